Source: an optimization exercise on an open RTL-to-GDS flow (aim: small area, a short achievable clock period and few clock cycles). Production flows keep margins and buffers that such runs may drop. The RTL was checked by simulation tests, not by an equivalence proof against the original design. Runs are listed by start time; runs that overlapped did not see each other's results, and the first one shown may already differ from the original design. The series may have gaps, and a smaller design here may also do less where the tests do not look. Power figures rest on the tool's default switching activity, not on a simulated workload.

==> design/flow/design.v <==
`timescale 1ns / 1ps
module queue_mac_controller #(parameter data_size= 8, out_data_size= 24, img_address_size = 14, weight_address_size = 8,out_address_size = 17,img_size = 128) (
    input clk,
    input rst,
    input start,
    input [data_size-1:0] img_data,
    input [data_size-1:0] weight_data,
    output [img_address_size -1:0] img_address,
    output [weight_address_size-1:0] weight_address,
    output img_data_ena,
    output weight_data_ena,
    output reg done,
    output reg data_validity,
    output reg [out_address_size-1:0] out_address,
    output [out_data_size-1:0] out_data
    );
    reg        busy;       
    reg        wld;        
    reg [1:0]  q;          
    reg        iss;        
    reg [2:0]  ph;         
    reg [6:0]  c;          
    reg [6:0]  r;          
    reg [6:0]  ra;         
    reg [4:0]  waddr;
    reg        wena;
    wire last_ph = (ph == 3'd5);
    wire last_c  = (c == 7'd127);
    wire last_r  = (r == 7'd122);
    wire iss_end = last_ph & last_c & last_r;
    reg        busy_n, wld_n, iss_n;
    reg [1:0]  q_n;
    reg [2:0]  ph_n;
    reg [6:0]  c_n, r_n, ra_n;
    wire begin_img = start & (~busy | done);
    always @(*) begin
        busy_n = busy; wld_n = wld; iss_n = iss; q_n = q;
        ph_n = last_ph ? 3'd0 : ph + 3'd1;
        c_n = c; r_n = r; ra_n = ra;
        if (begin_img) begin
            busy_n = 1'b1; wld_n = 1'b1; iss_n = 1'b0; q_n = 2'd0; ph_n = 3'd0;
            c_n = 7'd0; r_n = 7'd0; ra_n = 7'd0;
        end else if (done) begin
            busy_n = 1'b0; wld_n = 1'b0; iss_n = 1'b0;
        end else if (busy) begin
            if (last_ph) q_n = q + 2'd1;
            if (wld && last_ph && q == 2'd3) begin
                wld_n = 1'b0;
                iss_n = 1'b1;
            end
            if (iss) begin
                if (iss_end) iss_n = 1'b0;
                if (last_ph) begin
                    c_n = c + 7'd1;
                    if (last_c) begin
                        r_n  = r + 7'd2;
                        ra_n = r + 7'd2;
                    end else
                        ra_n = r;
                end else
                    ra_n = ra + 7'd1;
            end
        end
    end
    reg [4:0] wbase;
    always @(*) begin
        case (ph_n)
            3'd2:    wbase = 5'd5;
            3'd3:    wbase = 5'd10;
            3'd4:    wbase = 5'd15;
            3'd5:    wbase = 5'd20;
            default: wbase = 5'd0;
        endcase
        waddr = wbase + (iss_n ? 5'd4 : {3'b000, ~q_n});
    end
    reg [4:0] waddr_q;
    always @(posedge clk) begin
        if (rst) begin
            busy <= 1'b0;
            wld  <= 1'b0;
            iss  <= 1'b0;
            wena <= 1'b0;
        end else begin
            busy <= busy_n;
            wld  <= wld_n;
            iss  <= iss_n;
            wena <= (wld_n | iss_n) & (ph_n != 3'd0);
        end
        q  <= q_n;
        ph <= ph_n;
        c  <= c_n;
        r  <= r_n;
        ra <= ra_n;
        waddr_q <= waddr;
    end
    assign img_address     = {ra, c};
    assign img_data_ena    = iss;
    assign weight_address  = {3'b000, waddr_q};
    assign weight_data_ena = wena;
    reg [2:0] f_zero, f_wld;             
    reg [3:0] f_first;                   
    reg [4:0] f_col;                     
    reg [5:0] f_last, f_cend;            
    reg       out_b;
    always @(posedge clk) begin
        if (rst) begin
            f_zero  <= 3'd0;
            f_wld   <= 3'd0;
            f_first <= 4'd0;
            f_col   <= 5'd0;
            f_last  <= 6'd0;
            f_cend  <= 6'd0;
            out_b   <= 1'b0;
            data_validity <= 1'b0;
            done    <= 1'b0;
        end else begin
            f_zero  <= {f_zero[1:0],  busy & (ph == 3'd0)};
            f_wld   <= {f_wld[1:0],   wld};
            f_first <= {f_first[2:0], iss & (ph == 3'd1)};
            f_col   <= {f_col[3:0],   iss & last_ph & (c >= 7'd4)};
            f_last  <= {f_last[4:0],  iss & iss_end};
            f_cend  <= {f_cend[4:0],  iss & last_ph & last_c};
            out_b   <= f_col[4];
            data_validity <= f_col[3] | f_col[4];
            done    <= f_last[4];
        end
    end
    reg [7:0] pix, pixd, wt;
    always @(posedge clk) begin
        pix  <= img_data;
        pixd <= pix;
        wt   <= f_zero[1] ? 8'd0 : weight_data;
    end
    reg [31:0] wr0, wr1, wr2, wr3, wr4, wr5;
    always @(posedge clk) begin
        wr0 <= wr1;
        wr1 <= wr2;
        wr2 <= wr3;
        wr3 <= wr4;
        wr4 <= wr5;
        wr5 <= f_wld[2] ? {wr0[23:0], wt} : wr0;
    end
    wire signed [7:0] w0 = wr0[7:0];
    wire signed [7:0] w1 = wr0[15:8];
    wire signed [7:0] w2 = wr0[23:16];
    wire signed [7:0] w3 = wr0[31:24];
    wire signed [7:0] w4 = wt;
    wire signed [8:0] pa = {1'b0, pixd};
    wire signed [8:0] pb = {1'b0, pix};
    reg signed [15:0] pa0, pa1, pa2, pa3, pa4, pb0, pb1, pb2, pb3, pb4;
    always @(posedge clk) begin
        pa0 <= pa * w0;  pb0 <= pb * w0;
        pa1 <= pa * w1;  pb1 <= pb * w1;
        pa2 <= pa * w2;  pb2 <= pb * w2;
        pa3 <= pa * w3;  pb3 <= pb * w3;
        pa4 <= pa * w4;  pb4 <= pb * w4;
    end
    reg signed [18:0] a0, b0;
    reg signed [19:0] a1, a2, b1, b2;
    reg signed [20:0] a3, a4, b3, b4;
    wire first = f_first[3];
    wire shift = f_col[4];       
    always @(posedge clk) begin
        a0 <= (first ? 19'sd0 : a0) + pa0;
        a1 <= (first ? a0 : a1) + pa1;
        a2 <= (first ? a1 : a2) + pa2;
        a3 <= (first ? a2 : a3) + pa3;
        a4 <= (shift ? b4 : first ? a3 : a4) + pa4;
        b0 <= (first ? 19'sd0 : b0) + pb0;
        b1 <= (first ? b0 : b1) + pb1;
        b2 <= (first ? b1 : b2) + pb2;
        b3 <= (first ? b2 : b3) + pb3;
        b4 <= (first ? b3 : b4) + pb4;
    end
    assign out_data = {{3{a4[20]}}, a4};
    always @(posedge clk) begin
        if (rst || !busy || begin_img) out_address <= 0;
        else if (data_validity) begin
            if (!out_b)                    out_address <= out_address + 17'd124;
            else if (f_cend[5])            out_address <= out_address + 17'd1;
            else                           out_address <= out_address - 17'd123;
        end
    end
endmodule
==> design/flow/run.sh <==
#!/bin/bash
# synth_recipe.tcl (not shown) runs the flow's synth.tcl, then flattens the netlist and writes it again
# the make line also repeats each setting of config.mk as NAME=value (left out here)
make -C /OpenROAD-flow-scripts/flow DESIGN_CONFIG=/design/flow/config.mk WORK_HOME=/design/flow/orfs CLKGATE_MAP_FILE= SYNTH_SCRIPT=/design/flow/synth_recipe.tcl finish
==> design/flow/config.mk <==
export PLATFORM = sky130hd
export DESIGN_NAME = queue_mac_controller
export DESIGN_NICKNAME = queue_mac_controller
export VERILOG_FILES = /design/flow/design.v
export SDC_FILE = /design/flow/constraint.sdc
export NUM_CORES = 4
export LEC_CHECK = 0
export CAP_MARGIN = 20
export CORE_MARGIN = 2
export CORE_UTILIZATION = 30
export SLEW_MARGIN = 20
==> design/flow/constraint.sdc <==
create_clock -name core_clock -period 9.0 [get_ports {clk}]
set_input_delay 1.8000 -clock core_clock [delete_from_list [all_inputs] [get_ports {clk}]]
set_output_delay 1.8000 -clock core_clock [all_outputs]
set_load 0.01 [all_outputs]
==> results of run 1 <==
cells in the mapped netlist, types with 9 or more instances:
cell type / n / area share, %
and3_1: 36 / 0.46
mux2i_1: 39 / 0.80
nand2_1: 315 / 2.4
a21oi_1: 212 / 2.2
xor2_1: 88 / 1.6
a2111oi_0: 13 / 0.23
clkbuf_1: 160 / 1.2
a31oi_1: 26 / 0.33
nor4_1: 15 / 0.19
a31o_2: 9 / 0.16
and2_1: 423 / 5.4
a21boi_1: 10 / 0.15
or4_1: 13 / 0.20
dfxtp_1: 657 / 27
mux2_2: 160 / 3.7
nand3_1: 50 / 0.51
ha_1: 613 / 16
nand4_1: 29 / 0.37
nor3_1: 61 / 0.62
nor2_1: 274 / 2.1
o21ai_0: 165 / 1.7
nand3b_1: 11 / 0.17
o211ai_1: 32 / 0.49
fa_1: 381 / 16
xnor2_1: 215 / 3.8
o31ai_1: 12 / 0.18
nor2b_1: 112 / 1.4
o21a_1: 51 / 0.78
a21o_1: 78 / 1.2
o21ai_1: 15 / 0.15
a211oi_1: 24 / 0.37
inv_1: 657 / 5.0
o31a_1: 9 / 0.16
or3_1: 18 / 0.23
nand2b_1: 82 / 1.0
o21bai_1: 16 / 0.25
worst max-delay path, cell delays in order, from the launching register on:
cell,delay (ps)
dfxtp_1,650
inv_1,440
fa_1,550
fa_1,550
inv_1,60
fa_1,540
inv_1,50
fa_1,470
inv_1,40
ha_1,320
o21a_1,200
nor2_1,120
nor3_1,80
a2111oi_0,630
a21oi_1,170
xnor2_1,170
layout by cell type, fill, tap and decap left out, types with 165 or more instances in the layout:
cell type	count
and2_1	423
nand2_1	315
fa_1	381
ha_1	613
nor2_1	274
xnor2_1	215
inv_1	657
o21ai_0	165
dfxtp_1	656
a21oi_1	212
final cells by class:
type	count	area, um^2
multi-input cells	3733	32700
inverters	658	2470
diodes	1	2.50
clock inverters	34	400
well taps	2175	2720
fillers	16734	108000
clock buffers	97	2080
repair buffers	109	1020
flip-flops and latches	657	13200
worst paths after layout:
kind,to
worst max-delay path,pb1[15]$_DFF_P_
worst min-delay path,wr0[8]$_DFF_P_
worst max register to register,pb1[15]$_DFF_P_
worst min register to register,wr0[8]$_DFF_P_
per-stage QoR:
step	worst slack, ps	utilization (%)	std cells	total power, mW
after CTS	3800	33.6	7463	13.7
after global routing	3480	33.6	7464	14.7
final	3860	33.6	7464	13.6
after global placement	3890	32.0	7332	10.4
after detailed placement	3810	32.0	7332	10.5
after floorplan	4330	-	5226	8.74
logic make-up after synthesis:
family | synth area share [%]
adders and majority gates | 31.2
xor gates and xnor gates | 5.41
AOI/OAI and AO/OA | 9.98
DFF | 26.8
buffers and inverters | 6.46
and+or+nand+nor | 15.6
other | 0.00765
muxes | 4.49
registers in the layout (all words and copies together), names as in the netlist, 21 cells and up:
register  flops
wr0          32
wr4          32
a3           21
wr5          32
wr2          32
a4           21
wr3          32
b4           21
b3           21
wr1          32
power groups by stage:
stage	Combinational (mW)	Clock [mW]	Sequential (mW)
detailed placement	6.20	0	4.30
finish	6.27	3.13	4.22
global route	7.07	3.32	4.28
CTS	6.25	3.22	4.24
floorplan	4.85	0	3.90
global placement	6.09	0	4.30
metal layers:
metal	vias to the layer above	global-route usage [%]	share of wire, %
li1	17235	-	-
met1	17081	19.9	48
met2	508	24.2	46
met3	149	1.41	3.6
met4	2	4.43	2.5
met5	-	0	0.0099
==> results.sh, run 1 <==
export IMPL_path_class="reg2reg"
export IMPL_finalCritPeriodShare_pct=57.1
export IMPL_finalSetupTns_ps=0
export IMPL_hold_path_class="reg2reg"
export IMPL_cts_tree="built"
export IMPL_cap_violations=0
export IMPL_hpwl_mm=92.8
export IMPL_io_pins=86
export IMPL_dpl_instance_area_mm2=0.0521
export IMPL_reg2reg_depth=15
export IMPL_clock_power_share_pct=23.0
export IMPL_syn_cell_area_mm2=0.0490
export IMPL_rsz0062_at_grt="false"
export IMPL_avgSynthCellArea_um2=9.38
export IMPL_drt_pass1_iter_count=5
export IMPL_power_switching_mw=5.30
export IMPL_p_leak_nw=25.2
export IMPL_grt_pass1_wl_mm=194
export IMPL_clock_sinks=657
export IMPL_final_hold_viol_count=0
export IMPL_critPathMaxFanout=13
export IMPL_numPortBuffers=82
export IMPL_slew_headroom_pct=24.4
export IMPL_netSwitchingFraction_pct=39.0
export IMPL_slew_violations=0
export IMPL_setup_viol=0
export IMPL_htree_num_levels=3
export IMPL_synth_ff_type="dfxtp_1"
export IMPL_crit_start="wr0[15]$_DFF_P_"
export IMPL_whs_path_depth=0
export IMPL_intPower_mw=8.31
export IMPL_grt_antenna_before_repair=14
export IMPL_endpoint_kind="flop"
export IMPL_start_kind="flop"
export IMPL_async_reset_ff_share_pct=0
export IMPL_ctsResizeCount=0
export IMPL_p_comb_share_pct=46.0
export IMPL_vias=34975
export IMPL_dieArea_mm2=0.167
export IMPL_holdWs_ps=314
export IMPL_synth_seq_cells=657
export IMPL_wl_mm=121
export IMPL_r2r_slack_ps=3860
export IMPL_timing_rr_start="wr0[15]$_DFF_P_"
export IMPL_rows=148
export IMPL_p_seq_share_pct=31.0
export IMPL_synth_cell_types=77
export IMPL_drtIter0Drc=1877
export IMPL_critical_path_arrival_ps=5680
export IMPL_period_needed_ps=5140
export IMPL_hp_start="wr1[8]$_DFF_P_"
export IMPL_cts_setup_buffers=0
export IMPL_clk_path_buf_depth=3
export IMPL_grt_pass1_vias=35290
export IMPL_fin_area_mm2=0.0546
export IMPL_tightest_slew_ps=1130
export IMPL_overflow=0
export IMPL_antenna_left=0
export IMPL_grt_total_usage_pct=14.6
export IMPL_synth_cells=5224
export IMPL_path_clk_slew_ps=60
export IMPL_peakVddDrop_mv=0.151
export IMPL_root_buffer="clkbuf_16"
export IMPL_area_growth_pct=11.3
export IMPL_final_nets=6246
export IMPL_cp_required_ps=9530
export IMPL_gp_congestion=0.877
export IMPL_wl_per_cell_um=16.2
export IMPL_die_width_um=408
export IMPL_max_freq_mhz=195
export IMPL_hold_buffers=0
export IMPL_power_density_mw_per_mm2=249
export IMPL_drive_gt1_share_pct=6.30
export IMPL_die_y_um=408
export IMPL_clkLatencyLatePin_ps=660
export IMPL_drcViolationCount=0
export IMPL_via_per_inst=4.69
export IMPL_synth_edff_count=0
export IMPL_numCtsBuffers=74
export IMPL_fin_skew_ps=29.7
export IMPL_grt_max_degree=56
export IMPL_start_util_pct=30.1
export IMPL_ys_warn_count=1
export IMPL_coreArea_mm2=0.163
export IMPL_status="complete, no violations"
export IMPL_synth_seq_area_share_pct=26.8
Testbench counts, summed over its fixed seeds: cycles 762,336.
==> inputs of run 2 (changes only) <==
--- a/design/flow/design.v
+++ b/design/flow/design.v
@@ -1,2 +1,42 @@
+`timescale 1ns / 1ps
+module booth_digit (
+    input  [2:0] t,             
+    output [3:0] sel            
+    );
+    assign sel[0] = ~t[2] & (t[1] ^ t[0]);
+    assign sel[1] = ~t[2] &  t[1] &  t[0];
+    assign sel[2] =  t[2] & (t[1] ^ t[0]);
+    assign sel[3] =  t[2] & ~t[1] & ~t[0];
+endmodule
+module mac_cs (
+    input  [7:0]  p,
+    input  [9:0]  np,
+    input  [15:0] sel,           
+    input  [20:0] x_s,
+    input  [20:0] x_c,
+    output [20:0] s,
+    output [20:0] c
+    );
+    wire [9:0] p1  = {2'b00, p};
+    wire [9:0] p2  = {1'b0, p, 1'b0};
+    wire [9:0] n2  = {np[8:0], 1'b0};
+    wire [20:0] row [0:3];
+    genvar j;
+    generate for (j = 0; j < 4; j = j + 1) begin : g_pp
+        wire [3:0] d = sel[4*j+3:4*j];
+        wire [9:0] v = ({10{d[0]}} & p1) | ({10{d[1]}} & p2) |
+                       ({10{d[2]}} & np) | ({10{d[3]}} & n2);
+        wire [9:0] e = {~v[9], v[8:0]};
+        assign row[j] = {11'd0, e} << (2*j);
+    end endgenerate
+    wire [20:0] s1 = x_s ^ x_c ^ row[0];
+    wire [20:0] c1 = {(x_s[19:0] & x_c[19:0]) | (x_s[19:0] & row[0][19:0]) | (x_c[19:0] & row[0][19:0]), 1'b0};
+    wire [20:0] s2 = row[1] ^ row[2] ^ row[3];
+    wire [20:0] c2 = {(row[1][19:0] & row[2][19:0]) | (row[1][19:0] & row[3][19:0]) | (row[2][19:0] & row[3][19:0]), 1'b0};
+    wire [20:0] s3 = s1 ^ c1 ^ s2;
+    wire [20:0] c3 = {(s1[19:0] & c1[19:0]) | (s1[19:0] & s2[19:0]) | (c1[19:0] & s2[19:0]), 1'b0};
+    assign s = s3 ^ c3 ^ c2;
+    assign c = {(s3[19:0] & c3[19:0]) | (s3[19:0] & c2[19:0]) | (c3[19:0] & c2[19:0]), 1'b0};
+endmodule
 `timescale 1ns / 1ps
 module queue_mac_controller #(parameter data_size= 8, out_data_size= 24, img_address_size = 14, weight_address_size = 8,out_address_size = 17,img_size = 128) (
@@ -33,5 +73,6 @@
     reg [2:0]  ph_n;
     reg [6:0]  c_n, r_n, ra_n;
-    wire begin_img = start & (~busy | done);
+    reg  go;
+    wire begin_img = go;
     always @(*) begin
         busy_n = busy; wld_n = wld; iss_n = iss; q_n = q;
@@ -77,4 +118,5 @@
     always @(posedge clk) begin
         if (rst) begin
+            go   <= 1'b0;
             busy <= 1'b0;
             wld  <= 1'b0;
@@ -82,4 +124,5 @@
             wena <= 1'b0;
         end else begin
+            go   <= start & ~go & (~busy | done);
             busy <= busy_n;
             wld  <= wld_n;
@@ -100,6 +143,6 @@
     reg [2:0] f_zero, f_wld;             
     reg [3:0] f_first;                   
-    reg [4:0] f_col;                     
-    reg [5:0] f_last, f_cend;            
+    reg [5:0] f_col, f_last;             
+    reg [6:0] f_cend;                    
     reg       out_b;
     always @(posedge clk) begin
@@ -108,7 +151,7 @@
             f_wld   <= 3'd0;
             f_first <= 4'd0;
-            f_col   <= 5'd0;
+            f_col   <= 6'd0;
             f_last  <= 6'd0;
-            f_cend  <= 6'd0;
+            f_cend  <= 7'd0;
             out_b   <= 1'b0;
             data_validity <= 1'b0;
@@ -118,17 +161,22 @@
             f_wld   <= {f_wld[1:0],   wld};
             f_first <= {f_first[2:0], iss & (ph == 3'd1)};
-            f_col   <= {f_col[3:0],   iss & last_ph & (c >= 7'd4)};
+            f_col   <= {f_col[4:0],   iss & last_ph & (c >= 7'd4)};
             f_last  <= {f_last[4:0],  iss & iss_end};
-            f_cend  <= {f_cend[4:0],  iss & last_ph & last_c};
-            out_b   <= f_col[4];
-            data_validity <= f_col[3] | f_col[4];
-            done    <= f_last[4];
-        end
-    end
-    reg [7:0] pix, pixd, wt;
-    always @(posedge clk) begin
-        pix  <= img_data;
-        pixd <= pix;
-        wt   <= f_zero[1] ? 8'd0 : weight_data;
+            f_cend  <= {f_cend[5:0],  iss & last_ph & last_c};
+            out_b   <= f_col[5];
+            data_validity <= f_col[4] | f_col[5];
+            done    <= f_last[5];
+        end
+    end
+    reg [7:0] pix, pixd, pixdd, wt, wtd;
+    reg [9:0] npd, npdd;
+    always @(posedge clk) begin
+        pix   <= img_data;
+        pixd  <= pix;
+        pixdd <= pixd;
+        npd   <= ~{2'b00, pix} + 10'd1;
+        npdd  <= npd;
+        wt    <= f_zero[1] ? 8'd0 : weight_data;
+        wtd   <= wt;
     end
     reg [31:0] wr0, wr1, wr2, wr3, wr4, wr5;
@@ -141,42 +189,59 @@
         wr5 <= f_wld[2] ? {wr0[23:0], wt} : wr0;
     end
-    wire signed [7:0] w0 = wr0[7:0];
-    wire signed [7:0] w1 = wr0[15:8];
-    wire signed [7:0] w2 = wr0[23:16];
-    wire signed [7:0] w3 = wr0[31:24];
-    wire signed [7:0] w4 = wt;
-    wire signed [8:0] pa = {1'b0, pixd};
-    wire signed [8:0] pb = {1'b0, pix};
-    reg signed [15:0] pa0, pa1, pa2, pa3, pa4, pb0, pb1, pb2, pb3, pb4;
-    always @(posedge clk) begin
-        pa0 <= pa * w0;  pb0 <= pb * w0;
-        pa1 <= pa * w1;  pb1 <= pb * w1;
-        pa2 <= pa * w2;  pb2 <= pb * w2;
-        pa3 <= pa * w3;  pb3 <= pb * w3;
-        pa4 <= pa * w4;  pb4 <= pb * w4;
-    end
-    reg signed [18:0] a0, b0;
-    reg signed [19:0] a1, a2, b1, b2;
-    reg signed [20:0] a3, a4, b3, b4;
+    wire [39:0] wrow = {wtd, wr5};
+    wire [79:0] sel;                
+    genvar gb, gj;
+    generate for (gb = 0; gb < 5; gb = gb + 1) begin : g_w
+        wire [8:0] wx = {wrow[8*gb+7:8*gb], 1'b0};
+        for (gj = 0; gj < 4; gj = gj + 1) begin : g_d
+            booth_digit bd (.t(wx[2*gj+2:2*gj]), .sel(sel[16*gb+4*gj+3:16*gb+4*gj]));
+        end
+    end endgenerate
+    localparam [20:0] START_A = 21'd835072;    
+    localparam [20:0] START_B = 21'd791552;    
     wire first = f_first[3];
     wire shift = f_col[4];       
-    always @(posedge clk) begin
-        a0 <= (first ? 19'sd0 : a0) + pa0;
-        a1 <= (first ? a0 : a1) + pa1;
-        a2 <= (first ? a1 : a2) + pa2;
-        a3 <= (first ? a2 : a3) + pa3;
-        a4 <= (shift ? b4 : first ? a3 : a4) + pa4;
-        b0 <= (first ? 19'sd0 : b0) + pb0;
-        b1 <= (first ? b0 : b1) + pb1;
-        b2 <= (first ? b1 : b2) + pb2;
-        b3 <= (first ? b2 : b3) + pb3;
-        b4 <= (first ? b3 : b4) + pb4;
-    end
-    assign out_data = {{3{a4[20]}}, a4};
+    reg  [20:0] as [0:4], ac [0:4], bs [0:4], bc [0:4];
+    wire [20:0] as_n [0:4], ac_n [0:4], bs_n [0:4], bc_n [0:4];
+    reg  [20:0] axs [0:4], axc [0:4], bxs [0:4], bxc [0:4];
+    integer k;
+    always @(*) begin
+        axs[0] = first ? START_A : as[0];
+        axc[0] = first ? 21'd0   : ac[0];
+        bxs[0] = first ? START_B : bs[0];
+        bxc[0] = first ? 21'd0   : bc[0];
+        for (k = 1; k < 5; k = k + 1) begin
+            axs[k] = first ? as[k-1] : as[k];
+            axc[k] = first ? ac[k-1] : ac[k];
+            bxs[k] = first ? bs[k-1] : bs[k];
+            bxc[k] = first ? bc[k-1] : bc[k];
+        end
+        if (shift) begin
+            axs[4] = bs[4];
+            axc[4] = bc[4];
+        end
+    end
+    generate for (gb = 0; gb < 5; gb = gb + 1) begin : g_mac
+        mac_cs ma (.p(pixdd), .np(npdd), .sel(sel[16*gb+15:16*gb]),
+                   .x_s(axs[gb]), .x_c(axc[gb]), .s(as_n[gb]), .c(ac_n[gb]));
+        mac_cs mb (.p(pixd),  .np(npd),  .sel(sel[16*gb+15:16*gb]),
+                   .x_s(bxs[gb]), .x_c(bxc[gb]), .s(bs_n[gb]), .c(bc_n[gb]));
+    end endgenerate
+    always @(posedge clk) begin
+        for (k = 0; k < 5; k = k + 1) begin
+            as[k] <= as_n[k];
+            ac[k] <= ac_n[k];
+            bs[k] <= bs_n[k];
+            bc[k] <= bc_n[k];
+        end
+    end
+    reg [20:0] res;
+    always @(posedge clk) res <= as[4] + ac[4];
+    assign out_data = {{3{res[20]}}, res};
     always @(posedge clk) begin
         if (rst || !busy || begin_img) out_address <= 0;
         else if (data_validity) begin
             if (!out_b)                    out_address <= out_address + 17'd124;
-            else if (f_cend[5])            out_address <= out_address + 17'd1;
+            else if (f_cend[6])            out_address <= out_address + 17'd1;
             else                           out_address <= out_address - 17'd123;
         end
==> results.sh, run 2 <==
export IMPL_io_pins=86
export IMPL_cap_violations=0
export IMPL_grt_antenna_before_repair=5
export IMPL_die_width_um=401
export IMPL_finalSetupTns_ps=0
export IMPL_rsz0062_at_grt="false"
export IMPL_start_util_pct=30.2
export IMPL_overflow=0
export IMPL_p_leak_nw=22.7
export IMPL_numCtsBuffers=85
export IMPL_avgSynthCellArea_um2=10.0
export IMPL_cp_required_ps=9580
export IMPL_die_y_um=401
export IMPL_status="complete, no violations"
export IMPL_wl_per_cell_um=21.4
export IMPL_grt_pass1_wl_mm=220
export IMPL_power_mw=12.6
export IMPL_clock_sinks=744
export IMPL_root_buffer="clkbuf_16"
export IMPL_cts_setup_buffers=0
export IMPL_fill_cells=15528
export IMPL_synth_cell_types=73
export IMPL_syn_cell_area_mm2=0.0472
export IMPL_hold_buffers=0
export IMPL_synth_top_area_share_pct=31.6
export IMPL_hpwl_mm=94.3
export IMPL_drtIter0Drc=3186
export IMPL_peakVddDrop_mv=0.163
export IMPL_pre_cts_ws_ps=4840
export IMPL_reg2reg_depth=9
export IMPL_synth_seq_area_share_pct=31.6
export IMPL_antenna_left=0
export IMPL_synth_top_area_cell="dfxtp_1"
export IMPL_ys_warn_count=18
export IMPL_critPathMaxFanout=55
export IMPL_synth_edff_count=0
export IMPL_critical_path_arrival_ps=4830
export IMPL_clk_path_buf_depth=3
export IMPL_coreArea_mm2=0.156
export IMPL_vias=34953
export IMPL_grt_pass1_vias=35425
export IMPL_path_clk_slew_ps=60
export IMPL_synth_cells=4719
export IMPL_start_kind="flop"
export IMPL_slew_violations=0
export IMPL_setup_ws_ps=4760
export IMPL_yosysMostFrequentCell="dfxtp_1"
export IMPL_final_cells=6697
export IMPL_synth_ff_type="dfxtp_1"
export IMPL_place_inst=6539
export IMPL_yosys_top_cells_area="dfxtp_1, fa_1, ha_1"
export IMPL_slew_headroom_pct=25.4
export IMPL_layout_commonest_cell="dfxtp_1"
export IMPL_synth_seq_cells=744
export IMPL_wl_mm=143
export IMPL_whs_path_depth=0
export IMPL_final_cell_mix="dfxtp_1, inv_1, fa_1, mux2_2, ha_1"
export IMPL_path_class="reg2reg"
export IMPL_drt_pass1_iter_count=6
export IMPL_async_reset_ff_share_pct=0
export IMPL_dieArea_mm2=0.160
export IMPL_endpoint_kind="flop"
export IMPL_htree_num_levels=3
export IMPL_tightest_slew_ps=1120
export IMPL_rows=145
export IMPL_synth_common_cells="dfxtp_1, inv_1, fa_1, mux2_2, clkbuf_1"
export IMPL_setup_viol=0
export IMPL_grt_total_usage_pct=17.7
export IMPL_cts_tree="built"
export IMPL_drive_gt1_share_pct=14.7
export IMPL_max_freq_mhz=236
export IMPL_final_hold_viol_count=0
export IMPL_ctsResizeCount=0
export IMPL_via_per_inst=5.22
export IMPL_hold_path_class="reg2reg"
export IMPL_largestRegisters="as x105, bs x105"
export IMPL_numPortBuffers=82
export IMPL_final_nets=5299
export IMPL_area_growth_pct=12.3
export IMPL_grt_max_degree=161
export IMPL_period_needed_ps=4240
export IMPL_clkLatencyLatePin_ps=740
export IMPL_finalCritPeriodShare_pct=47.1
export IMPL_power_density_mw_per_mm2=238
export IMPL_drcViolationCount=0
export IMPL_gp_congestion=0.860
export IMPL_fin_skew_ps=55.6
run 2: cell count changes after synthesis, sizes merged, moves of 70 or more:
cell,before,now
ha,613,339
mux2i,39,178
clkbuf,160,353
inv,657,507
a221oi,7,99
dfxtp,657,744
and2,423,39
nand2,315,245
xnor2,215,46
a22oi,8,145
mux2,161,368
nor2,274,139
a22o,1,134
run 2: critical path, stage by stage, from the launching register on:
cell,delay (ps)
dfxtp_4,760
buf_4,540
buf_4,780
mux2i_1,260
o21ai_0,130
fa_1,540
inv_1,50
fa_1,480
inv_1,50
fa_1,420
run 2: stage by stage:
stage / utilization (%) / hold WS (ps) / area, um^2
4_1_cts: 33.9 / 294 / 53000
3_3_place_gp: 31.9 / 310 / 49900
2_1_floorplan: - / 310 / 47200
3_5_place_dp: 31.9 / 312 / 49900
5_1_grt: 33.9 / 322 / 53000
6_report: 33.9 / 313 / 53000
run 2: per-layer routing:
| layer | track usage (%) | routed length, um |
|---|---|---|
| met5 | 0 | 34 |
| met4 | 7.99 | 6200 |
| met3 | 3.20 | 11500 |
| met2 | 28.9 | 66500 |
| met1 | 22.6 | 58900 |
run 2: report_power, final:
part / internal (mW) / switching [mW] / leakage, nW
Sequential: 4.06 / 0.492 / 6.12
Clock: 2.22 / 1.55 / 1.49
Combinational: 1.93 / 2.34 / 15.1
run 2: area by class of cell:
cell class,count,area [um^2],share of cell area (%)
Clock inverter,45,741,1.40
Tap cell,2058,2570,4.86
Timing Repair Buffer,184,1620,3.06
Inverter,510,1910,3.61
Antenna cell,3,7.51,0.0142
Clock buffer,109,2340,4.41
Multi-Input combinational cell,3044,28900,54.5
Sequential cell,744,14900,28.2
run 2: logic make-up after synthesis:
| logic type | after synthesis | share of synthesized area [%] |
|---|---|---|
| flops | 744 | 31.6 |
| mux | 552 | 12.8 |
| compound gates | 977 | 14.2 |
| fa+ha+maj | 711 | 24.8 |
| buf+inv | 933 | 7.51 |
| simple gates | 703 | 7.23 |
| other cells | 1 | 0.00795 |
| xor+xnor | 98 | 1.82 |
run 2: path summary, 6_finish.rpt:
path / to / startpoint / slack [ps]
worst max-delay path: as[4][6]$_DFF_P_ / f_first[3]$_SDFF_PP0_ / 4760
worst min-delay path: wr2[16]$_DFF_P_ / wr3[16]$_DFF_P_ / 310
worst max register to register: as[4][6]$_DFF_P_ / f_first[3]$_SDFF_PP0_ / 4760
worst min register to register: wr2[16]$_DFF_P_ / wr3[16]$_DFF_P_ / 310
Testbench counts for the RTL of run 2, summed over its fixed seeds: cycles 762,368.
==> inputs of run 3 (changes only) <==
--- a/design/flow/design.v
+++ b/design/flow/design.v
@@ -21,21 +21,164 @@
     wire [9:0] p2  = {1'b0, p, 1'b0};
     wire [9:0] n2  = {np[8:0], 1'b0};
-    wire [20:0] row [0:3];
-    genvar j;
-    generate for (j = 0; j < 4; j = j + 1) begin : g_pp
-        wire [3:0] d = sel[4*j+3:4*j];
-        wire [9:0] v = ({10{d[0]}} & p1) | ({10{d[1]}} & p2) |
-                       ({10{d[2]}} & np) | ({10{d[3]}} & n2);
-        wire [9:0] e = {~v[9], v[8:0]};
-        assign row[j] = {11'd0, e} << (2*j);
-    end endgenerate
-    wire [20:0] s1 = x_s ^ x_c ^ row[0];
-    wire [20:0] c1 = {(x_s[19:0] & x_c[19:0]) | (x_s[19:0] & row[0][19:0]) | (x_c[19:0] & row[0][19:0]), 1'b0};
-    wire [20:0] s2 = row[1] ^ row[2] ^ row[3];
-    wire [20:0] c2 = {(row[1][19:0] & row[2][19:0]) | (row[1][19:0] & row[3][19:0]) | (row[2][19:0] & row[3][19:0]), 1'b0};
-    wire [20:0] s3 = s1 ^ c1 ^ s2;
-    wire [20:0] c3 = {(s1[19:0] & c1[19:0]) | (s1[19:0] & s2[19:0]) | (c1[19:0] & s2[19:0]), 1'b0};
-    assign s = s3 ^ c3 ^ c2;
-    assign c = {(s3[19:0] & c3[19:0]) | (s3[19:0] & c2[19:0]) | (c3[19:0] & c2[19:0]), 1'b0};
+    wire [3:0] d0 = sel[3:0];
+    wire [9:0] v0 = ({10{d0[0]}} & p1) | ({10{d0[1]}} & p2) |
+                    ({10{d0[2]}} & np) | ({10{d0[3]}} & n2);
+    wire [9:0] e0 = {~v0[9], v0[8:0]};
+    wire [3:0] d1 = sel[7:4];
+    wire [9:0] v1 = ({10{d1[0]}} & p1) | ({10{d1[1]}} & p2) |
+                    ({10{d1[2]}} & np) | ({10{d1[3]}} & n2);
+    wire [9:0] e1 = {~v1[9], v1[8:0]};
+    wire [3:0] d2 = sel[11:8];
+    wire [9:0] v2 = ({10{d2[0]}} & p1) | ({10{d2[1]}} & p2) |
+                    ({10{d2[2]}} & np) | ({10{d2[3]}} & n2);
+    wire [9:0] e2 = {~v2[9], v2[8:0]};
+    wire [3:0] d3 = sel[15:12];
+    wire [9:0] v3 = ({10{d3[0]}} & p1) | ({10{d3[1]}} & p2) |
+                    ({10{d3[2]}} & np) | ({10{d3[3]}} & n2);
+    wire [9:0] e3 = {~v3[9], v3[8:0]};
+    wire s1 = x_s[4] ^ x_c[4];
+    wire c2 = x_s[4] & x_c[4];
+    wire s3 = x_s[5] ^ x_c[5] ^ e0[5];
+    wire c4 = (x_s[5] & x_c[5]) | (x_s[5] & e0[5]) | (x_c[5] & e0[5]);
+    wire s5 = x_s[6] ^ x_c[6] ^ e0[6];
+    wire c6 = (x_s[6] & x_c[6]) | (x_s[6] & e0[6]) | (x_c[6] & e0[6]);
+    wire s7 = e1[4] ^ e2[2];
+    wire c8 = e1[4] & e2[2];
+    wire s9 = x_s[7] ^ x_c[7] ^ e0[7];
+    wire c10 = (x_s[7] & x_c[7]) | (x_s[7] & e0[7]) | (x_c[7] & e0[7]);
+    wire s11 = e1[5] ^ e2[3] ^ e3[1];
+    wire c12 = (e1[5] & e2[3]) | (e1[5] & e3[1]) | (e2[3] & e3[1]);
+    wire s13 = x_s[8] ^ x_c[8] ^ e0[8];
+    wire c14 = (x_s[8] & x_c[8]) | (x_s[8] & e0[8]) | (x_c[8] & e0[8]);
+    wire s15 = e1[6] ^ e2[4] ^ e3[2];
+    wire c16 = (e1[6] & e2[4]) | (e1[6] & e3[2]) | (e2[4] & e3[2]);
+    wire s17 = x_s[9] ^ x_c[9] ^ e0[9];
+    wire c18 = (x_s[9] & x_c[9]) | (x_s[9] & e0[9]) | (x_c[9] & e0[9]);
+    wire s19 = e1[7] ^ e2[5] ^ e3[3];
+    wire c20 = (e1[7] & e2[5]) | (e1[7] & e3[3]) | (e2[5] & e3[3]);
+    wire s21 = x_s[10] ^ x_c[10] ^ e1[8];
+    wire c22 = (x_s[10] & x_c[10]) | (x_s[10] & e1[8]) | (x_c[10] & e1[8]);
+    wire s23 = e2[6] ^ e3[4];
+    wire c24 = e2[6] & e3[4];
+    wire s25 = x_s[11] ^ x_c[11] ^ e1[9];
+    wire c26 = (x_s[11] & x_c[11]) | (x_s[11] & e1[9]) | (x_c[11] & e1[9]);
+    wire s27 = e2[7] ^ e3[5];
+    wire c28 = e2[7] & e3[5];
+    wire s29 = x_s[12] ^ x_c[12] ^ e2[8];
+    wire c30 = (x_s[12] & x_c[12]) | (x_s[12] & e2[8]) | (x_c[12] & e2[8]);
+    wire s31 = x_s[13] ^ x_c[13];
+    wire c32 = x_s[13] & x_c[13];
+    wire s33 = x_s[2] ^ x_c[2];
+    wire c34 = x_s[2] & x_c[2];
+    wire s35 = x_s[3] ^ x_c[3] ^ e0[3];
+    wire c36 = (x_s[3] & x_c[3]) | (x_s[3] & e0[3]) | (x_c[3] & e0[3]);
+    wire s37 = e0[4] ^ e1[2] ^ e2[0];
+    wire c38 = (e0[4] & e1[2]) | (e0[4] & e2[0]) | (e1[2] & e2[0]);
+    wire s39 = e1[3] ^ e2[1] ^ c2;
+    wire c40 = (e1[3] & e2[1]) | (e1[3] & c2) | (e2[1] & c2);
+    wire s41 = e3[0] ^ c4 ^ s5;
+    wire c42 = (e3[0] & c4) | (e3[0] & s5) | (c4 & s5);
+    wire s43 = c6 ^ c8 ^ s9;
+    wire c44 = (c6 & c8) | (c6 & s9) | (c8 & s9);
+    wire s45 = c10 ^ c12 ^ s13;
+    wire c46 = (c10 & c12) | (c10 & s13) | (c12 & s13);
+    wire s47 = c14 ^ c16 ^ s17;
+    wire c48 = (c14 & c16) | (c14 & s17) | (c16 & s17);
+    wire s49 = c18 ^ c20 ^ s21;
+    wire c50 = (c18 & c20) | (c18 & s21) | (c20 & s21);
+    wire s51 = c22 ^ c24 ^ s25;
+    wire c52 = (c22 & c24) | (c22 & s25) | (c24 & s25);
+    wire s53 = e3[6] ^ c26 ^ c28;
+    wire c54 = (e3[6] & c26) | (e3[6] & c28) | (c26 & c28);
+    wire s55 = e2[9] ^ e3[7] ^ c30;
+    wire c56 = (e2[9] & e3[7]) | (e2[9] & c30) | (e3[7] & c30);
+    wire s57 = x_s[14] ^ x_c[14] ^ e3[8];
+    wire c58 = (x_s[14] & x_c[14]) | (x_s[14] & e3[8]) | (x_c[14] & e3[8]);
+    wire s59 = x_s[15] ^ x_c[15];
+    wire c60 = x_s[15] & x_c[15];
+    wire s61 = x_s[0] ^ x_c[0];
+    wire c62 = x_s[0] & x_c[0];
+    wire s63 = x_s[1] ^ x_c[1] ^ e0[1];
+    wire c64 = (x_s[1] & x_c[1]) | (x_s[1] & e0[1]) | (x_c[1] & e0[1]);
+    wire s65 = e0[2] ^ e1[0] ^ s33;
+    wire c66 = (e0[2] & e1[0]) | (e0[2] & s33) | (e1[0] & s33);
+    wire s67 = e1[1] ^ c34 ^ s35;
+    wire c68 = (e1[1] & c34) | (e1[1] & s35) | (c34 & s35);
+    wire s69 = s1 ^ c36 ^ s37;
+    wire c70 = (s1 & c36) | (s1 & s37) | (c36 & s37);
+    wire s71 = s3 ^ c38 ^ s39;
+    wire c72 = (s3 & c38) | (s3 & s39) | (c38 & s39);
+    wire s73 = s7 ^ c40 ^ s41;
+    wire c74 = (s7 & c40) | (s7 & s41) | (c40 & s41);
+    wire s75 = s11 ^ c42 ^ s43;
+    wire c76 = (s11 & c42) | (s11 & s43) | (c42 & s43);
+    wire s77 = s15 ^ c44 ^ s45;
+    wire c78 = (s15 & c44) | (s15 & s45) | (c44 & s45);
+    wire s79 = s19 ^ c46 ^ s47;
+    wire c80 = (s19 & c46) | (s19 & s47) | (c46 & s47);
+    wire s81 = s23 ^ c48 ^ s49;
+    wire c82 = (s23 & c48) | (s23 & s49) | (c48 & s49);
+    wire s83 = s27 ^ c50 ^ s51;
+    wire c84 = (s27 & c50) | (s27 & s51) | (c50 & s51);
+    wire s85 = s29 ^ c52 ^ s53;
+    wire c86 = (s29 & c52) | (s29 & s53) | (c52 & s53);
+    wire s87 = s31 ^ c54 ^ s55;
+    wire c88 = (s31 & c54) | (s31 & s55) | (c54 & s55);
+    wire s89 = c32 ^ c56 ^ s57;
+    wire c90 = (c32 & c56) | (c32 & s57) | (c56 & s57);
+    wire s91 = e3[9] ^ c58 ^ s59;
+    wire c92 = (e3[9] & c58) | (e3[9] & s59) | (c58 & s59);
+    wire s93 = x_s[16] ^ x_c[16] ^ c60;
+    wire c94 = (x_s[16] & x_c[16]) | (x_s[16] & c60) | (x_c[16] & c60);
+    wire s95 = x_s[17] ^ x_c[17];
+    wire c96 = x_s[17] & x_c[17];
+    wire s97 = x_s[18] ^ x_c[18];
+    wire c98 = x_s[18] & x_c[18];
+    wire s99 = x_s[19] ^ x_c[19];
+    wire c100 = x_s[19] & x_c[19];
+    wire s101 = x_s[20] ^ x_c[20];
+    wire c102 = x_s[20] & x_c[20];
+    assign s[0] = e0[0];
+    assign c[0] = s61;
+    assign s[1] = c62;
+    assign c[1] = s63;
+    assign s[2] = c64;
+    assign c[2] = s65;
+    assign s[3] = c66;
+    assign c[3] = s67;
+    assign s[4] = c68;
+    assign c[4] = s69;
+    assign s[5] = c70;
+    assign c[5] = s71;
+    assign s[6] = c72;
+    assign c[6] = s73;
+    assign s[7] = c74;
+    assign c[7] = s75;
+    assign s[8] = c76;
+    assign c[8] = s77;
+    assign s[9] = c78;
+    assign c[9] = s79;
+    assign s[10] = c80;
+    assign c[10] = s81;
+    assign s[11] = c82;
+    assign c[11] = s83;
+    assign s[12] = c84;
+    assign c[12] = s85;
+    assign s[13] = c86;
+    assign c[13] = s87;
+    assign s[14] = c88;
+    assign c[14] = s89;
+    assign s[15] = c90;
+    assign c[15] = s91;
+    assign s[16] = c92;
+    assign c[16] = s93;
+    assign s[17] = c94;
+    assign c[17] = s95;
+    assign s[18] = c96;
+    assign c[18] = s97;
+    assign s[19] = c98;
+    assign c[19] = s99;
+    assign s[20] = c100;
+    assign c[20] = s101;
 endmodule
 `timescale 1ns / 1ps
@@ -200,20 +343,31 @@
     localparam [20:0] START_A = 21'd835072;    
     localparam [20:0] START_B = 21'd791552;    
-    wire first = f_first[3];
     wire shift = f_col[4];       
     reg  [20:0] as [0:4], ac [0:4], bs [0:4], bc [0:4];
     wire [20:0] as_n [0:4], ac_n [0:4], bs_n [0:4], bc_n [0:4];
-    reg  [20:0] axs [0:4], axc [0:4], bxs [0:4], bxc [0:4];
     integer k;
+    reg  [2:0] jca [0:4], jcb [0:4];
+    wire [4:0] fa, fb;
+    always @(posedge clk) begin
+        for (k = 0; k < 5; k = k + 1) begin
+            jca[k] <= begin_img ? 3'b000 : {jca[k][1:0], ~jca[k][2]};
+            jcb[k] <= begin_img ? 3'b000 : {jcb[k][1:0], ~jcb[k][2]};
+        end
+    end
+    generate for (gb = 0; gb < 5; gb = gb + 1) begin : g_first
+        assign fa[gb] = jca[gb][2] & ~jca[gb][1];
+        assign fb[gb] = jcb[gb][2] & ~jcb[gb][1];
+    end endgenerate
+    reg  [20:0] axs [0:4], axc [0:4], bxs [0:4], bxc [0:4];
     always @(*) begin
-        axs[0] = first ? START_A : as[0];
-        axc[0] = first ? 21'd0   : ac[0];
-        bxs[0] = first ? START_B : bs[0];
-        bxc[0] = first ? 21'd0   : bc[0];
+        axs[0] = fa[0] ? START_A : as[0];
+        axc[0] = fa[0] ? 21'd0   : ac[0];
+        bxs[0] = fb[0] ? START_B : bs[0];
+        bxc[0] = fb[0] ? 21'd0   : bc[0];
         for (k = 1; k < 5; k = k + 1) begin
-            axs[k] = first ? as[k-1] : as[k];
-            axc[k] = first ? ac[k-1] : ac[k];
-            bxs[k] = first ? bs[k-1] : bs[k];
-            bxc[k] = first ? bc[k-1] : bc[k];
+            axs[k] = fa[k] ? as[k-1] : as[k];
+            axc[k] = fa[k] ? ac[k-1] : ac[k];
+            bxs[k] = fb[k] ? bs[k-1] : bs[k];
+            bxc[k] = fb[k] ? bc[k-1] : bc[k];
         end
         if (shift) begin
==> results.sh, run 3 <==
export IMPL_syn_cell_area_mm2=0.0446
export IMPL_path_class="reg2out"
export IMPL_drt_pass1_iter_count=7
export IMPL_io_pins=86
export IMPL_p_comb_share_pct=34.7
export IMPL_status="complete, no violations"
export IMPL_overflow=0
export IMPL_cp_required_ps=7200
export IMPL_via_per_inst=5.26
export IMPL_grt_pass1_wl_mm=204
export IMPL_fin_area_mm2=0.0505
export IMPL_start_kind="flop"
export IMPL_synth_top_area_share_pct=35.9
export IMPL_start_util_pct=30.2
export IMPL_coreArea_mm2=0.148
export IMPL_htree_num_levels=3
export IMPL_final_nets=4677
export IMPL_max_freq_mhz=250
export IMPL_clk_path_buf_depth=3
export IMPL_worstPathCellList="clkdlybuf4s50_1"
export IMPL_cts_setup_buffers=0
export IMPL_yosys_top_cells_area="dfxtp_1, fa_1, mux2_2"
export IMPL_cts_tree="built"
export IMPL_gp_congestion=0.899
export IMPL_p_seq_share_pct=37.1
export IMPL_grt_antenna_before_repair=6
export IMPL_grt_total_usage_pct=17.5
export IMPL_endpoint_kind="output pin"
export IMPL_synth_top_area_cell="dfxtp_1"
export IMPL_clock_power_share_pct=28.2
export IMPL_power_density_mw_per_mm2=276
export IMPL_finalCritPeriodShare_pct=44.5
export IMPL_numPortBuffers=82
export IMPL_grt_pass1_vias=32528
export IMPL_die_width_um=389
export IMPL_dieArea_mm2=0.152
export IMPL_antenna_left=0
export IMPL_seqCellArea_mm2=0.0160
export IMPL_area_growth_pct=13.2
export IMPL_peakVddDrop_mv=0.152
export IMPL_period_needed_ps=4010
export IMPL_vias=32172
export IMPL_netSwitchingFraction_pct=35.2
export IMPL_path_clk_slew_ps=60
export IMPL_synth_ff_type="dfxtp_1"
export IMPL_final_cell_mix="dfxtp_1, inv_1, fa_1, mux2_2, a22oi_1"
export IMPL_wl_per_cell_um=22.0
export IMPL_numCtsBuffers=89
export IMPL_rows=141
export IMPL_slew_headroom_pct=21.3
export IMPL_synth_seq_area_share_pct=35.9
export IMPL_critical_path_arrival_ps=2210
export IMPL_drive_gt1_share_pct=14.6
export IMPL_tightest_slew_ps=1180
export IMPL_ctsResizeCount=0
export IMPL_die_y_um=389
export IMPL_slew_violations=0
export IMPL_power_switching_mw=4.89
export IMPL_hpwl_mm=89.7
export IMPL_max_stage_delay_ps=870
export IMPL_root_buffer="clkbuf_16"
export IMPL_final_hold_viol_count=0
export IMPL_drtIter0Drc=3155
export IMPL_clkLatencyLatePin_ps=680
export IMPL_final_cells=6116
export IMPL_async_reset_ff_share_pct=0
export IMPL_cap_violations=0
export IMPL_finalSetupTns_ps=0
export IMPL_fill_cells=14664
export IMPL_setup_viol=0
export IMPL_drcViolationCount=0
export IMPL_layout_commonest_cell="dfxtp_1"
export IMPL_hold_path_class="reg2reg"
export IMPL_intPower_mw=9.01
export IMPL_synth_edff_count=0
export IMPL_place_inst=5953
export IMPL_rsz0062_at_grt="false"
export IMPL_avgSynthCellArea_um2=10.6
export IMPL_p_leak_nw=22.2
export IMPL_dpl_instance_area_mm2=0.0473
export IMPL_fin_skew_ps=36.4
export IMPL_multi_input_area_mm2=0.0257
export IMPL_crit_buf_inv=1
export IMPL_cp_slowest_cell="dfxtp_1"
export IMPL_hold_buffers=0
export IMPL_clock_sinks=800
export IMPL_synth_seq_cells=800
export IMPL_yosysMostFrequentCell="dfxtp_1"
export IMPL_synth_common_cells="dfxtp_1, inv_1, fa_1, clkbuf_1, mux2_2"
export IMPL_crit_family="flip-flops"
export IMPL_synth_cells=4215
export IMPL_synth_cell_types=70
export IMPL_wl_mm=134
export IMPL_critPathMaxFanout=26
export IMPL_ys_warn_count=21
export IMPL_grt_max_degree=83
## run 3: cell types whose count changed in the layout (fill, tap and decap cells not counted), sizes merged, moves of 82 or more
| cell | previous run | this run |
|---|---|---|
| a221oi | 99 | 181 |
| ha | 339 | 152 |
| a22oi | 145 | 265 |
| nand2 | 245 | 154 |
| o21ai | 183 | 54 |
| inv | 510 | 413 |
## run 3: cells by family after synthesis
family	Yosys count	share of synthesized area (%)
multiplexers	495	12.0
buffers and inverters	793	6.75
flip-flops	800	35.9
AO/OA/AOI/OAI	933	15.6
AND/OR/NAND/NOR	574	6.40
other	1	0.00841
adder cells (fa/ha/maj)	544	21.9
XOR/XNOR	75	1.47
## run 3: per-stage QoR
| step | total power, mW | hold slack, ps | util [%] | setup WS, ps |
|---|---|---|---|---|
| CTS | 14.1 | 322 | 34.2 | 4970 |
| detailed placement | 10.1 | 312 | 32.0 | 4520 |
| global route | 15.0 | 322 | 34.2 | 4880 |
| global placement | 9.86 | 310 | 32.0 | 4540 |
| finish | 13.9 | 317 | 34.2 | 4990 |
| floorplan | 8.49 | 310 | - | 5810 |
## run 3: final timing paths
kind | start | endpoint | slack (ps) | cells past startpoint
max | data_validity$_SDFF_PP0_ | data_validity | 4990 | 1
min | wr2[7]$_DFF_P_ | wr1[7]$_DFF_P_ | 320 | 0
max reg2reg | wtd[1]$_DFF_P_ | bc[4][10]$_DFF_P_ | 5030 | 7
min reg2reg | wr2[7]$_DFF_P_ | wr1[7]$_DFF_P_ | 320 | 0
## run 3: cell type report
class | instances | share of cell area [%]
clock inverters | 43 | 1.15
inverters | 410 | 3.05
flip-flops and latches | 800 | 31.7
repair buffers | 189 | 3.22
diodes | 1 | 0.00496
well taps | 1930 | 4.78
multi-input cells | 2624 | 50.9
clock buffers | 119 | 5.12
## run 3: power groups by stage
stage | registers (mW) | logic (mW) | clock network, mW
floorplan | 4.88 | 3.61 | 0
global placement | 5.24 | 4.62 | 0
detailed placement | 5.25 | 4.87 | 0
CTS | 5.18 | 4.87 | 4.00
global route | 5.25 | 5.62 | 4.15
finish | 5.16 | 4.82 | 3.92
## run 3: per-layer routing
metal / vias to the layer above / GRT usage (%) / wire, um / part of all wire (%)
met5: - / 0 / 48 / 0.036
met4: 8 / 7.65 / 5890 / 4.4
met3: 335 / 4.05 / 12600 / 9.3
met2: 1552 / 28.4 / 62200 / 46
met1: 15925 / 22.2 / 53700 / 40
li1: 14352 / - / - / -
Testbench counts for the RTL of run 3, summed over its fixed seeds: cycles 762,368.
==> inputs of run 4 (changes only) <==
--- a/design/flow/config.mk
+++ b/design/flow/config.mk
@@ -8,4 +8,4 @@
 export CAP_MARGIN = 20
 export CORE_MARGIN = 2
-export CORE_UTILIZATION = 30
+export CORE_UTILIZATION = 55
 export SLEW_MARGIN = 20
==> results.sh, run 4 <==
export IMPL_cp_required_ps=7200
export IMPL_final_cell_mix="dfxtp_1, inv_1, fa_1, mux2_2, a22oi_1"
export IMPL_critical_path_arrival_ps=2310
export IMPL_final_hold_viol_count=0
export IMPL_drt_pass1_iter_count=6
export IMPL_ctsResizeCount=0
export IMPL_dieArea_mm2=0.0833
export IMPL_overflow=0
export IMPL_setup_ws_ps=4890
export IMPL_grt_total_usage_pct=33.0
export IMPL_worstSetupEndpoint="data_validity"
export IMPL_io_pins=86
export IMPL_cp_slowest_cell="dfxtp_1"
export IMPL_peakVddDrop_mv=0.184
export IMPL_drive_gt1_share_pct=14.6
export IMPL_endpoint_kind="output pin"
export IMPL_reg2reg_depth=9
export IMPL_rows=104
export IMPL_final_nets=4670
export IMPL_timing_rr_start="wr5[29]$_DFF_P_"
export IMPL_die_width_um=289
export IMPL_ys_warn_count=21
export IMPL_vias=32758
export IMPL_async_reset_ff_share_pct=0
export IMPL_avgSynthCellArea_um2=10.6
export IMPL_power_mw=14.1
export IMPL_grt_antenna_before_repair=4
export IMPL_cap_violations=0
export IMPL_hold_buffers=0
export IMPL_synth_seq_area_share_pct=35.9
export IMPL_slew_violations=0
export IMPL_rr_endpoint="ac[3][8]$_DFF_P_"
export IMPL_synth_seq_cells=800
export IMPL_gp_congestion=0.942
export IMPL_via_per_inst=6.26
export IMPL_diodes=0
export IMPL_antenna_left=0
export IMPL_grt_pass1_vias=33176
export IMPL_start_util_pct=55.4
export IMPL_pre_cts_ws_ps=4360
export IMPL_power_density_mw_per_mm2=285
export IMPL_htree_num_levels=3
export IMPL_finalCritPeriodShare_pct=45.7
export IMPL_hpwl_mm=93.3
export IMPL_whs_path_depth=0
export IMPL_synth_cells=4215
export IMPL_synth_ff_type="dfxtp_1"
export IMPL_fin_skew_ps=23.7
export IMPL_slew_headroom_pct=23.1
export IMPL_period_needed_ps=4110
export IMPL_crit_start="data_validity$_SDFF_PP0_"
export IMPL_coreArea_mm2=0.0804
export IMPL_setup_viol=0
export IMPL_p_leak_nw=22.2
export IMPL_numCtsBuffers=87
export IMPL_root_buffer="clkbuf_16"
export IMPL_synth_common_cells="dfxtp_1, inv_1, fa_1, clkbuf_1, mux2_2"
export IMPL_syn_cell_area_mm2=0.0446
export IMPL_path_class="reg2out"
export IMPL_tightest_slew_ps=1150
export IMPL_cts_tree="built"
export IMPL_fin_area_mm2=0.0493
export IMPL_die_y_um=289
export IMPL_status="complete, no violations"
export IMPL_yosysMostFrequentCell="dfxtp_1"
export IMPL_worstPathCellList="clkdlybuf4s50_1"
export IMPL_synth_edff_count=0
export IMPL_grt_max_degree=83
export IMPL_synth_cell_types=70
export IMPL_max_stage_delay_ps=950
export IMPL_area_growth_pct=10.5
export IMPL_fill_cells=6677
export IMPL_clock_sinks=800
export IMPL_drcViolationCount=0
export IMPL_dpl_instance_area_mm2=0.0462
export IMPL_holdWs_ps=319
export IMPL_max_freq_mhz=243
export IMPL_critPathMaxFanout=26
export IMPL_r2r_slack_ps=5250
export IMPL_grt_pass1_wl_mm=206
export IMPL_synth_top_area_share_pct=35.9
export IMPL_hold_path_class="reg2reg"
export IMPL_wl_mm=136
export IMPL_wl_per_cell_um=26.1
export IMPL_clkLatencyLatePin_ps=660
export IMPL_path_clk_slew_ps=70
export IMPL_crit_buf_inv=1
export IMPL_crit_family="flip-flops"
export IMPL_layout_commonest_cell="dfxtp_1"
export IMPL_start_kind="flop"
export IMPL_path_depth=1
export IMPL_numPortBuffers=82
export IMPL_cts_setup_buffers=0
export IMPL_synth_top_area_cell="dfxtp_1"
export IMPL_finalSetupTns_ps=0
export IMPL_rsz0062_at_grt="false"
export IMPL_clk_path_buf_depth=3
export IMPL_yosys_top_cells_area="dfxtp_1, fa_1, mux2_2"
export IMPL_drtIter0Drc=3245
[run 4: cell counts after synthesis]
No cell type changed its count.
[run 4: worst min-delay path by stage]
stage | endpoint | from
floorplan | wr0[0]$_DFF_P_ | wr1[0]$_DFF_P_
finish | wr3[27]$_DFF_P_ | wr4[27]$_DFF_P_
detailed placement | wr1[10]$_DFF_P_ | wr2[10]$_DFF_P_
CTS | wr3[15]$_DFF_P_ | wr4[15]$_DFF_P_
global placement | wr2[8]$_DFF_P_ | wr3[8]$_DFF_P_
global route | wr2[0]$_DFF_P_ | wr3[0]$_DFF_P_
[run 4: final cells by class]
type	instances	area [um^2]	share of cell area, %
clock buffers	105	2380	4.83
clock inverters	53	689	1.40
inverters	410	1540	3.12
multi-input cells	2624	25700	52.2
flip-flops and latches	800	16000	32.5
well taps	1060	1330	2.69
repair buffers	184	1590	3.22
[run 4: logic make-up (layout without fill, tap and decap cells)]
kind of cell,count (synthesis),in the layout,share of synthesized area (%)
AO/OA/AOI/OAI,933,933,15.6
flip-flops,800,800,35.9
buffers and inverters,793,752,6.75
AND/OR/NAND/NOR,574,574,6.40
adder cells (fa/ha/maj),544,544,21.9
multiplexers,495,495,12.0
XOR/XNOR,75,75,1.47
other,1,3,0.00841
[run 4: worst register-to-register path, delay by kind of cell (launching register included)]
kind / cells / cell delay, ps
AOI/OAI and AO/OA: 2 / 370
and+or+nand+nor: 2 / 980
adders and majority gates: 3 / 1500
DFF: 1 / 310
buffers and inverters: 2 / 460
[run 4: through the flow]
| step | instances | util [%] |
|---|---|---|
| 6_report | 5236 | 61.3 |
| 5_1_grt | 5236 | 61.3 |
| 4_1_cts | 5236 | 61.3 |
| 3_5_place_dp | 5078 | 57.4 |
| 3_3_place_gp | 5078 | 57.4 |
| 2_1_floorplan | 4217 | - |
[run 4: layer usage]
| layer | vias up | routed length, um | track usage [%] |
|---|---|---|---|
| met2 | 1698 | 59400 | 49.7 |
| met4 | 2 | 6130 | 13.8 |
| met5 | - | 13 | 0 |
| met1 | 16336 | 59200 | 46.5 |
| met3 | 382 | 11700 | 6.42 |
| li1 | 14340 | - | - |
[run 4: report_power, final]
group	internal, mW	total, mW	leakage (nW)	switching [mW]
logic	2.17	4.95	14.1	2.78
clock network	2.25	3.83	1.50	1.58
registers	4.51	5.27	6.60	0.765
==> inputs of run 5 (changes only) <==
--- a/design/flow/config.mk
+++ b/design/flow/config.mk
@@ -9,3 +9,4 @@
 export CORE_MARGIN = 2
 export CORE_UTILIZATION = 55
+export SETUP_SLACK_MARGIN = 5
 export SLEW_MARGIN = 20
==> results.sh, run 5 <==
export IMPL_status="complete, no violations"
export IMPL_area_growth_pct=10.5
export IMPL_synth_cell_types=70
export IMPL_clk_path_buf_depth=3
export IMPL_antenna_left=0
export IMPL_final_hold_viol_count=0
export IMPL_max_stage_delay_ps=650
export IMPL_htree_num_levels=3
export IMPL_synth_ff_type="dfxtp_1"
export IMPL_slew_headroom_pct=23.2
export IMPL_hold_path_class="reg2reg"
export IMPL_wl_mm=136
export IMPL_grt_pass1_wl_mm=206
export IMPL_dieArea_mm2=0.0833
export IMPL_cts_setup_buffers=0
export IMPL_synth_common_cells="dfxtp_1, inv_1, fa_1, clkbuf_1, mux2_2"
export IMPL_ys_warn_count=21
export IMPL_grt_total_usage_pct=33.0
export IMPL_max_freq_mhz=266
export IMPL_grt_max_degree=83
export IMPL_path_class="reg2out"
export IMPL_reg2reg_depth=9
export IMPL_vias=32692
export IMPL_cp_required_ps=7200
export IMPL_clock_power_share_pct=27.2
export IMPL_crit_buf_inv=1
export IMPL_synth_edff_count=0
export IMPL_synth_seq_cells=800
export IMPL_rows=104
export IMPL_p_comb_share_pct=35.2
export IMPL_synth_cells=4215
export IMPL_crit_family="flip-flops"
export IMPL_holdWs_ps=320
export IMPL_clkLatencyLatePin_ps=660
export IMPL_intPower_mw=8.93
export IMPL_rr_endpoint="ac[3][8]$_DFF_P_"
export IMPL_p_leak_nw=22.2
export IMPL_grt_pass1_vias=33176
export IMPL_synth_seq_area_share_pct=35.9
export IMPL_clock_sinks=800
export IMPL_drive_gt1_share_pct=14.7
export IMPL_setup_viol=0
export IMPL_overflow=0
export IMPL_final_nets=4670
export IMPL_power_density_mw_per_mm2=285
export IMPL_numCtsBuffers=87
export IMPL_start_util_pct=55.4
export IMPL_cts_tree="built"
export IMPL_slew_violations=0
export IMPL_die_y_um=289
export IMPL_hold_buffers=0
export IMPL_finalSetupTns_ps=0
export IMPL_async_reset_ff_share_pct=0
export IMPL_critPathMaxFanout=26
export IMPL_yosys_top_cells_area="dfxtp_1, fa_1, mux2_2"
export IMPL_endpoint_kind="output pin"
export IMPL_final_cell_mix="dfxtp_1, inv_1, fa_1, mux2_2, a22oi_1"
export IMPL_path_clk_slew_ps=60
export IMPL_min_to="wr3[15]$_DFF_P_"
export IMPL_timing_rr_start="wr5[29]$_DFF_P_"
export IMPL_hp_start="wr4[15]$_DFF_P_"
export IMPL_p_seq_share_pct=37.5
export IMPL_coreArea_mm2=0.0804
export IMPL_rsz0062_at_grt="false"
export IMPL_drt_pass1_iter_count=9
export IMPL_power_switching_mw=5.12
export IMPL_layout_commonest_cell="dfxtp_1"
export IMPL_finalCritPeriodShare_pct=41.7
export IMPL_whs_path_depth=0
export IMPL_period_needed_ps=3750
export IMPL_tightest_slew_ps=1150
export IMPL_root_buffer="clkbuf_16"
export IMPL_cp_slowest_cell="dfxtp_2"
export IMPL_diodes=0
export IMPL_numPortBuffers=82
export IMPL_start_kind="flop"
export IMPL_critical_path_arrival_ps=1950
export IMPL_wl_per_cell_um=26.0
export IMPL_gp_congestion=0.942
export IMPL_r2r_slack_ps=5250
export IMPL_synth_top_area_cell="dfxtp_1"
export IMPL_synth_top_area_share_pct=35.9
export IMPL_peakVddDrop_mv=0.184
export IMPL_die_width_um=289
export IMPL_worstPathCellList="clkdlybuf4s50_1"
export IMPL_avgSynthCellArea_um2=10.6
export IMPL_fill_cells=6678
export IMPL_fin_skew_ps=23.5
export IMPL_via_per_inst=6.24
export IMPL_io_pins=86
export IMPL_netSwitchingFraction_pct=36.4
export IMPL_drcViolationCount=0
export IMPL_yosysMostFrequentCell="dfxtp_1"
export IMPL_grt_antenna_before_repair=4
export IMPL_hpwl_mm=93.3
export IMPL_cap_violations=0
export IMPL_drtIter0Drc=3354
export IMPL_syn_cell_area_mm2=0.0446
-- run 5: cell counts after synthesis --
Identical to the previous run, type by type.
-- run 5: kinds of logic (layout without fill, tap and decap cells) --
group / after synthesis / count (layout) / synth area share [%]
and+or+nand+nor: 574 / 574 / 6.40
DFF: 800 / 800 / 35.9
adders and majority gates: 544 / 544 / 21.9
xor gates and xnor gates: 75 / 75 / 1.47
other: 1 / 3 / 0.00841
buffers and inverters: 793 / 752 / 6.75
AOI/OAI and AO/OA: 933 / 933 / 15.6
muxes: 495 / 495 / 12.0
-- run 5: area by class of cell --
type	instances	area [um^2]	area share (%)
Multi-Input combinational cell	2624	25700	52.2
Sequential cell	800	16000	32.5
Clock buffer	105	2380	4.82
Timing Repair Buffer	184	1590	3.22
Inverter	410	1540	3.12
Tap cell	1060	1330	2.69
Clock inverter	53	689	1.40
-- run 5: power groups by stage --
stage                     clock [mW]  combinational, mW  sequential [mW]
after floorplan                    0               3.61             4.88
after global placement             0               4.61             5.29
after detailed placement           0               4.95             5.32
after CTS                       3.88               4.98             5.25
after global routing            4.02               5.72             5.33
final                           3.83               4.95             5.27
-- run 5: repair_timing --
action	4_1_cts	5_1_grt
gates resized for setup	1	1
endpoints found under the setup margin	1	1
endpoints found under the hold margin	0	0
-- run 5: metal layers --
metal	up-vias	GRT usage [%]	part of all wire, %
met5	-	0	0.0095
met4	2	13.8	4.4
met3	368	6.42	8.5
met2	1684	49.7	44
met1	16303	46.5	44
li1	14335	-	-
-- run 5: worst max path at each step --
stage,slack [ps],start,endpoint,depth (start not counted)
finish,5250,data_validity$_SDFF_PP0_,data_validity,1
global route,5130,rst,out_address[12]$_SDFFE_PP0P_,5
CTS,5040,rst,out_address[12]$_SDFFE_PP0P_,5
detailed placement,4360,rst,out_address[12]$_SDFFE_PP0P_,5
global placement,4440,rst,out_address[12]$_SDFFE_PP0P_,5
floorplan,5810,wr5[17]$_DFF_P_,ac[2][7]$_DFF_P_,8
-- run 5: per-stage QoR --
| step | power, mW | instance area, um^2 | setup WS, ps | utilization, % | std cells |
|---|---|---|---|---|---|
| 3_3_place_gp | 9.91 | 46200 | 4440 | 57.4 | 5078 |
| 2_1_floorplan | 8.49 | 44600 | 5810 | - | 4217 |
| 5_1_grt | 15.1 | 49300 | 5130 | 61.3 | 5236 |
| 4_1_cts | 14.1 | 49300 | 5040 | 61.3 | 5236 |
| 3_5_place_dp | 10.3 | 46200 | 4360 | 57.4 | 5078 |
| 6_report | 14.0 | 49300 | 5250 | 61.3 | 5236 |
==> inputs of run 6 (changes only) <==
--- a/design/flow/design.v
+++ b/design/flow/design.v
@@ -225,5 +225,5 @@
             busy_n = 1'b1; wld_n = 1'b1; iss_n = 1'b0; q_n = 2'd0; ph_n = 3'd0;
             c_n = 7'd0; r_n = 7'd0; ra_n = 7'd0;
-        end else if (done) begin
+        end else if (f_last[5]) begin
             busy_n = 1'b0; wld_n = 1'b0; iss_n = 1'b0;
         end else if (busy) begin
@@ -267,5 +267,5 @@
             wena <= 1'b0;
         end else begin
-            go   <= start & ~go & (~busy | done);
+            go   <= start & ~go & ~busy;
             busy <= busy_n;
             wld  <= wld_n;
@@ -285,16 +285,15 @@
     assign weight_data_ena = wena;
     reg [2:0] f_zero, f_wld;             
-    reg [3:0] f_first;                   
     reg [5:0] f_col, f_last;             
     reg [6:0] f_cend;                    
-    reg       out_b;
+    reg       out_a, out_b;                
     always @(posedge clk) begin
         if (rst) begin
             f_zero  <= 3'd0;
             f_wld   <= 3'd0;
-            f_first <= 4'd0;
             f_col   <= 6'd0;
             f_last  <= 6'd0;
             f_cend  <= 7'd0;
+            out_a   <= 1'b0;
             out_b   <= 1'b0;
             data_validity <= 1'b0;
@@ -303,8 +302,8 @@
             f_zero  <= {f_zero[1:0],  busy & (ph == 3'd0)};
             f_wld   <= {f_wld[1:0],   wld};
-            f_first <= {f_first[2:0], iss & (ph == 3'd1)};
             f_col   <= {f_col[4:0],   iss & last_ph & (c >= 7'd4)};
             f_last  <= {f_last[4:0],  iss & iss_end};
             f_cend  <= {f_cend[5:0],  iss & last_ph & last_c};
+            out_a   <= f_col[4];
             out_b   <= f_col[5];
             data_validity <= f_col[4] | f_col[5];
@@ -312,5 +311,5 @@
         end
     end
-    reg [7:0] pix, pixd, pixdd, wt, wtd;
+    reg [7:0] pix, pixd, pixdd, wt;
     reg [9:0] npd, npdd;
     always @(posedge clk) begin
@@ -321,5 +320,4 @@
         npdd  <= npd;
         wt    <= f_zero[1] ? 8'd0 : weight_data;
-        wtd   <= wt;
     end
     reg [31:0] wr0, wr1, wr2, wr3, wr4, wr5;
@@ -332,13 +330,15 @@
         wr5 <= f_wld[2] ? {wr0[23:0], wt} : wr0;
     end
-    wire [39:0] wrow = {wtd, wr5};
-    wire [79:0] sel;                
+    wire [39:0] wrow = {wt, wr0};
+    wire [79:0] sel_n;              
+    reg  [79:0] sel;
     genvar gb, gj;
     generate for (gb = 0; gb < 5; gb = gb + 1) begin : g_w
         wire [8:0] wx = {wrow[8*gb+7:8*gb], 1'b0};
         for (gj = 0; gj < 4; gj = gj + 1) begin : g_d
-            booth_digit bd (.t(wx[2*gj+2:2*gj]), .sel(sel[16*gb+4*gj+3:16*gb+4*gj]));
+            booth_digit bd (.t(wx[2*gj+2:2*gj]), .sel(sel_n[16*gb+4*gj+3:16*gb+4*gj]));
         end
     end endgenerate
+    always @(posedge clk) sel <= sel_n;
     localparam [20:0] START_A = 21'd835072;    
     localparam [20:0] START_B = 21'd791552;    
@@ -395,5 +395,5 @@
     always @(posedge clk) begin
         if (rst || !busy || begin_img) out_address <= 0;
-        else if (data_validity) begin
+        else if (out_a | out_b) begin
             if (!out_b)                    out_address <= out_address + 17'd124;
             else if (f_cend[6])            out_address <= out_address + 17'd1;
==> results.sh, run 6 <==
export IMPL_status="complete, no violations"
export IMPL_final_nets=4528
export IMPL_fill_cells=6346
export IMPL_crit_buf_inv=1
export IMPL_hpwl_mm=81.0
export IMPL_die_width_um=286
export IMPL_grt_busiest_layer="met2"
export IMPL_async_reset_ff_share_pct=0
export IMPL_synth_edff_count=0
export IMPL_numPortBuffers=82
export IMPL_yosysMostFrequentCell="dfxtp_1"
export IMPL_whs_path_depth=0
export IMPL_rows=103
export IMPL_clk_path_buf_depth=3
export IMPL_cp_slowest_cell="clkdlybuf4s50_1"
export IMPL_syn_cell_area_mm2=0.0439
export IMPL_grt_total_usage_pct=31.1
export IMPL_final_core_util_pct=61.8
export IMPL_slew_violations=0
export IMPL_grt_max_degree=65
export IMPL_setup_ws_ps=5380
export IMPL_fin_area_mm2=0.0488
export IMPL_die_y_um=286
export IMPL_cts_tree="built"
export IMPL_use_met3_pct=6.57
export IMPL_hp_start="wr3[26]$_DFF_P_"
export IMPL_area_growth_pct=11.3
export IMPL_min_to="wr2[26]$_DFF_P_"
export IMPL_synth_ff_type="dfxtp_1"
export IMPL_start_kind="flop"
export IMPL_vias=31474
export IMPL_root_buffer="clkbuf_16"
export IMPL_max_stage_delay_ps=620
export IMPL_coreArea_mm2=0.0790
export IMPL_endpoint_kind="output pin"
export IMPL_slew_headroom_pct=23.7
export IMPL_gp_congestion=0.910
export IMPL_final_hold_viol_count=0
export IMPL_overflow=0
export IMPL_synth_cells=4058
export IMPL_finalSetupTns_ps=0
export IMPL_grt_pass1_wl_mm=195
export IMPL_reg2reg_depth=7
export IMPL_grtUsageMet2_pct=49.7
export IMPL_grt_met1_usage_pct=40.3
export IMPL_path_class="reg2out"
export IMPL_avgSynthCellArea_um2=10.8
export IMPL_timing_rr_start="pixdd[2]$_DFF_P_"
export IMPL_crit_family="buffers and inverters"
export IMPL_power_density_mw_per_mm2=291
export IMPL_dpl_instance_area_mm2=0.0454
export IMPL_htree_num_levels=3
export IMPL_r2r_slack_ps=5720
export IMPL_drt_pass1_iter_count=7
export IMPL_hold_buffers=0
export IMPL_start_util_pct=55.5
export IMPL_final_cell_mix="dfxtp_1, inv_1, fa_1, nand2_1, mux2_2"
export IMPL_finalCritPeriodShare_pct=40.3
export IMPL_clkLatencyLatePin_ps=700
export IMPL_path_clk_slew_ps=60
export IMPL_rsz0062_at_grt="false"
export IMPL_grt_pass1_vias=33363
export IMPL_peakVddDrop_mv=0.174
export IMPL_synth_common_cells="dfxtp_1, inv_1, fa_1, clkbuf_1, nand2_1"
export IMPL_tightest_slew_ps=1140
export IMPL_pre_cts_ws_ps=5320
export IMPL_io_pins=86
export IMPL_cts_setup_buffers=0
export IMPL_rr_endpoint="ac[4][9]$_DFF_P_"
export IMPL_setup_viol=0
export IMPL_synth_seq_cells=867
export IMPL_final_cells=5093
export IMPL_p_leak_nw=22.0
export IMPL_period_needed_ps=3620
export IMPL_layout_commonest_cell="dfxtp_1"
export IMPL_clock_sinks=867
export IMPL_synth_top_area_share_pct=39.6
export IMPL_drcViolationCount=0
export IMPL_drive_gt1_share_pct=12.1
export IMPL_wl_per_cell_um=25.1
export IMPL_wl_mm=128
export IMPL_hold_path_class="reg2reg"
export IMPL_ctsResizeCount=0
export IMPL_antenna_left=0
export IMPL_via_per_inst=6.18
export IMPL_synth_top_area_cell="dfxtp_1"
export IMPL_power_mw=14.2
export IMPL_critPathMaxFanout=9
export IMPL_yosys_top_cells_area="dfxtp_1, fa_1, mux2_2"
export IMPL_numCtsBuffers=92
export IMPL_dieArea_mm2=0.0820
export IMPL_grt_antenna_before_repair=3
export IMPL_cp_required_ps=7200
export IMPL_critical_path_arrival_ps=1820
export IMPL_max_freq_mhz=276
export IMPL_drtIter0Drc=3320
export IMPL_holdWs_ps=318
export IMPL_place_inst=4921
export IMPL_ys_warn_count=21
export IMPL_fin_skew_ps=60.2
export IMPL_worstPathCellList="clkdlybuf4s50_1"
export IMPL_cap_violations=0
export IMPL_synth_seq_area_share_pct=39.6
export IMPL_synth_cell_types=65
## run 6: cell count changes after synthesis, moves of 67 or more
cell      delta
a221oi_1    -70
a21o_1     -112
a222oi_1   +120
a21oi_1     -70
mux2_2     -116
dfxtp_1     +67
a22oi_1     -76
## run 6: cells by family (layout without fill, tap and decap cells)
family	after synthesis	in the layout	synth area share, %
muxes	364	364	8.85
adders and majority gates	544	544	22.2
DFF	867	867	39.6
AOI/OAI and AO/OA	759	759	13.7
buffers and inverters	831	813	7.19
other	1	4	0.00855
and+or+nand+nor	610	610	6.88
xor gates and xnor gates	82	82	1.64
## run 6: how the worst max path moves through the flow
| stage | start | to | slack [ps] | cells past startpoint |
|---|---|---|---|---|
| 2_1_floorplan | jca[1][2]$_SDFF_PP0_ | ac[1][6]$_DFF_P_ | 5960 | 9 |
| 3_3_place_gp | rst | out_address[14]$_SDFFE_PP0N_ | 5330 | 6 |
| 3_5_place_dp | rst | out_address[14]$_SDFFE_PP0N_ | 5320 | 6 |
| 4_1_cts | out_address[3]$_SDFFE_PP0N_ | out_address[3] | 5350 | 1 |
| 5_1_grt | out_address[3]$_SDFFE_PP0N_ | out_address[3] | 5300 | 1 |
| 6_report | out_address[3]$_SDFFE_PP0N_ | out_address[3] | 5380 | 1 |
## run 6: where the power goes
part | internal, mW | switching [mW] | total (mW)
Combinational | 2.00 | 2.52 | 4.53
Sequential | 4.80 | 0.619 | 5.41
Clock | 2.56 | 1.69 | 4.25
Total | 9.36 | 4.84 | 14.2
## run 6: routing by layer
| metal | wire (um) | part of all wire [%] | up-vias |
|---|---|---|---|
| met2 | 58700 | 46 | 1741 |
| met3 | 12300 | 9.7 | 476 |
| met4 | 6010 | 4.7 | 0 |
| met5 | 0 | 0 | - |
| met1 | 50600 | 40 | 15549 |
| li1 | - | - | 13708 |
## run 6: area by class of cell
cell class                 count  area [um^2]  area share (%)
multi-input combinational   2362        23400            47.9
sequential                   867        17400            35.6
tap                         1050         1310            2.69
clock buffer                 122         2610            5.33
timing repair buffer         179         1550            3.17
clock inverter                49          873            1.79
inverter                     463         1740            3.56
antenna                        1         2.50         0.00512
Testbench counts for the RTL of run 6, summed over its fixed seeds: cycles 762,368.
==> inputs of run 7 (changes only) <==
==> design/flow/flow/run.sh (new file) <==
#!/bin/bash
set -euo pipefail
bash standard.sh "BUFFER_PORTS_ARGS=-buffer_cell sky130_fd_sc_hd__buf_4" \
    SETUP_SLACK_MARGIN=6.2 finish > make_finish.log 2>&1
==> design/flow/standard.sh (new file) <==
#!/bin/bash
# synth_recipe.tcl (not shown) runs the flow's synth.tcl, then flattens the netlist and writes it again
# the make line also repeats each setting of config.mk as NAME=value (left out here)
make -C /OpenROAD-flow-scripts/flow DESIGN_CONFIG=/design/flow/config.mk WORK_HOME=/design/flow/orfs CLKGATE_MAP_FILE= SYNTH_SCRIPT=/design/flow/synth_recipe.tcl "${@:-finish}"
--- a/design/flow/config.mk
+++ b/design/flow/config.mk
@@ -9,4 +9,3 @@
 export CORE_MARGIN = 2
 export CORE_UTILIZATION = 55
-export SETUP_SLACK_MARGIN = 5
 export SLEW_MARGIN = 20
removed: design/flow/run.sh
==> results.sh, run 7 <==
export IMPL_status="complete, no violations"
export IMPL_grt_pass1_wl_mm=207
export IMPL_final_hold_viol_count=0
export IMPL_grt_max_degree=65
export IMPL_slew_violations=0
export IMPL_async_reset_ff_share_pct=0
export IMPL_synth_cell_types=65
export IMPL_synth_seq_area_share_pct=39.6
export IMPL_synth_top_area_share_pct=39.6
export IMPL_critical_path_arrival_ps=1160
export IMPL_rows=103
export IMPL_yosys_top_cells_area="dfxtp_1, fa_1, mux2_2"
export IMPL_cts_tree="built"
export IMPL_pre_cts_ws_ps=5710
export IMPL_yosysMostFrequentCell="dfxtp_1"
export IMPL_synth_cells=4058
export IMPL_hpwl_mm=81.5
export IMPL_wl_per_cell_um=26.9
export IMPL_vias=32824
export IMPL_p_leak_nw=23.4
export IMPL_crit_family="flip-flops"
export IMPL_numPortBuffers=82
export IMPL_dieArea_mm2=0.0820
export IMPL_path_clk_slew_ps=60
export IMPL_max_stage_delay_ps=360
export IMPL_peakVddDrop_mv=0.176
export IMPL_grt_pass1_vias=33906
export IMPL_max_freq_mhz=338
export IMPL_fin_area_mm2=0.0518
export IMPL_finalSetupTns_ps=0
export IMPL_period_needed_ps=2960
export IMPL_fin_skew_ps=66.6
export IMPL_dpl_instance_area_mm2=0.0451
export IMPL_path_depth=1
export IMPL_final_nets=4674
export IMPL_rsz0062_at_grt="true"
export IMPL_whs_path_depth=0
export IMPL_avgSynthCellArea_um2=10.8
export IMPL_synth_top_area_cell="dfxtp_1"
export IMPL_io_pins=86
export IMPL_holdWs_ps=316
export IMPL_overflow=0
export IMPL_clock_sinks=867
export IMPL_grt_total_usage_pct=33.5
export IMPL_power_mw=14.3
export IMPL_fill_cells=6089
export IMPL_synth_edff_count=0
export IMPL_tightest_slew_ps=797
export IMPL_crit_buf_inv=1
export IMPL_layout_commonest_cell="dfxtp_1"
export IMPL_start_util_pct=55.5
export IMPL_hold_path_class="reg2reg"
export IMPL_diodes=0
export IMPL_cp_required_ps=7200
export IMPL_ys_warn_count=21
export IMPL_final_cell_mix="dfxtp_1, inv_1, fa_1, nand2_1, a22oi_1"
export IMPL_drt_pass1_iter_count=10
export IMPL_drive_gt1_share_pct=21.3
export IMPL_die_width_um=286
export IMPL_synth_common_cells="dfxtp_1, inv_1, fa_1, clkbuf_1, nand2_1"
export IMPL_via_per_inst=6.28
export IMPL_synth_seq_cells=867
export IMPL_power_density_mw_per_mm2=277
export IMPL_drcViolationCount=0
export IMPL_die_y_um=286
export IMPL_antenna_left=0
export IMPL_root_buffer="clkbuf_16"
export IMPL_reg2reg_depth=9
export IMPL_grt_antenna_before_repair=1
export IMPL_htree_num_levels=3
export IMPL_coreArea_mm2=0.0790
export IMPL_worstPathCellList="buf_6"
export IMPL_numCtsBuffers=91
export IMPL_wl_mm=140
export IMPL_slew_headroom_pct=46.8
export IMPL_cp_slowest_cell="dfxtp_4"
export IMPL_synth_ff_type="dfxtp_1"
export IMPL_drtIter0Drc=4225
export IMPL_cap_violations=0
export IMPL_gp_congestion=0.912
export IMPL_endpoint_kind="output pin"
export IMPL_syn_cell_area_mm2=0.0439
export IMPL_finalCritPeriodShare_pct=32.9
export IMPL_critPathMaxFanout=4
export IMPL_start_kind="flop"
export IMPL_clk_path_buf_depth=3
export IMPL_path_class="reg2out"
export IMPL_area_growth_pct=18.0
export IMPL_clkLatencyLatePin_ps=710
export IMPL_setup_ws_ps=6040
export IMPL_hold_buffers=0
export IMPL_setup_viol=0
[run 7: metal layers]
metal / wire (um) / vias up / track usage (%)
li1: - / 14014 / -
met1: 52800 / 16037 / 42.6
met2: 63300 / 2137 / 52.8
met3: 15900 / 636 / 8.66
met4: 8340 / 0 / 17.1
met5: 0 / - / 0
[run 7: kinds of logic (layout without fill, tap and decap cells)]
family,after synthesis,after routing,synth area share [%]
AOI/OAI and AO/OA,759,759,13.7
and+or+nand+nor,610,610,6.88
other,1,3,0.00855
adders and majority gates,544,544,22.2
muxes,364,364,8.85
xor gates and xnor gates,82,82,1.64
buffers and inverters,831,946,7.19
DFF,867,867,39.6
[run 7: through the flow]
| step | instances | utilization (%) |
|---|---|---|
| global placement | 4914 | 57.1 |
| detailed placement | 4914 | 57.1 |
| floorplan | 4060 | - |
| global route | 5225 | 65.5 |
| CTS | 5157 | 63.6 |
| finish | 5225 | 65.5 |
[run 7: worst reg2reg max path, cell delays in order, from the launching register on]
cell	delay, ps
dfxtp_2	330
nand2b_4	160
buf_12	150
buf_4	150
mux2_4	300
fa_1	510
inv_1	60
fa_1	520
inv_2	50
fa_2	540
[run 7: worst paths after layout]
check	from	endpoint	slack, ps
max	res[20]$_DFF_P_	out_data[23]	6040
min	wr4[21]$_DFF_P_	wr3[21]$_DFF_P_	320
max reg2reg	jcb[3][1]$_SDFF_PP0_	bc[3][11]$_DFF_P_	6160
min reg2reg	wr4[21]$_DFF_P_	wr3[21]$_DFF_P_	320
[run 7: timing repair]
action	4_1_cts	5_1_grt
endpoints found under the setup margin	211	180
pin swaps	21	104
resized for setup	278	221
cloned	23	10
buffers inserted	63	58
[run 7: final cells by class]
type	count	area (um^2)	area share, %
inverter	463	1740	3.36
multi-input combinational	2362	23900	46.1
timing repair buffer	326	4120	7.96
clock inverter	36	518	1.00
clock buffer	121	2560	4.94
sequential	867	17600	34.1
tap	1050	1310	2.54
[run 7: power by group]
group / switching [mW] / internal (mW) / total [mW]
sequential: 0.717 / 4.80 / 5.52
combinational: 2.65 / 2.34 / 4.99
clock: 1.64 / 2.19 / 3.83
total: 5.00 / 9.33 / 14.3
==> inputs of run 8 (changes only) <==
==> design/flow/run.sh (new file) <==
#!/bin/bash
# synth_recipe.tcl (not shown) runs the flow's synth.tcl, then flattens the netlist and writes it again
# the make line also repeats each setting of config.mk as NAME=value (left out here)
make -C /OpenROAD-flow-scripts/flow DESIGN_CONFIG=/design/flow/config.mk WORK_HOME=/design/flow/orfs CLKGATE_MAP_FILE= SYNTH_SCRIPT=/design/flow/synth_recipe.tcl finish
--- a/design/flow/config.mk
+++ b/design/flow/config.mk
@@ -9,3 +9,6 @@
 export CORE_MARGIN = 2
 export CORE_UTILIZATION = 55
+export CTS_CLUSTER_DIAMETER = 100
+export CTS_CLUSTER_SIZE = 30
+export SETUP_SLACK_MARGIN = 5
 export SLEW_MARGIN = 20
removed: design/flow/flow/run.sh
removed: design/flow/standard.sh
==> results.sh, run 8 <==
export IMPL_status="complete, no violations"
export IMPL_clock_sinks=867
export IMPL_numCtsBuffers=40
export IMPL_clk_path_buf_depth=3
export IMPL_grt_pass1_vias=32666
export IMPL_die_width_um=286
export IMPL_coreArea_mm2=0.0790
export IMPL_finalSetupTns_ps=0
export IMPL_die_y_um=286
export IMPL_io_pins=86
export IMPL_area_growth_pct=6.40
export IMPL_synth_common_cells="dfxtp_1, inv_1, fa_1, clkbuf_1, nand2_1"
export IMPL_root_buffer="clkbuf_16"
export IMPL_drcViolationCount=0
export IMPL_grtUsageMet2_pct=49.4
export IMPL_yosysMostFrequentCell="dfxtp_1"
export IMPL_antenna_left=0
export IMPL_ctsResizeCount=0
export IMPL_max_stage_delay_ps=620
export IMPL_period_needed_ps=3630
export IMPL_fin_area_mm2=0.0467
export IMPL_grt_max_degree=65
export IMPL_grt_antenna_before_repair=3
export IMPL_fin_skew_ps=36.2
export IMPL_crit_family="buffers and inverters"
export IMPL_cp_required_ps=7200
export IMPL_grt_pass1_wl_mm=193
export IMPL_grt_busiest_layer="met2"
export IMPL_slew_violations=0
export IMPL_power_density_mw_per_mm2=261
export IMPL_slew_headroom_pct=23.8
export IMPL_ys_warn_count=21
export IMPL_wl_mm=126
export IMPL_clkLatencyLatePin_ps=650
export IMPL_final_nets=4476
export IMPL_setup_viol=0
export IMPL_crit_buf_inv=1
export IMPL_path_class="reg2out"
export IMPL_final_hold_viol_count=0
export IMPL_synth_top_area_share_pct=39.6
export IMPL_drive_gt1_share_pct=9.87
export IMPL_synth_top_area_cell="dfxtp_1"
export IMPL_drtIter0Drc=3663
export IMPL_layout_commonest_cell="dfxtp_1"
export IMPL_final_core_util_pct=59.1
export IMPL_critical_path_arrival_ps=1830
export IMPL_start_kind="flop"
export IMPL_vias=31120
export IMPL_cts_tree="built"
export IMPL_max_freq_mhz=276
export IMPL_wl_per_cell_um=25.3
export IMPL_start_util_pct=55.5
export IMPL_p_leak_nw=20.9
export IMPL_dpl_instance_area_mm2=0.0454
export IMPL_critPathMaxFanout=9
export IMPL_path_clk_slew_ps=110
export IMPL_dieArea_mm2=0.0820
export IMPL_tightest_slew_ps=1140
export IMPL_synth_ff_type="dfxtp_1"
export IMPL_synth_cells=4058
export IMPL_via_per_inst=6.25
export IMPL_gp_congestion=0.910
export IMPL_grt_total_usage_pct=30.6
export IMPL_finalCritPeriodShare_pct=40.3
export IMPL_yosys_top_cells_area="dfxtp_1, fa_1, mux2_2"
export IMPL_numPortBuffers=82
export IMPL_overflow=0
export IMPL_avgSynthCellArea_um2=10.8
export IMPL_grt_met1_usage_pct=40.3
export IMPL_async_reset_ff_share_pct=0
export IMPL_rows=103
export IMPL_synth_cell_types=65
export IMPL_endpoint_kind="output pin"
export IMPL_hold_buffers=0
export IMPL_synth_seq_area_share_pct=39.6
export IMPL_synth_edff_count=0
export IMPL_drt_pass1_iter_count=8
export IMPL_cts_setup_buffers=0
export IMPL_hold_path_class="reg2reg"
export IMPL_hpwl_mm=81.0
export IMPL_cp_slowest_cell="clkdlybuf4s50_1"
export IMPL_peakVddDrop_mv=0.173
export IMPL_rsz0062_at_grt="false"
export IMPL_worstPathCellList="clkdlybuf4s50_1"
export IMPL_syn_cell_area_mm2=0.0439
export IMPL_cap_violations=0
export IMPL_synth_seq_cells=867
export IMPL_htree_num_levels=2
export IMPL_use_met3_pct=5.62
export IMPL_final_cell_mix="dfxtp_1, inv_1, fa_1, nand2_1, mux2_2"
==> run 8: path summary, 6_finish.rpt <==
path,slack (ps),startpoint,end,cells after the start
max,5370,out_address[3]$_SDFFE_PP0N_,out_address[3],1
min,330,wr2[12]$_DFF_P_,wr1[12]$_DFF_P_,0
max reg2reg,5680,pixdd[2]$_DFF_P_,ac[4][9]$_DFF_P_,7
min reg2reg,330,wr2[12]$_DFF_P_,wr1[12]$_DFF_P_,0
==> run 8: cell families after synthesis <==
kind of cell    count (synthesis)  share of synthesized area (%)
flops                         867                           39.6
buf+inv                       831                           7.19
compound gates                759                           13.7
simple gates                  610                           6.88
fa+ha+maj                     544                           22.2
mux                           364                           8.85
xor+xnor                       82                           1.64
other cells                     1                        0.00855
==> run 8: report_power, final <==
part | internal, mW | total [mW] | switching (mW)
Sequential | 4.79 | 5.40 | 0.615
Clock | 0.899 | 2.29 | 1.39
Combinational | 2.00 | 4.51 | 2.51
==> run 8: final cells by class <==
class | count | area (um^2)
diodes | 1 | 2.50
clock buffers | 42 | 1030
clock inverters | 18 | 292
fillers | 6559 | 32300
inverters | 463 | 1740
multi-input cells | 2362 | 23400
flip-flops and latches | 867 | 17400
well taps | 1050 | 1310
repair buffers | 179 | 1550
==> run 8: per-stage QoR <==
stage               hold WS [ps]  worst slack [ps]  std cells  total power, mW
floorplan                    310              5960       4060             8.61
global placement             310              5330       4921             9.72
detailed placement           312              5320       4921             10.0
CTS                          328              5350       4981             12.3
global route                 336              5290       4981             13.2
finish                       325              5370       4982             12.2
==> run 8: layer usage <==
metal	share of wire (%)	vias to the layer above
met5	0.010	-
met4	4.9	2
met3	9.4	490
met2	46	1738
met1	40	15346
li1	-	13544
==> inputs of run 9 (changes only) <==
==> design/flow/flow/run.sh (new file) <==
#!/bin/bash
set -euo pipefail
bash standard.sh "BUFFER_PORTS_ARGS=-buffer_cell sky130_fd_sc_hd__buf_4" \
    SETUP_SLACK_MARGIN=6.2 \
    "CTS_ARGS=-sink_clustering_enable -repair_clock_nets -dont_use_dummy_load -sink_clustering_size 20 -sink_clustering_max_diameter 80" \
    finish > make_finish.log 2>&1
==> design/flow/standard.sh (new file) <==
#!/bin/bash
# synth_recipe.tcl (not shown) runs the flow's synth.tcl, then flattens the netlist and writes it again
# the make line also repeats each setting of config.mk as NAME=value (left out here)
make -C /OpenROAD-flow-scripts/flow DESIGN_CONFIG=/design/flow/config.mk WORK_HOME=/design/flow/orfs CLKGATE_MAP_FILE= SYNTH_SCRIPT=/design/flow/synth_recipe.tcl "${@:-finish}"
--- a/design/flow/config.mk
+++ b/design/flow/config.mk
@@ -8,7 +8,4 @@
 export CAP_MARGIN = 20
 export CORE_MARGIN = 2
-export CORE_UTILIZATION = 55
-export CTS_CLUSTER_DIAMETER = 100
-export CTS_CLUSTER_SIZE = 30
-export SETUP_SLACK_MARGIN = 5
+export CORE_UTILIZATION = 45
 export SLEW_MARGIN = 20
removed: design/flow/run.sh
==> results.sh, run 9 <==
export IMPL_power_mw=12.7
export IMPL_ys_warn_count=21
export IMPL_grt_pass1_vias=31628
export IMPL_power_density_mw_per_mm2=253
export IMPL_dieArea_mm2=0.100
export IMPL_pre_cts_ws_ps=5770
export IMPL_r2r_slack_ps=6200
export IMPL_io_pins=86
export IMPL_wl_mm=132
export IMPL_place_inst=5155
export IMPL_path_clk_slew_ps=80
export IMPL_layout_commonest_cell="dfxtp_1"
export IMPL_cp_slowest_cell="dfxtp_4"
export IMPL_root_buffer="clkbuf_16"
export IMPL_crit_buf_inv=1
export IMPL_grt_total_usage_pct=25.5
export IMPL_via_per_inst=5.88
export IMPL_crit_family="flip-flops"
export IMPL_rsz0062_at_grt="true"
export IMPL_holdWs_ps=311
export IMPL_status="complete, no violations"
export IMPL_drt_pass1_iter_count=9
export IMPL_syn_cell_area_mm2=0.0439
export IMPL_die_width_um=316
export IMPL_slew_headroom_pct=53.3
export IMPL_synth_seq_area_share_pct=39.6
export IMPL_start_kind="flop"
export IMPL_yosys_top_cells_area="dfxtp_1, fa_1, mux2_2"
export IMPL_start_util_pct=45.4
export IMPL_max_stage_delay_ps=370
export IMPL_avgSynthCellArea_um2=10.8
export IMPL_area_growth_pct=14.1
export IMPL_clk_path_buf_depth=3
export IMPL_final_cells=5352
export IMPL_max_freq_mhz=340
export IMPL_yosysMostFrequentCell="dfxtp_1"
export IMPL_cap_violations=0
export IMPL_hold_buffers=0
export IMPL_setup_viol=0
export IMPL_drtIter0Drc=3610
export IMPL_grt_pass1_wl_mm=194
export IMPL_critical_path_arrival_ps=1140
export IMPL_hold_path_class="reg2reg"
export IMPL_synth_common_cells="dfxtp_1, inv_1, fa_1, clkbuf_1, nand2_1"
export IMPL_fin_skew_ps=57.8
export IMPL_cts_tree="built"
export IMPL_antenna_left=0
export IMPL_synth_top_area_cell="dfxtp_1"
export IMPL_rows=114
export IMPL_async_reset_ff_share_pct=0
export IMPL_hpwl_mm=78.1
export IMPL_numPortBuffers=82
export IMPL_die_y_um=316
export IMPL_final_hold_viol_count=0
export IMPL_path_class="reg2out"
export IMPL_clock_sinks=867
export IMPL_finalSetupTns_ps=0
export IMPL_gp_congestion=0.862
export IMPL_drive_gt1_share_pct=19.0
export IMPL_clkLatencyLatePin_ps=660
export IMPL_finalCritPeriodShare_pct=32.7
export IMPL_coreArea_mm2=0.0967
export IMPL_p_leak_nw=22.4
export IMPL_wl_per_cell_um=24.7
export IMPL_slew_violations=0
export IMPL_peakVddDrop_mv=0.163
export IMPL_grt_antenna_before_repair=2
export IMPL_worstPathCellList="buf_6"
export IMPL_endpoint_kind="output pin"
export IMPL_drcViolationCount=0
export IMPL_final_cell_mix="dfxtp_1, inv_1, fa_1, nand2_1, a22oi_1"
export IMPL_synth_top_area_share_pct=39.6
export IMPL_vias=31477
export IMPL_cp_required_ps=7200
export IMPL_critPathMaxFanout=2
export IMPL_grt_max_degree=64
export IMPL_synth_cells=4058
export IMPL_final_nets=4640
export IMPL_synth_seq_cells=867
export IMPL_setup_ws_ps=6060
export IMPL_synth_cell_types=65
export IMPL_htree_num_levels=2
export IMPL_synth_edff_count=0
export IMPL_synth_ff_type="dfxtp_1"
export IMPL_period_needed_ps=2940
export IMPL_tightest_slew_ps=701
export IMPL_overflow=0
export IMPL_numCtsBuffers=54
-- run 9: cell counts after synthesis --
Identical to the previous run, type by type.
-- run 9: kinds of logic (layout without fill, tap and decap cells) --
family / Yosys count / in the layout / share of synthesized area, %
flops: 867 / 867 / 39.6
buf+inv: 831 / 846 / 7.19
compound gates: 759 / 759 / 13.7
simple gates: 610 / 610 / 6.88
fa+ha+maj: 544 / 544 / 22.2
mux: 364 / 364 / 8.85
xor+xnor: 82 / 82 / 1.64
other cells: 1 / 4 / 0.00855
-- run 9: timing repair --
action,in CTS,in global routing
resized for setup,220,226
buffers inserted,52,57
gates cloned,17,16
endpoints found under the setup margin,202,152
pin swaps,3,84
-- run 9: worst paths after layout --
| check | end | cells after the start | startpoint |
|---|---|---|---|
| max reg2reg | ac[2][11]$_DFF_P_ | 8 | jca[2][1]$_SDFF_PP0_ |
| min | wr3[20]$_DFF_P_ | 0 | wr4[20]$_DFF_P_ |
| min reg2reg | wr3[20]$_DFF_P_ | 0 | wr4[20]$_DFF_P_ |
| max | out_address[13] | 1 | out_address[13]$_SDFFE_PP0N_ |
-- run 9: cell type report --
cell class	count	area, um^2
fillers	8538	46700
repair buffers	329	3930
multi-input cells	2362	23800
well taps	1276	1600
inverters	463	1740
diodes	1	2.50
flip-flops and latches	867	17600
clock buffers	54	1350
-- run 9: metrics by stage --
step,utilization [%],cell area [um^2]
final,51.8,50100
after global routing,51.8,50000
after CTS,50.1,48500
after detailed placement,47.0,45500
after global placement,47.0,45500
after floorplan,-,43900
-- run 9: routing by layer --
metal	track usage (%)	wire, um	vias up	share of wire [%]
li1	-	-	13874	-
met1	33.7	53300	15499	40
met2	41.3	60000	1707	45
met3	5.34	13300	395	10
met4	9.66	5370	2	4.1
met5	0	9	-	0.0068
-- run 9: power by group --
group / total, mW / internal, mW / leakage, nW / switching (mW)
clock network: 2.36 / 1.06 / 0.665 / 1.30
logic: 4.83 / 2.26 / 14.6 / 2.57
registers: 5.47 / 4.79 / 7.18 / 0.673
==> inputs of run 10 (changes only) <==
==> design/flow/flow/run.sh (replaced) <==
#!/bin/bash
set -euo pipefail
bash standard.sh "BUFFER_PORTS_ARGS=-buffer_cell sky130_fd_sc_hd__buf_4" \
    SETUP_SLACK_MARGIN=6.05 \
    "CTS_ARGS=-sink_clustering_enable -repair_clock_nets -dont_use_dummy_load -sink_clustering_size 24 -sink_clustering_max_diameter 90" \
    finish > make_finish.log 2>&1
==> results.sh, run 10 <==
export IMPL_layout_commonest_cell="dfxtp_1"
export IMPL_synth_top_area_share_pct=39.6
export IMPL_root_buffer="clkbuf_16"
export IMPL_final_cell_mix="dfxtp_1, inv_1, fa_1, nand2_1, mux2_2"
export IMPL_hold_path_class="reg2reg"
export IMPL_drt_pass1_iter_count=10
export IMPL_finalCritPeriodShare_pct=32.7
export IMPL_area_growth_pct=8.83
export IMPL_cts_tree="built"
export IMPL_crit_family="flip-flops"
export IMPL_met3WireLength_mm=13.1
export IMPL_fin_skew_ps=62.3
export IMPL_holdWs_ps=298
export IMPL_synth_seq_area_share_pct=39.6
export IMPL_overflow=0
export IMPL_worstPathCellList="buf_6"
export IMPL_period_needed_ps=2940
export IMPL_drtIter0Drc=3543
export IMPL_rsz0062_at_grt="true"
export IMPL_max_stage_delay_ps=380
export IMPL_synth_cells=4058
export IMPL_setup_viol=0
export IMPL_status="complete, no violations"
export IMPL_yosysMostFrequentCell="dfxtp_1"
export IMPL_grt_antenna_before_repair=4
export IMPL_grt_pass1_wl_mm=188
export IMPL_syn_cell_area_mm2=0.0439
export IMPL_synth_cell_types=65
export IMPL_tightest_slew_ps=705
export IMPL_dr_max_layer_used="met5"
export IMPL_io_pins=86
export IMPL_vias=30814
export IMPL_cap_violations=0
export IMPL_final_hold_viol_count=0
export IMPL_crit_buf_inv=1
export IMPL_r2r_slack_ps=6140
export IMPL_cp_slowest_cell="dfxtp_4"
export IMPL_synth_top_area_cell="dfxtp_1"
export IMPL_avgSynthCellArea_um2=10.8
export IMPL_peakVddDrop_mv=0.152
export IMPL_synth_common_cells="dfxtp_1, inv_1, fa_1, clkbuf_1, nand2_1"
export IMPL_die_width_um=316
export IMPL_drive_gt1_share_pct=14.3
export IMPL_slew_headroom_pct=52.9
export IMPL_clkLatencyLatePin_ps=650
export IMPL_worstSetupEndpoint="img_address[0]"
export IMPL_drcViolationCount=0
export IMPL_async_reset_ff_share_pct=0
export IMPL_grt_pass1_vias=31576
export IMPL_wl_met2_mm=56.7
export IMPL_slew_violations=0
export IMPL_path_class="reg2out"
export IMPL_grt_max_degree=52
export IMPL_final_nets=4543
export IMPL_via_per_inst=5.86
export IMPL_drt_met1_wl_mm=51.8
export IMPL_ys_warn_count=21
export IMPL_hold_buffers=0
export IMPL_critical_path_arrival_ps=1140
export IMPL_rr_endpoint="bc[0][11]$_DFF_P_"
export IMPL_pre_cts_ws_ps=5740
export IMPL_cp_required_ps=7200
export IMPL_gp_congestion=0.880
export IMPL_synth_ff_type="dfxtp_1"
export IMPL_endpoint_kind="output pin"
export IMPL_setup_ws_ps=6060
export IMPL_reg2reg_depth=7
export IMPL_grt_total_usage_pct=24.4
export IMPL_synth_edff_count=0
export IMPL_start_util_pct=45.4
export IMPL_p_leak_nw=21.5
export IMPL_path_depth=1
export IMPL_htree_num_levels=2
export IMPL_numCtsBuffers=46
export IMPL_numPortBuffers=82
export IMPL_coreArea_mm2=0.0967
export IMPL_wl_mm=126
export IMPL_timing_rr_start="npd[8]$_DFF_P_"
export IMPL_critPathMaxFanout=4
export IMPL_power_density_mw_per_mm2=253
export IMPL_rows=114
export IMPL_start_kind="flop"
export IMPL_dieArea_mm2=0.100
export IMPL_clock_sinks=867
export IMPL_finalSetupTns_ps=0
export IMPL_clk_path_buf_depth=3
export IMPL_path_clk_slew_ps=100
export IMPL_antenna_left=0
export IMPL_yosys_top_cells_area="dfxtp_1, fa_1, mux2_2"
export IMPL_die_y_um=316
export IMPL_max_freq_mhz=340
export IMPL_synth_seq_cells=867
export IMPL_hpwl_mm=77.9
export IMPL_wl_per_cell_um=24.0
export IMPL_crit_start="c[0]$_SDFFE_PP0P_"
[run 10: how the worst min path moves through the flow]
stage | from | endpoint | slack [ps] | cells past startpoint
final | wr5[16]$_DFF_P_ | wr4[16]$_DFF_P_ | 300 | 0
after global routing | wr5[16]$_DFF_P_ | wr4[16]$_DFF_P_ | 300 | 0
after CTS | wr3[10]$_DFF_P_ | wr2[10]$_DFF_P_ | 300 | 0
after detailed placement | wr1[19]$_DFF_P_ | wr0[19]$_DFF_P_ | 310 | 0
after global placement | wr1[5]$_DFF_P_ | wr0[5]$_DFF_P_ | 310 | 0
after floorplan | wr1[0]$_DFF_P_ | wr0[0]$_DFF_P_ | 310 | 0
[run 10: logic make-up (layout without fill, tap and decap cells)]
group / count (synthesis) / in the layout / share of synthesized area, %
DFF: 867 / 867 / 39.6
buffers and inverters: 831 / 749 / 7.19
AOI/OAI and AO/OA: 759 / 759 / 13.7
and+or+nand+nor: 610 / 610 / 6.88
adders and majority gates: 544 / 544 / 22.2
muxes: 364 / 364 / 8.85
xor gates and xnor gates: 82 / 82 / 1.64
other: 1 / 4 / 0.00855
[run 10: cell type report]
cell class	instances	area [um^2]
repair buffers	240	2330
inverters	463	1740
flip-flops and latches	867	17500
clock buffers	46	1150
well taps	1276	1600
fillers	8842	49000
diodes	1	2.50
multi-input cells	2362	23400
[run 10: where the power goes]
| part | switching [mW] | internal [mW] |
|---|---|---|
| clock network | 1.26 | 0.912 |
| logic | 2.49 | 2.00 |
| registers | 0.631 | 4.78 |
| total | 4.38 | 7.70 |
[run 10: per-layer routing]
| metal | vias up | GRT usage, % |
|---|---|---|
| met5 | - | 0 |
| li1 | 13655 | - |
| met1 | 15171 | 33.3 |
| met3 | 376 | 5.82 |
| met2 | 1608 | 38.0 |
| met4 | 4 | 8.90 |
[run 10: repair_timing]
action / CTS / global route
setup buffers: 30 / 6
setup endpoints to repair: 108 / 90
pin swaps: 0 / 10
gates resized for setup: 110 / 55
cloned: 0 / 13
[run 10: per-stage QoR]
step                      power, mW  instances  cell area [um^2]  utilization (%)
after floorplan                8.61       4060             43900                -
after global placement         9.72       5159             45500             47.1
after detailed placement       9.91       5159             45500             47.1
after CTS                      12.1       5235             47200             48.8
after global routing           13.1       5254             47700             49.4
final                          12.1       5255             47700             49.4
==> inputs of run 11 (changes only) <==
--- a/design/flow/design.v
+++ b/design/flow/design.v
@@ -347,15 +347,14 @@
     wire [20:0] as_n [0:4], ac_n [0:4], bs_n [0:4], bc_n [0:4];
     integer k;
-    reg  [2:0] jca [0:4], jcb [0:4];
+    reg  [2:0] jca [0:4];
     wire [4:0] fa, fb;
     always @(posedge clk) begin
         for (k = 0; k < 5; k = k + 1) begin
             jca[k] <= begin_img ? 3'b000 : {jca[k][1:0], ~jca[k][2]};
-            jcb[k] <= begin_img ? 3'b000 : {jcb[k][1:0], ~jcb[k][2]};
         end
     end
     generate for (gb = 0; gb < 5; gb = gb + 1) begin : g_first
         assign fa[gb] = jca[gb][2] & ~jca[gb][1];
-        assign fb[gb] = jcb[gb][2] & ~jcb[gb][1];
+        assign fb[gb] = fa[gb];
     end endgenerate
     reg  [20:0] axs [0:4], axc [0:4], bxs [0:4], bxc [0:4];
==> design/flow/flow/run.sh (replaced) <==
#!/bin/bash
set -euo pipefail
bash standard.sh "BUFFER_PORTS_ARGS=-buffer_cell sky130_fd_sc_hd__buf_4" \
    SETUP_SLACK_MARGIN=6.0 \
    "CTS_ARGS=-sink_clustering_enable -repair_clock_nets -dont_use_dummy_load -sink_clustering_size 27 -sink_clustering_max_diameter 95" \
    finish > make_finish.log 2>&1
==> results.sh, run 11 <==
export IMPL_yosys_top_cells_area="dfxtp_1, fa_1, mux2_2"
export IMPL_p_leak_nw=20.9
export IMPL_multi_input_area_mm2=0.0233
export IMPL_grt_antenna_before_repair=1
export IMPL_p_comb_share_pct=37.0
export IMPL_async_reset_ff_share_pct=0
export IMPL_synth_seq_cells=852
export IMPL_clock_power_share_pct=17.1
export IMPL_overflow=0
export IMPL_start_kind="flop"
export IMPL_cap_violations=0
export IMPL_final_cells=5126
export IMPL_drtIter0Drc=3236
export IMPL_grt_max_degree=75
export IMPL_final_core_util_pct=48.8
export IMPL_cp_slowest_cell="dfxtp_4"
export IMPL_synth_ff_type="dfxtp_1"
export IMPL_cts_tree="built"
export IMPL_layout_commonest_cell="dfxtp_1"
export IMPL_slew_violations=0
export IMPL_endpoint_kind="output pin"
export IMPL_drive_gt1_share_pct=12.8
export IMPL_root_buffer="clkbuf_16"
export IMPL_place_inst=5040
export IMPL_final_cell_mix="dfxtp_1, inv_1, fa_1, a22oi_1, nand2_1"
export IMPL_synth_top_area_share_pct=39.4
export IMPL_clk_path_buf_depth=3
export IMPL_power_density_mw_per_mm2=256
export IMPL_clock_sinks=852
export IMPL_synth_cells=3990
export IMPL_rows=113
export IMPL_drcViolationCount=0
export IMPL_grt_pass1_vias=30517
export IMPL_ys_warn_count=19
export IMPL_p_seq_share_pct=45.8
export IMPL_die_y_um=314
export IMPL_antenna_left=0
export IMPL_yosysMostFrequentCell="dfxtp_1"
export IMPL_area_growth_pct=7.16
export IMPL_final_hold_viol_count=0
export IMPL_max_freq_mhz=337
export IMPL_setup_viol=0
export IMPL_holdWs_ps=304
export IMPL_period_needed_ps=2970
export IMPL_synth_common_cells="dfxtp_1, inv_1, fa_1, clkbuf_1, a22oi_1"
export IMPL_power_switching_mw=4.35
export IMPL_path_class="reg2out"
export IMPL_die_width_um=314
export IMPL_io_pins=86
export IMPL_finalCritPeriodShare_pct=32.9
export IMPL_power_mw=11.9
export IMPL_start_util_pct=45.5
export IMPL_tightest_slew_ps=1070
export IMPL_wl_per_cell_um=23.7
export IMPL_crit_family="flip-flops"
export IMPL_htree_num_levels=2
export IMPL_worstPathCellList="buf_4"
export IMPL_grt_total_usage_pct=24.4
export IMPL_dieArea_mm2=0.0987
export IMPL_grt_pass1_wl_mm=185
export IMPL_numPortBuffers=82
export IMPL_seqCellArea_mm2=0.0172
export IMPL_drt_pass1_iter_count=8
export IMPL_gp_congestion=0.845
export IMPL_finalSetupTns_ps=0
export IMPL_peakVddDrop_mv=0.156
export IMPL_synth_top_area_cell="dfxtp_1"
export IMPL_critPathMaxFanout=4
export IMPL_final_nets=4425
export IMPL_path_clk_slew_ps=110
export IMPL_wl_mm=121
export IMPL_fill_cells=8732
export IMPL_rsz0062_at_grt="true"
export IMPL_clkLatencyLatePin_ps=640
export IMPL_hold_buffers=0
export IMPL_hpwl_mm=76.0
export IMPL_cp_required_ps=7200
export IMPL_synth_cell_types=63
export IMPL_fin_skew_ps=59.1
export IMPL_hold_path_class="reg2reg"
export IMPL_avgSynthCellArea_um2=10.9
export IMPL_coreArea_mm2=0.0952
export IMPL_critical_path_arrival_ps=1170
export IMPL_slew_headroom_pct=28.5
export IMPL_crit_buf_inv=1
export IMPL_max_stage_delay_ps=370
export IMPL_syn_cell_area_mm2=0.0433
export IMPL_via_per_inst=5.82
export IMPL_numCtsBuffers=41
export IMPL_synth_edff_count=0
export IMPL_intPower_mw=7.51
export IMPL_status="complete, no violations"
export IMPL_netSwitchingFraction_pct=36.7
export IMPL_synth_seq_area_share_pct=39.4
export IMPL_vias=29853
[run 11: cell count changes after synthesis, sizes merged, moves of 4 or more]
cell / change
xnor2: +4
nand2b: -4
inv: -7
buf: +14
o31ai: -4
mux2i: +4
xor2: +4
nor4: -4
dfxtp: -15
nor2b: -5
nand2: -15
nand3b: -7
clkbuf: -19
[run 11: worst paths after layout]
check / endpoint / from / slack (ps) / depth (start not counted)
max: img_address[1] / c[1]$_SDFFE_PP0P_ / 6030 / 1
min: wr0[23]$_DFF_P_ / wr1[23]$_DFF_P_ / 300 / 0
max reg2reg: ac[1][6]$_DFF_P_ / jca[1][1]$_SDFF_PP0_ / 6050 / 8
min reg2reg: wr0[23]$_DFF_P_ / wr1[23]$_DFF_P_ / 300 / 0
[run 11: routing by layer]
layer / track usage [%] / part of all wire [%]
met1: 33.7 / 43
met2: 38.1 / 45
met3: 4.87 / 9.2
met4: 8.74 / 3.3
met5: 0 / 0
[run 11: final cells by class]
type	count	share of cell area, %
multi-input combinational	2328	50.2
clock buffer	41	2.21
sequential	852	37.0
timing repair buffer	183	3.48
inverter	456	3.69
antenna	1	0.00539
tap	1265	3.41
[run 11: logic make-up (layout without fill, tap and decap cells)]
kind of cell / Yosys count / in the layout / synth area share, %
compound gates: 746 / 746 / 13.6
xor+xnor: 90 / 90 / 1.82
fa+ha+maj: 544 / 544 / 22.5
buf+inv: 819 / 680 / 7.17
flops: 852 / 852 / 39.4
mux: 367 / 367 / 9.04
other cells: 1 / 4 / 0.00866
simple gates: 571 / 578 / 6.40
[run 11: repair_timing]
action	CTS	global route
buffers inserted	26	7
gates cloned	9	2
pin swaps	1	2
setup endpoints to repair	183	59
resized for setup	79	44
[run 11: power by group through the flow]
stage	logic, mW	registers (mW)	clock network [mW]
after floorplan	3.39	5.10	0
after global placement	4.14	5.49	0
after detailed placement	4.35	5.50	0
after CTS	4.43	5.42	2.10
after global routing	5.16	5.52	2.22
final	4.39	5.44	2.03
[run 11: metrics by stage]
| stage | setup slack, ps | instance area [um^2] |
|---|---|---|
| global placement | 5300 | 44600 |
| CTS | 5980 | 46200 |
| finish | 6030 | 46400 |
| detailed placement | 5230 | 44600 |
| floorplan | 5920 | 43300 |
| global route | 5970 | 46400 |
Testbench counts for the RTL of run 11, summed over its fixed seeds: cycles 762,368.
==> inputs of run 12 (changes only) <==
==> design/flow/flow/run.sh (replaced) <==
#!/bin/bash
set -euo pipefail
bash standard.sh "BUFFER_PORTS_ARGS=-buffer_cell sky130_fd_sc_hd__buf_4" \
    SETUP_SLACK_MARGIN=5.95 \
    "CTS_ARGS=-sink_clustering_enable -repair_clock_nets -dont_use_dummy_load -sink_clustering_size 27 -sink_clustering_max_diameter 95" \
    finish > make_finish.log 2>&1
==> results.sh, run 12 <==
export IMPL_drive_gt1_share_pct=11.6
export IMPL_max_stage_delay_ps=420
export IMPL_rsz0062_at_grt="true"
export IMPL_via_per_inst=5.78
export IMPL_grt_total_usage_pct=24.2
export IMPL_synth_edff_count=0
export IMPL_rows=113
export IMPL_min_to="wr4[20]$_DFF_P_"
export IMPL_critical_path_arrival_ps=1220
export IMPL_finalCritPeriodShare_pct=33.6
export IMPL_numCtsBuffers=41
export IMPL_gp_congestion=0.838
export IMPL_hpwl_mm=75.7
export IMPL_crit_family="flip-flops"
export IMPL_fill_cells=8771
export IMPL_final_cell_mix="dfxtp_1, inv_1, fa_1, a22oi_1, nand2_1"
export IMPL_drt_pass1_iter_count=10
export IMPL_max_freq_mhz=331
export IMPL_grt_pass1_wl_mm=183
export IMPL_tightest_slew_ps=1090
export IMPL_status="complete, no violations"
export IMPL_numPortBuffers=82
export IMPL_clkLatencyLatePin_ps=640
export IMPL_final_hold_viol_count=0
export IMPL_setup_viol=0
export IMPL_cp_required_ps=7200
export IMPL_period_needed_ps=3020
export IMPL_worstPathCellList="buf_4"
export IMPL_dieArea_mm2=0.0987
export IMPL_power_density_mw_per_mm2=257
export IMPL_die_y_um=314
export IMPL_drcViolationCount=0
export IMPL_io_pins=86
export IMPL_coreArea_mm2=0.0952
export IMPL_wl_mm=121
export IMPL_slew_headroom_pct=27.2
export IMPL_yosysMostFrequentCell="dfxtp_1"
export IMPL_htree_num_levels=2
export IMPL_synth_ff_type="dfxtp_1"
export IMPL_ys_warn_count=19
export IMPL_grt_pass1_vias=29978
export IMPL_whs_path_depth=0
export IMPL_area_growth_pct=6.52
export IMPL_dpl_instance_area_mm2=0.0446
export IMPL_cp_slowest_cell="dfxtp_1"
export IMPL_grt_max_degree=84
export IMPL_crit_start="c[5]$_SDFFE_PP0P_"
export IMPL_holdWs_ps=291
export IMPL_synth_cells=3990
export IMPL_syn_cell_area_mm2=0.0433
export IMPL_cts_tree="built"
export IMPL_drtIter0Drc=3180
export IMPL_vias=29477
export IMPL_synth_seq_cells=852
export IMPL_overflow=0
export IMPL_path_class="reg2out"
export IMPL_grt_antenna_before_repair=1
export IMPL_fin_area_mm2=0.0461
export IMPL_peakVddDrop_mv=0.178
export IMPL_die_width_um=314
export IMPL_synth_seq_area_share_pct=39.4
export IMPL_clock_sinks=852
export IMPL_async_reset_ff_share_pct=0
export IMPL_synth_top_area_share_pct=39.4
export IMPL_final_nets=4396
export IMPL_crit_buf_inv=1
export IMPL_hold_path_class="reg2reg"
export IMPL_hp_start="wr5[20]$_DFF_P_"
export IMPL_synth_cell_types=63
export IMPL_finalSetupTns_ps=0
export IMPL_synth_common_cells="dfxtp_1, inv_1, fa_1, clkbuf_1, a22oi_1"
export IMPL_start_kind="flop"
export IMPL_rr_endpoint="bc[3][9]$_DFF_P_"
export IMPL_layout_commonest_cell="dfxtp_1"
export IMPL_wl_per_cell_um=23.7
export IMPL_slew_violations=0
export IMPL_timing_rr_start="jca[3][1]$_SDFF_PP0_"
export IMPL_synth_top_area_cell="dfxtp_1"
export IMPL_root_buffer="clkbuf_16"
export IMPL_fin_skew_ps=61.9
export IMPL_yosys_top_cells_area="dfxtp_1, fa_1, mux2_2"
export IMPL_final_core_util_pct=48.5
export IMPL_cap_violations=0
export IMPL_path_clk_slew_ps=100
export IMPL_p_leak_nw=20.8
export IMPL_reg2reg_depth=8
export IMPL_avgSynthCellArea_um2=10.9
export IMPL_critPathMaxFanout=4
export IMPL_start_util_pct=45.5
export IMPL_antenna_left=0
export IMPL_r2r_slack_ps=6010
export IMPL_clk_path_buf_depth=3
export IMPL_endpoint_kind="output pin"
[run 12: cell type report]
class,instances,area [um^2],area share [%]
Antenna cell,2,5.00,0.0109
Sequential cell,852,17100,37.1
Tap cell,1265,1580,3.43
Timing Repair Buffer,155,1430,3.10
Clock buffer,41,1030,2.22
Multi-Input combinational cell,2327,23200,50.4
Inverter,456,1710,3.71
[run 12: how the worst max path moves through the flow]
| stage | end | slack [ps] | cells past startpoint |
|---|---|---|---|
| after floorplan | ac[2][6]$_DFF_P_ | 5920 | 9 |
| after global placement | ac[4][9]$_DFF_P_ | 5330 | 9 |
| after detailed placement | ac[4][11]$_DFF_P_ | 5230 | 9 |
| after CTS | bc[1][6]$_DFF_P_ | 5920 | 8 |
| after global routing | ac[3][6]$_DFF_P_ | 5950 | 8 |
| final | img_address[5] | 5980 | 1 |
[run 12: kinds of logic after synthesis]
kind of cell,Yosys count,share of synthesized area [%]
mux,367,9.04
fa+ha+maj,544,22.5
simple gates,571,6.40
compound gates,746,13.6
buf+inv,819,7.17
other cells,1,0.00866
xor+xnor,90,1.82
flops,852,39.4
[run 12: report_power, final]
group,switching (mW),leakage [nW],internal [mW]
Combinational,2.39,13.3,1.97
Sequential,0.731,7.03,4.71
Clock,1.21,0.505,0.819
Total,4.33,20.8,7.50
[run 12: routing by layer]
metal	vias to the layer above	global-route usage [%]	share of wire (%)
met5	-	0	0
met4	0	8.04	2.9
met3	298	3.99	8.3
met2	1298	38.3	45
met1	14607	33.8	43
li1	13274	-	-
[run 12: through the flow]
step | worst slack [ps] | cells | power, mW
3_3_place_gp | 5330 | 5035 | 9.64
5_1_grt | 5950 | 5096 | 12.9
3_5_place_dp | 5230 | 5035 | 9.82
2_1_floorplan | 5920 | 3992 | 8.48
4_1_cts | 5920 | 5091 | 11.9
6_report | 5980 | 5098 | 11.8
[run 12: timing repair]
action                     CTS  global route
hold buffers                 0             0
gates resized for setup     38            36
buffers inserted             6             2
setup endpoints to repair  127            66
pin swaps                    1             4
cloned                       9             2
[run 12: worst register-to-register path, cell delays in order, from the launching register on]
cell,delay (ps)
dfxtp_2,420
nand2b_4,180
buf_4,230
mux2_2,380
fa_1,500
inv_1,50
fa_1,530
inv_1,50
fa_1,470

-- re-timing with driven ports --
The flow's constraints put no driver on any port. The routed layouts listed below were extracted and timed again, unchanged, in two steps. Step 1: set_driving_cell puts a clkbuf_16 on clk and a buf_2 on each other input, an assumption about the parent block. Step 2 adds t to the input delays and takes it off the output delays; t is the mean of the earliest and latest rising clock arrival at the registers after step 1. Input paths then give back, and output paths get back, about the clock's delay inside the block. Three values: ideal, step 1, step 2; two values: the first two.
| run | t, ns | slack for setup (ns) | worst data-port slew with drivers (ns) |
|---|---|---|---|
| run 1 | 0.722 | 3.859 / 3.859 / 3.859 | 0.06 |
| run 2 | 0.794 | 4.757 / 4.757 / 4.757 | 0.10 |
| run 3 | 0.734 | 4.994 / 4.923 / 4.498 | 0.08 |
| run 4 | 0.722 | 4.890 / 4.820 / 4.338 | 0.04 |
| run 5 | 0.722 | 5.246 / 5.176 / 4.670 | 0.04 |
| run 6 | 0.736 | 5.376 / 5.307 / 5.324 | 0.03 |
| run 7 | 0.742 | 6.042 / 5.971 / 5.791 | 0.03 |
| run 8 | 0.707 | 5.373 / 5.301 / 5.326 | 0.03 |
| run 9 | 0.701 | 6.060 / 5.988 / 5.782 | 0.04 |
| run 10 | 0.681 | 6.057 / 5.991 / 5.718 | 0.04 |
| run 11 | 0.684 | 6.035 / 5.969 / 6.011 | 0.04 |
| run 12 | 0.682 | 5.978 / 5.908 / 6.008 | 0.03 |
After both steps every run listed still meets setup and hold. For run 5, which loses most, drivers alone change the setup slack by -0.070 ns; drivers and shift together by -0.576 ns.
